From an optimization exercise on the open Yosys and OpenROAD flow, aimed at a short achievable clock period and few clock cycles; shortcuts taken in it are not production practice. Function was checked by simulation only, so behaviour that the tests miss may differ from the original. Order is by start time. A run may have started before the one above it ended, and the first run may already hold edits. Not every run is shown, and edits may drop behaviour that the tests do not exercise.

`constraint.sdc`:
```
create_clock -name core_clock -period 22.0 [get_ports {clk_i}]
set_input_delay 4.4000 -clock core_clock [delete_from_list [all_inputs] [get_ports {clk_i}]]
set_output_delay 4.4000 -clock core_clock [all_outputs]
set_load 0.01 [all_outputs]
```
`config.mk`:
```
export PLATFORM = sky130hd
export DESIGN_NAME = riscv_multicycle
export DESIGN_NICKNAME = riscv_multicycle
export VERILOG_FILES = /design/flow/design.v
export SDC_FILE = /design/flow/constraint.sdc
export NUM_CORES = 4
export LEC_CHECK = 0
export CAP_MARGIN = 20
export CORE_MARGIN = 2
export CORE_UTILIZATION = 40
export SLEW_MARGIN = 20
```
`design.v`:
```
`timescale 1ns / 1ps
module MUX(
    input logic [31:0] A,
    input logic [31:0] B,
    input logic  S,
    output logic [31:0] C
    );
    always_comb begin
        C = (!S) ? A : B;
    end
endmodule
`timescale 1ns / 1ps
module state3_MUX(
    input logic [31:0] A,
    input logic [31:0] B,
    input logic [31:0] C,
    input logic [1:0] S,
    output logic [31:0] R
    );
    always_comb begin
        case(S)
            2'b00: R = A;
            2'b01: R = B;
            2'b10: R = C;
            default: R = A;
        endcase
    end
endmodule
`timescale 1ns / 1ps
module PC_Adder(
    input logic [31:0] a,
    input logic [31:0] b,
    output logic [31:0] c
    );
    always_comb begin
        c = a + b;
    end
endmodule
`timescale 1ns / 1ps
module program_counter(
    input logic clk,
    input logic rst_n,
    input logic enable, 
    input logic [31:0] PC_next,
    output logic [31:0] PC 
    );
    always_ff @(posedge clk) begin
    if (!rst_n)
        PC <= 32'h00000000;                
    else if (PC == 32'h00000000)
        PC <= 32'h80000000;                
    else if (enable)
        PC <= PC_next;                     
end
endmodule
`timescale 1ns / 1ps
module f_d_pipeline(
    input logic clk,
    input logic rst_n,
    input logic clear,  
    input logic enable, 
    input logic [31:0] instr_f,
    input logic [31:0] pc_f,
    input logic [31:0] pcplus4_f,
    output logic [31:0] instr_d,
    output logic [31:0] pc_d,
    output logic [31:0] pcplus4_d
);
    always_ff @(posedge clk) begin
        if (!rst_n) begin
            instr_d   <= 32'h00000000; 
            pc_d      <= 32'b0;
            pcplus4_d <= 32'b0;
        end
        else if (clear) begin
            instr_d   <= 32'h00000000; 
            pc_d      <= 32'hFFFFFFFF;
            pcplus4_d <= 32'hFFFFFFFF;
        end
        else if (enable) begin
            instr_d   <= instr_f;
            pc_d      <= pc_f;
            pcplus4_d <= pcplus4_f;
        end
    end
endmodule
`timescale 1ns / 1ps
module register_file #(
)(
    input logic clk,
    input logic rst_n,  
    input logic [4:0] rs1,
    input logic [4:0] rs2,
    input logic [4:0] rd,
    input logic [31:0] write_data,
    input logic write_enable,
    output logic [31:0] read_data1,
    output logic [31:0] read_data2 
    );
    logic [31:0] registers [0:31];
    always_ff @(posedge clk) begin
        if(!rst_n) begin
            for(int i=0; i<32; i++) begin
                registers[i] <= 32'b0;
            end
        end
        else if(write_enable && rd != 5'b0) begin    
            registers[rd] <= write_data;   
        end         
    end
    assign read_data1 = (write_enable && rd != 5'b0 && rd == rs1) ? write_data : registers[rs1];
    assign read_data2 = (write_enable && rd != 5'b0 && rd == rs2) ? write_data : registers[rs2];
endmodule
`timescale 1ns / 1ps
module main_decoder(
    input logic [6:0] op,
    input logic [2:0] funct3,
    input logic [6:0] funct7,
    input logic [11:0] imm12,
    output logic Branch,
    output logic MemWrite,
    output logic ALUSrc,
    output logic RegWrite,
    output logic [1:0] ResultSrc,
    output logic [1:0] ALUOp,
    output logic [2:0] ImmSrc,
    output logic Jump
    );
    always_comb begin
        Branch = (op == 7'b1100011);  
        MemWrite = (op == 7'b0100011);
        case(op)
            7'b0000011: ALUSrc = 1'b1;
            7'b0100011: ALUSrc = 1'b1;
            7'b0110111: ALUSrc = 1'b1;
            7'b0010011: begin
                if(((imm12 == 12'b011000000001) || (imm12 == 12'b011000000000) || (imm12 == 12'b011000000010)) && (funct3 == 3'b001))
                    ALUSrc = 1'b0;  
                else   
                    ALUSrc = 1'b1;  
            end
            default ALUSrc = 1'b0;
        endcase
        RegWrite = (op == 7'b0000011 || op == 7'b0110011 || op == 7'b0010011 || op == 7'b1101111 || op == 7'b0110111);
        case(op)
            7'b0110011: ResultSrc = 2'b00;  
            7'b0010011: ResultSrc = 2'b00;  
            7'b0110111: ResultSrc = 2'b00;  
            7'b0000011: ResultSrc = 2'b01;  
            7'b1101111: ResultSrc = 2'b10;  
            default:    ResultSrc = 2'b00;
        endcase
        case(op)
            7'b0110011: ALUOp = 2'b10;   
            7'b0010011: ALUOp = 2'b10;   
            7'b1100011: ALUOp = 2'b01;   
            default:    ALUOp = 2'b00;   
        endcase
        case(op)
            7'b0100011: ImmSrc = 3'b001;   
            7'b1100011: ImmSrc = 3'b010;   
            7'b1101111: ImmSrc = 3'b011;   
            7'b0110111: ImmSrc = 3'b100;   
            default:    ImmSrc = 3'b000;   
        endcase
        Jump = (op == 7'b1101111);
    end
endmodule
`timescale 1ns / 1ps
module ALU_decoder(
    input logic [1:0] ALUOp,
    input logic [2:0] funct3,
    input logic [6:0] funct7,
    input logic [11:0] imm12,
    input logic [6:0] op,
    output logic [3:0] ALUControl
    );
    always_comb begin
    case(ALUOp)
        2'b00: ALUControl = 4'b0000;  
        2'b01: ALUControl = 4'b0001;  
        2'b10: begin
            case(funct3)
                3'b000: 
                    ALUControl = ({op[5], funct7[5]} == 2'b11) ? 4'b0001 : 4'b0000;
                3'b010: ALUControl = 4'b0101;   
                3'b001: begin
                    case(imm12)
                        12'b011000000000: ALUControl = 4'b0111;  
                        12'b011000000001: ALUControl = 4'b0110;  
                        12'b011000000010: ALUControl = 4'b1000;  
                        default: ALUControl = 4'b0000;  
                    endcase
                end
                3'b110: ALUControl = 4'b0011;   
                3'b111: ALUControl = 4'b0010;   
                default: ALUControl = 4'b0000;  
            endcase
        end
        default: ALUControl = 4'b0000;          
    endcase
end
endmodule
`timescale 1ns / 1ps
module ControlUnit_Top(
    input logic [6:0] op,
    input logic [6:0] funct7,
    input logic [2:0] funct3,
    input logic [11:0] imm12,
    output logic RegWrite, ALUSrc, MemWrite,
    output logic [2:0] ImmSrc,
    output logic [1:0] ResultSrc,
    output logic [3:0] ALUControl,
    output logic Branch,
    output logic Jump
    );
    logic [1:0] ALUOp;
    main_decoder main_decoder(
        .op(op),
        .funct3(funct3),
        .funct7(funct7),
        .imm12(imm12),
        .Branch(Branch),
        .MemWrite(MemWrite),
        .ALUSrc(ALUSrc),
        .RegWrite(RegWrite),
        .ResultSrc(ResultSrc),
        .ALUOp(ALUOp),
        .ImmSrc(ImmSrc),
        .Jump(Jump) 
    );
    ALU_decoder ALU_decoder(
        .ALUOp(ALUOp),
        .funct3(funct3),
        .funct7(funct7),
        .imm12(imm12),
        .op(op),
        .ALUControl(ALUControl)
    );
endmodule
`timescale 1ns / 1ps
module Sign_Extend(
    input logic [2:0] ImmSrc,     
    input logic [31:0] Instr,     
    output logic [31:0] ExtImm     
);
    always_comb begin
        case (ImmSrc)
            3'b000:    ExtImm = {{20{Instr[31]}}, Instr[31:20]};                                          
            3'b001:    ExtImm = {{20{Instr[31]}}, Instr[31:25], Instr[11:7]};                             
            3'b010:    ExtImm = {{19{Instr[31]}}, Instr[31], Instr[7], Instr[30:25], Instr[11:8], 1'b0};  
            3'b011:    ExtImm = {{12{Instr[31]}}, Instr[19:12], Instr[20], Instr[30:21], 1'b0};           
            3'b100:    ExtImm = Instr[31:12] << 12;                                                       
            default:   ExtImm = 32'b0;   
        endcase
    end
endmodule
`timescale 1ns / 1ps
module d_e_pipeline(
    input logic clk,
    input logic rst_n,
    input logic clear,  
    input logic enable, 
    input logic [31:0] rd1_d,
    input logic [31:0] rd2_d,
    input logic [31:0] pc_d,
    input logic [4:0] rs1_d,
    input logic [4:0] rs2_d,
    input logic [4:0] rd_d,
    input logic [31:0] ext_imm_d,
    input logic [31:0] pcplus4_d,
    input logic RegWrite_d,
    input logic [1:0] ResultSrc_d,
    input logic MemWrite_d,
    input logic Jump_d,
    input logic Branch_d,
    input logic [3:0] ALUControl_d,
    input logic ALUSrc_d,
    input logic [31:0] instr_d,
    output logic [31:0] rd1_e,
    output logic [31:0] rd2_e,
    output logic [31:0] pc_e,
    output logic [4:0] rs1_e,
    output logic [4:0] rs2_e,
    output logic [4:0] rd_e,
    output logic [31:0] ext_imm_e,
    output logic [31:0] pcplus4_e,
    output logic RegWrite_e,
    output logic [1:0] ResultSrc_e,
    output logic MemWrite_e,
    output logic Jump_e,
    output logic Branch_e,
    output logic [3:0] ALUControl_e,
    output logic ALUSrc_e,
    output logic [31:0] instr_e
);
    always_ff @(posedge clk) begin
        if (!rst_n) begin
            rd1_e      <= 32'b0;
            rd2_e      <= 32'b0;
            pc_e       <= 32'b0;
            rs1_e      <= 5'b0;
            rs2_e      <= 5'b0;
            rd_e       <= 5'b0;
            ext_imm_e  <= 32'b0;
            pcplus4_e  <= 32'b0;
            RegWrite_e     <= 1'b0;
            MemWrite_e     <= 1'b0;
            ResultSrc_e    <= 2'b00;
            ALUControl_e   <= 4'b0000;
            ALUSrc_e       <= 1'b0;
            Jump_e         <= 1'b0;
            Branch_e       <= 1'b0;
            instr_e        <= 32'h00000000;
        end
        else if (clear) begin
            rd1_e      <= 32'b0;
            rd2_e      <= 32'b0;
            pc_e       <= 32'hFFFFFFFF;
            rs1_e      <= 5'b0;
            rs2_e      <= 5'b0;
            rd_e       <= 5'b0;
            ext_imm_e  <= 32'b0;
            pcplus4_e  <= 32'hFFFFFFFF;
            RegWrite_e     <= 1'b0;
            MemWrite_e     <= 1'b0;
            ResultSrc_e    <= 2'b00;
            ALUControl_e   <= 4'b0000;
            ALUSrc_e       <= 1'b0;
            Jump_e         <= 1'b0;
            Branch_e       <= 1'b0;
            instr_e        <= 32'h00000000;
        end
        else if (enable) begin
            rd1_e      <= rd1_d;
            rd2_e      <= rd2_d;
            pc_e       <= pc_d;
            rs1_e      <= rs1_d;
            rs2_e      <= rs2_d;
            rd_e       <= rd_d;
            ext_imm_e  <= ext_imm_d;
            pcplus4_e  <= pcplus4_d;
            RegWrite_e     <= RegWrite_d;
            MemWrite_e     <= MemWrite_d;
            ResultSrc_e    <= ResultSrc_d;
            ALUControl_e   <= ALUControl_d;
            ALUSrc_e       <= ALUSrc_d;
            Jump_e         <= Jump_d;
            Branch_e       <= Branch_d;
            instr_e        <= instr_d;
        end
    end
endmodule
`timescale 1ns / 1ps
module ALU(
    input logic [31:0] A,
    input logic [31:0] B,
    input logic [3:0] ALU_control,
    output logic [31:0] result,
    output logic Zero
    );
    localparam [3:0]
        ALU_ADD  = 4'b0000,
        ALU_SUB  = 4'b0001,
        ALU_AND  = 4'b0010,
        ALU_OR   = 4'b0011,
        ALU_XOR  = 4'b0100,
        ALU_SLT  = 4'b0101,
        ALU_CTZ  = 4'b0110,
        ALU_CLZ  = 4'b0111,
        ALU_CPOP = 4'b1000;
    always_comb begin
        case(ALU_control)
            ALU_ADD: result = A + B;
            ALU_SUB: result = A - B;
            ALU_AND: result = A & B;
            ALU_OR:  result = A | B;
            ALU_XOR: result = A ^ B; 
            ALU_SLT: result = ($signed(A) < $signed(B)) ? 32'd1 : 32'd0;  
            ALU_CTZ: begin
                result = 32'd32;
                for (int i = 0; i < 32; i++) begin
                    if (A[i] == 1'b1 && result == 32)
                        result = i;
                end
            end
            ALU_CLZ: begin
                result = 32'd32;
                for (int i = 31; i >= 0; i--) begin
                    if (A[i] == 1'b1 && result == 32)
                        result = 31 - i;
                end
            end
            ALU_CPOP: begin
                result = 32'b0;
                for (int i = 0; i < 32; i++) begin
                    if (A[i])
                        result += 1;
                end
            end
            default: result = 32'd0;
        endcase
    case (ALU_control)
        ALU_SUB:   Zero = (result == 0);                        
        ALU_SLT:   Zero = ($signed(A) < $signed(B));            
        default:   Zero = 0;
    endcase
    end
endmodule
`timescale 1ns / 1ps
module e_m_pipeline(
    input logic clk,
    input logic rst_n,
    input logic clear,  
    input logic enable, 
    input logic [31:0] ALUResult_e,
    input logic [31:0] WriteData_e,
    input logic [4:0] rd_e,
    input logic [31:0] pcplus4_e,
    input logic [31:0] pc_e,
    input logic RegWrite_e,
    input logic [1:0] ResultSrc_e,
    input logic MemWrite_e,
    input logic [31:0] instr_e,
    output logic [31:0] ALUResult_m,
    output logic [31:0] WriteData_m,
    output logic [4:0] rd_m,
    output logic [31:0] pcplus4_m,
    output logic [31:0] pc_m,
    output logic RegWrite_m,
    output logic [1:0] ResultSrc_m,
    output logic MemWrite_m,
    output logic [31:0] instr_m
);
    always_ff @(posedge clk) begin
        if (!rst_n) begin
            ALUResult_m   <= 32'b0; 
            WriteData_m   <= 32'b0;
            rd_m          <= 5'b0;
            pcplus4_m     <= 32'b0;
            pc_m          <= 32'b0;
            RegWrite_m     <= 1'b0;
            MemWrite_m     <= 1'b0;
            ResultSrc_m    <= 2'b00;
            instr_m        <= 32'h00000000;
        end
        else if (clear) begin
            ALUResult_m   <= 32'b0; 
            WriteData_m   <= 32'b0;
            rd_m          <= 5'b0;
            pcplus4_m     <= 32'hFFFFFFFF;
            pc_m          <= 32'hFFFFFFFF;
            RegWrite_m     <= 1'b0;
            MemWrite_m     <= 1'b0;
            ResultSrc_m    <= 2'b00;
            instr_m        <= 32'h00000000;
        end
        else if (enable) begin
            ALUResult_m   <= ALUResult_e;
            WriteData_m   <= WriteData_e;
            rd_m          <= rd_e;
            pcplus4_m     <= pcplus4_e;
            pc_m          <= pc_e;
            RegWrite_m     <= RegWrite_e;
            ResultSrc_m    <= ResultSrc_e;
            MemWrite_m     <= MemWrite_e;
            instr_m        <= instr_e;
        end
    end
endmodule
`timescale 1ns / 1ps
module m_w_pipeline(
    input logic clk,
    input logic rst_n,
    input logic clear,  
    input logic enable, 
    input logic [31:0] ALUResult_m,
    input logic [31:0] ReadData_m,
    input logic [4:0] rd_m,
    input logic [31:0] pcplus4_m,
    input logic [31:0] pc_m,
    input logic RegWrite_m,
    input logic [1:0] ResultSrc_m,
    input logic [31:0] instr_m,
    input logic [31:0] WriteData_m,
    input logic MemWrite_m,
    output logic [31:0] ALUResult_w,
    output logic [31:0] ReadData_w,
    output logic [4:0] rd_w,
    output logic [31:0] pcplus4_w,
    output logic [31:0] pc_w,
    output logic RegWrite_w,
    output logic [1:0] ResultSrc_w,
    output logic [31:0] instr_w,
    output logic [31:0] WriteData_w,
    output logic MemWrite_w
);
    always_ff @(posedge clk) begin
        if (!rst_n) begin
            ALUResult_w   <= 32'b0; 
            ReadData_w    <= 32'b0;
            rd_w          <= 5'b0;
            pcplus4_w     <= 32'b0;
            pc_w          <= 32'b0;
            RegWrite_w     <= 1'b0;
            ResultSrc_w    <= 2'b00;
            instr_w        <= 32'h00000000;
            WriteData_w    <= 32'h00000000;
            MemWrite_w     <= 1'b0;
        end
        else if (clear) begin
            ALUResult_w   <= 32'b0; 
            ReadData_w    <= 32'b0;
            rd_w          <= 5'b0;
            pcplus4_w     <= 32'hFFFFFFFF;
            pc_w          <= 32'hFFFFFFFF;
            RegWrite_w     <= 1'b0;
            ResultSrc_w    <= 2'b00;
            instr_w        <= 32'h00000000;
            WriteData_w    <= 32'h00000000;
            MemWrite_w     <= 1'b0;
        end
        else if (enable) begin
            ALUResult_w   <= ALUResult_m;
            ReadData_w    <= ReadData_m;
            rd_w          <= rd_m;
            pcplus4_w     <= pcplus4_m;
            pc_w          <= pc_m;
            RegWrite_w     <= RegWrite_m;
            ResultSrc_w    <= ResultSrc_m;
            instr_w        <= instr_m;
            WriteData_w    <= WriteData_m;
            MemWrite_w     <= MemWrite_m;
        end
    end
endmodule
`timescale 1ns / 1ps
module hazard_unit(
    input logic [4:0] RS1_e,
    input logic [4:0] RS2_e,
    input logic [4:0] RD_m,
    input logic [4:0] RD_w,
    input logic RegWrite_m,
    input logic RegWrite_w,
    input logic [4:0] RS1_d,
    input logic [4:0] RS2_d,
    input logic [4:0] RD_e,
    input logic [1:0] ResultSrc_e,
    input logic PCSrc_e,
    output logic [1:0] ForwardA_e,
    output logic [1:0] ForwardB_e,
    output logic Stall_f,
    output logic Stall_d,
    output logic Flush_e, 
    output logic Flush_d
);
    logic lw_stall;
    always_comb begin
        if((RS1_e == RD_m) && (RegWrite_m) && (RD_m != 0)) begin
            ForwardA_e = 2'b10;
        end
        else if((RS1_e == RD_w) && (RegWrite_w) && (RD_w != 0)) begin
            ForwardA_e = 2'b01;
        end
        else begin
            ForwardA_e = 2'b00;
        end
        if((RS2_e == RD_m) && (RegWrite_m) && (RD_m != 0)) begin
            ForwardB_e = 2'b10;
        end
        else if((RS2_e == RD_w) && (RegWrite_w) && (RD_w != 0)) begin
            ForwardB_e = 2'b01;
        end
        else begin
            ForwardB_e = 2'b00;
        end
        if(((RS1_d == RD_e) || (RS2_d == RD_e)) && (ResultSrc_e == 2'b01)) begin
            lw_stall = 1'b1;
        end
        else begin
            lw_stall = 1'b0;
        end
        Stall_f = lw_stall;
        Stall_d = lw_stall;
        Flush_e = (lw_stall | PCSrc_e);
        Flush_d = PCSrc_e;       
    end
endmodule
`timescale 1ns / 1ps
module riscv_multicycle (
    input  logic        clk_i,           
    input  logic        rstn_i,          
    output logic [31:0] imem_addr_o,     
    input  logic [31:0] imem_rdata_i,    
    output logic [31:0] dmem_addr_o,     
    output logic [31:0] dmem_wdata_o,    
    output logic        dmem_we_o,       
    input  logic [31:0] dmem_rdata_i,    
    output logic        update_o,        
    output logic [31:0] pc_o,            
    output logic [31:0] instr_o,         
    output logic [ 4:0] reg_addr_o,      
    output logic [31:0] reg_data_o,      
    output logic [31:0] mem_addr_o,      
    output logic [31:0] mem_data_o,      
    output logic        mem_wrt_o        
);
    logic [31:0] instr_f, pc_f, nextPC_f, PCplus4_f;
    logic [31:0] instr_d, pc_d, PCplus_d, RD1_d, RD2_d, Imm_Ext_d;
    logic [4:0] RS1_d, RS2_d, RD_d;
    logic [3:0] ALUControl_d;
    logic [2:0] ImmSrc_d;
    logic [1:0] ResultSrc_d;
    logic RegWrite_d, ALU_Src_d, MemWrite_d, Branch_d, Jump_d;
    logic [31:0] instr_e, RD1_e, RD2_e, pc_e, Imm_Ext_e, PCplus4_e, WriteData_e, SrcA_e, SrcB_e, ALUResult_e, PCTarget_e;
    logic [4:0] RS1_e, RS2_e, RD_e;
    logic [3:0] ALUControl_e;
    logic [1:0] ResultSrc_e;
    logic RegWrite_e, ALU_Src_e, MemWrite_e, Branch_e, Jump_e, Zero_e, PCSrc_e;
    logic [31:0] instr_m, ALUResult_m, WriteData_m, PCplus4_m, ReadData_m, pc_m;
    logic [4:0] RD_m;
    logic [1:0] ResultSrc_m;
    logic RegWrite_m, MemWrite_m;
    logic [31:0] instr_w, ALUResult_w, ReadData_w, PCplus4_w, Result_w, pc_w, WriteData_w;
    logic [4:0] RD_w;
    logic [1:0] ResultSrc_w;
    logic RegWrite_w, MemWrite_w;
    logic [1:0] ForwardA_e, ForwardB_e;
    logic Stall_f, Stall_d, Flush_e, Flush_d;
    MUX nextPC_MUX(
        .A(PCplus4_f),
        .B(PCTarget_e),
        .S(PCSrc_e), 
        .C(nextPC_f)
    );
    program_counter program_counter(
        .clk(clk_i),
        .rst_n(rstn_i),
        .enable(!Stall_f),
        .PC_next(nextPC_f),
        .PC(pc_f) 
    );
    PC_Adder PC_Adder(
        .a(pc_f),
        .b(32'd4),
        .c(PCplus4_f)
    );
    assign imem_addr_o = pc_f;
    assign instr_f = (!rstn_i || pc_f < 32'h80000000) ? 32'b0 : imem_rdata_i;
    f_d_pipeline f_d_pipeline(
        .clk(clk_i),
        .rst_n(rstn_i),
        .clear(Flush_d),  
        .enable(!Stall_d), 
        .instr_f(instr_f),
        .pc_f(pc_f),
        .pcplus4_f(PCplus4_f),
        .instr_d(instr_d),
        .pc_d(pc_d),
        .pcplus4_d(PCplus_d)
    );
    assign RS1_d = instr_d[19:15];
    assign RS2_d = instr_d[24:20];
    assign RD_d  = instr_d[11:7]; 
    register_file register_file(
        .clk(clk_i),
        .rst_n(rstn_i),
        .rs1(RS1_d),
        .rs2(RS2_d),
        .rd(RD_w),
        .write_data(Result_w), 
        .write_enable(RegWrite_w), 
        .read_data1(RD1_d),
        .read_data2(RD2_d)     
    );
    ControlUnit_Top ControlUnit_d(
        .op(instr_d[6:0]),
        .funct7(instr_d[31:25]),
        .funct3(instr_d[14:12]),
        .imm12(instr_d[31:20]),
        .RegWrite(RegWrite_d),
        .ALUSrc(ALU_Src_d),
        .MemWrite(MemWrite_d),
        .ResultSrc(ResultSrc_d),
        .ImmSrc(ImmSrc_d),
        .ALUControl(ALUControl_d),
        .Branch(Branch_d),
        .Jump(Jump_d)
    );
    Sign_Extend Sign_Extend(
        .ImmSrc(ImmSrc_d),
        .Instr(instr_d),
        .ExtImm(Imm_Ext_d)
    );
    d_e_pipeline d_e_pipeline(
        .clk(clk_i),
        .rst_n(rstn_i),
        .clear(Flush_e),
        .enable(1'b1),
        .rd1_d(RD1_d),
        .rd2_d(RD2_d),
        .pc_d(pc_d),
        .rs1_d(RS1_d),
        .rs2_d(RS2_d),
        .rd_d(RD_d),
        .ext_imm_d(Imm_Ext_d),
        .pcplus4_d(PCplus_d),
        .RegWrite_d(RegWrite_d),
        .ResultSrc_d(ResultSrc_d),
        .MemWrite_d(MemWrite_d),
        .Jump_d(Jump_d),
        .Branch_d(Branch_d),
        .ALUControl_d(ALUControl_d),
        .ALUSrc_d(ALU_Src_d),
        .instr_d(instr_d),
        .rd1_e(RD1_e),
        .rd2_e(RD2_e),
        .pc_e(pc_e),
        .rs1_e(RS1_e),
        .rs2_e(RS2_e),
        .rd_e(RD_e),
        .ext_imm_e(Imm_Ext_e),
        .pcplus4_e(PCplus4_e),
        .RegWrite_e(RegWrite_e),
        .ResultSrc_e(ResultSrc_e),
        .MemWrite_e(MemWrite_e),
        .Jump_e(Jump_e),
        .Branch_e(Branch_e),
        .ALUControl_e(ALUControl_e),
        .ALUSrc_e(ALU_Src_e),
        .instr_e(instr_e)
    ); 
    state3_MUX srcB_hazard_mux(
        .A(RD2_e),
        .B(Result_w),
        .C(ALUResult_m),
        .S(ForwardB_e),
        .R(WriteData_e)
    );
    MUX mux_register_to_ALU(
        .A(WriteData_e), 
        .B(Imm_Ext_e),
        .S(ALU_Src_e),
        .C(SrcB_e)
    );
    state3_MUX srcA_hazard_mux(
        .A(RD1_e),
        .B(Result_w),
        .C(ALUResult_m),
        .S(ForwardA_e),
        .R(SrcA_e)
    );
    ALU ALU(
        .A(SrcA_e), 
        .B(SrcB_e),
        .ALU_control(ALUControl_e),
        .result(ALUResult_e),
        .Zero(Zero_e)
    );
    assign PCSrc_e = ((Zero_e & Branch_e) | (Jump_e));
    PC_Adder Target_PC_Adder_e(
        .a(pc_e),
        .b(Imm_Ext_e),
        .c(PCTarget_e)
    );
    e_m_pipeline e_m_pipeline(
        .clk(clk_i),
        .rst_n(rstn_i),
        .clear(1'b0),  
        .enable(1'b1), 
        .ALUResult_e(ALUResult_e),
        .WriteData_e(WriteData_e),  
        .rd_e(RD_e),
        .pcplus4_e(PCplus4_e),
        .pc_e(pc_e),
        .RegWrite_e(RegWrite_e),
        .ResultSrc_e(ResultSrc_e),
        .MemWrite_e(MemWrite_e),
        .instr_e(instr_e),
        .ALUResult_m(ALUResult_m),
        .WriteData_m(WriteData_m),  
        .rd_m(RD_m),
        .pcplus4_m(PCplus4_m),
        .pc_m(pc_m),
        .RegWrite_m(RegWrite_m),
        .ResultSrc_m(ResultSrc_m),
        .MemWrite_m(MemWrite_m),
        .instr_m(instr_m)
    );
    assign dmem_addr_o  = ALUResult_m;
    assign dmem_wdata_o = WriteData_m;
    assign dmem_we_o    = MemWrite_m;
    assign ReadData_m   = dmem_rdata_i;
    m_w_pipeline m_w_pipeline(
        .clk(clk_i),
        .rst_n(rstn_i),
        .clear(1'b0),  
        .enable(1'b1), 
        .ALUResult_m(ALUResult_m),
        .ReadData_m(ReadData_m),
        .rd_m(RD_m),
        .pcplus4_m(PCplus4_m),
        .pc_m(pc_m),
        .RegWrite_m(RegWrite_m),
        .ResultSrc_m(ResultSrc_m),
        .instr_m(instr_m),
        .WriteData_m(WriteData_m),
        .MemWrite_m(MemWrite_m),
        .ALUResult_w(ALUResult_w),
        .ReadData_w(ReadData_w),
        .rd_w(RD_w),
        .pcplus4_w(PCplus4_w),
        .pc_w(pc_w),
        .RegWrite_w(RegWrite_w),
        .ResultSrc_w(ResultSrc_w),
        .instr_w(instr_w),
        .WriteData_w(WriteData_w),
        .MemWrite_w(MemWrite_w)
    );
    state3_MUX mux_dmemory_to_registerfile(
        .A(ALUResult_w),
        .B(ReadData_w),
        .C(PCplus4_w),
        .S(ResultSrc_w),
        .R(Result_w)
    );
    hazard_unit hazard_unit(
        .RS1_e(RS1_e),
        .RS2_e(RS2_e),
        .RD_m(RD_m),
        .RD_w(RD_w),
        .RegWrite_m(RegWrite_m),
        .RegWrite_w(RegWrite_w),
        .RS1_d(RS1_d),
        .RS2_d(RS2_d),
        .RD_e(RD_e),
        .ResultSrc_e(ResultSrc_e),
        .PCSrc_e(PCSrc_e),
        .ForwardA_e(ForwardA_e),
        .ForwardB_e(ForwardB_e),
        .Stall_f(Stall_f),
        .Stall_d(Stall_d),
        .Flush_e(Flush_e), 
        .Flush_d(Flush_d)
    ); 
    assign pc_o        = pc_w;                                       
    assign instr_o     = instr_w;                                    
    assign reg_addr_o  = RD_w & {5{RegWrite_w}};                     
    assign reg_data_o  = Result_w & {32{RegWrite_w}};                
    assign mem_addr_o  = (ALUResult_w >> 2) & {32{MemWrite_w}};     
    assign mem_data_o  = WriteData_w & {32{MemWrite_w}};           
    assign mem_wrt_o   = MemWrite_w;                                
    assign update_o    = (instr_w != 32'b0) && rstn_i;
endmodule
```
`run.sh`:
```
#!/bin/bash
# synth_recipe.tcl (not shown) runs the flow's synth.tcl, then flattens the netlist and writes it again
# the make line also repeats each setting of config.mk as NAME=value (left out here)
make -C /OpenROAD-flow-scripts/flow DESIGN_CONFIG=/design/flow/config.mk WORK_HOME=/design/flow/orfs CLKGATE_MAP_FILE= SYNTH_SCRIPT=/design/flow/synth_recipe.tcl finish
```
==> key figures, run 1 <==
Outcome
  • Status: finished clean

CTS
  • Root cell of the clock tree: clkbuf_16
  • H-tree depth: 4
  • Clock Path Buffers: 3
  • Reg clk slew, reported paths: 60 ps
  • Total CTS buffers: 177
  • Hold_buf cts: 0
  • CTS tree: yes
  • Sink Count: 1706
  • Clock latency on the worst-skew pair: 860 ps

Placed design
  • GPL Wtd Cong: 0.974
  • DP Cell Count: 10965
  • Dpl hpwl: 239000 um
  • IO buf count: 327

Drt
  • DRT met1 WL: 134000 um
  • DRT Pass-1 Iters: 6
  • Remaining DRCs: 0
  • Detailed-route via count: 70708
  • Met3 wire len: 41800 um
  • Routed Antenna Nets: 0
  • DR iter-0 viols: 10329
  • WL/cell: 31.8 um
  • Met2 routed wirelength: 163000 um
  • Vias per inst: 6.25
  • Routed wire length: 360000 um
  • Highest metal used: met5

Cells and area
  • Share of cells above drive strength 1: 0.181
  • Filler cells: 20365
  • Finished Layout Cells: 11319
  • # nets final: 8407
  • Final core occ: 0.464
  • Synth-to-Final Area Change: 15.3%

STA
  • Fin Clk Skew: 73.8 ps
  • Slew Viols, Final: 0
  • Fin crit share: 0.952
  • Setup TNS Final: 0 ps
  • Final Hold Vio Count: 0
  • F_max: 0.0477 GHz
  • Slew at the pin with the worst max-slew slack: 1270 ps
  • Count of final setup violators: 0
  • Min cycle time layout: 20950 ps
  • Slew Limit Headroom: 0.150

Worst setup path
  • Startpoint class of the critical path: register
  • WS Path Type: register to register
  • Largest fanout on the critical path: 7
  • Most used cell, CP: ha_1
  • CP Data Required Time: 22740 ps
  • Critical Path Slowest Stage Cell: or4_4
  • CP peak stage delay: 560 ps
  • Data arrival, critical path: 21690 ps
  • Crit end category: register

Logic synthesis
  • Post-Syn Area: 90400 um2
  • Top post-synthesis cells by count: nor2_1 (1544), edfxtp_1 (1024), dfxtp_1 (682), mux4_2 (640), and2_1 (508)
  • Post-synth cell types: 126
  • FF+latch count, synth: 1706
  • Synth warn: 14
  • Post-synth top flop: edfxtp_1
  • EDFF count, synth: 1024
  • Largest cells by area after synthesis: edfxtp_1 (34%), mux4_2 (16%), dfxtp_1 (15%)
  • Yosys top cell by area: edfxtp_1
  • Synthesized area per cell: 11.4 um2
  • Synth async-reset ratio: 0
  • Most common cell in the netlist: nor2_1
  • Yosys top cell area share: 0.340
  • Mapped Cells: 7942
  • Post-synthesis sequential area ratio: 0.491

Flow run
  • MaxCap Viol Count: 0

Die
  • Die area: 230000 um2
  • Vert. Die Dim: 479 um
  • Die W: 479 um
  • Core Rows: 174
  • Starting Density: 0.402
  • Boundary Pins: 330
  • Core area: 225000 um2

Global routing
  • Total GRT Usage: 0.305
  • Vias in the first global route: 67982
  • Grt ovf: 0
  • Largest net degree at the start of global routing: 145
  • First-pass GRT wire length: 502000 um
  • Initial antenna violation count: 15

Min path
  • Hold Path Class: register to register
sequential cells by signal, summed over array words and instances, names as in the netlist, 32 cells and up, named ones only:
name / cells
f_d_pipeline.instr_d: 32
m_w_pipeline.ALUResult_w: 32
d_e_pipeline.pcplus4_e: 32
e_m_pipeline.WriteData_m: 32
register_file.registers: 1024
e_m_pipeline.pc_m: 32
m_w_pipeline.pc_w: 32
d_e_pipeline.ext_imm_e: 32
m_w_pipeline.instr_w: 32
f_d_pipeline.pcplus4_d: 32
e_m_pipeline.ALUResult_m: 32
d_e_pipeline.rd1_e: 32
d_e_pipeline.rd2_e: 32
m_w_pipeline.WriteData_w: 32
m_w_pipeline.ReadData_w: 32
through the flow:
stage	worst slack, ps	area [um2]	hold WS [ps]
after floorplan	21.0	90500	412
after detailed placement	454	97900	418
final	1050	104000	430
after global placement	833	97900	417
after CTS	308	104000	430
after global routing	-100	104000	438
final timing paths:
check | to | cells after the start | slack [ps] | startpoint
max | program_counter.PC[22]$_SDFFE_PP0N_ | 117 | 1050 | e_m_pipeline.rd_m[1]$_SDFF_PN0_
min | m_w_pipeline.instr_w[26]$_SDFF_PN0_ | 1 | 430 | e_m_pipeline.instr_m[26]$_SDFF_PN0_
max reg2reg | program_counter.PC[22]$_SDFFE_PP0N_ | 117 | 1050 | e_m_pipeline.rd_m[1]$_SDFF_PN0_
min reg2reg | m_w_pipeline.instr_w[26]$_SDFF_PN0_ | 1 | 430 | e_m_pipeline.instr_m[26]$_SDFF_PN0_
logic make-up (layout without fill, tap and decap cells):
group                    after synthesis  count (layout)  share of synthesized area
buffers and inverters                862            1206                     0.0374
adder cells (fa/ha/maj)              169             169                     0.0236
AND/OR/NAND/NOR                     2974            2974                      0.151
flip-flops                          1706            1706                      0.491
AO/OA/AOI/OAI                       1222            1224                     0.0936
other                                  1              40                  0.0000415
XOR/XNOR                             264             264                     0.0316
multiplexers                         744             744                      0.171
layout make-up:
class	instances	area, um2	area share
clock inverters	87	973	0.00934
flip-flops and latches	1706	44400	0.426
inverters	236	896	0.00859
well taps	2992	3740	0.0359
multi-input cells	5409	43300	0.416
clock buffers	241	4930	0.0473
repair buffers	642	5920	0.0568
diodes	6	15.0	0.000144
routing by layer:
| layer | global-route usage | vias up |
|---|---|---|
| li1 | - | 29486 |
| met1 | 0.398 | 35486 |
| met4 | 0.161 | 10 |
| met5 | 0 | - |
| met2 | 0.472 | 4782 |
| met3 | 0.0708 | 944 |
critical path, delay by kind of cell, from the launching register on:
kind	cells	cell delay [ps]
flip-flops	1	340
AO/OA/AOI/OAI	34	4780
buffers and inverters	10	1020
adder cells (fa/ha/maj)	30	8790
XOR/XNOR	1	150
multiplexers	6	1420
AND/OR/NAND/NOR	36	4290
placed cells by master, fill, tap and decap left out, types with 37 or more instances in the layout:
cell type,n
nor2_1,1540
edfxtp_1,1024
dfxtp_1,671
mux4_2,640
and2_1,508
nand2_1,338
clkdlybuf4s50_1,326
buf_4,291
a21oi_1,261
inv_1,216
o21ai_0,195
clkbuf_16,184
ha_1,164
xnor2_1,155
a211oi_1,148
nand3_1,127
nor3_1,99
mux2i_1,73
o22ai_1,69
xor2_1,66
a31oi_1,62
nand2b_1,46
and3_1,43
clkbuf_1,41
nor2b_1,40
nand2_2,37
nor4_1,37
timing repair:
action | 4_1_cts | 5_1_grt
gates resized for setup | 0 | 39
endpoints found under the hold margin | 0 | 0
endpoints found under the setup margin | 0 | 326
setup buffers | 0 | 14
Testbench counts, summed over its fixed seeds: cycles 11,204.
Power of run 1 is not shown: the default activity estimate is doubtful for this run.
==> run 2, diff against run 1 <==
==> design.v (replaced) <==
`timescale 1ns / 1ps
module riscv_multicycle (
    input  logic        clk_i,
    input  logic        rstn_i,
    output logic [31:0] imem_addr_o,
    input  logic [31:0] imem_rdata_i,
    output logic [31:0] dmem_addr_o,
    output logic [31:0] dmem_wdata_o,
    output logic        dmem_we_o,
    input  logic [31:0] dmem_rdata_i,
    output logic        update_o,
    output logic [31:0] pc_o,
    output logic [31:0] instr_o,
    output logic [ 4:0] reg_addr_o,
    output logic [31:0] reg_data_o,
    output logic [31:0] mem_addr_o,
    output logic [31:0] mem_data_o,
    output logic        mem_wrt_o
);
    function automatic logic [5:0] clz32(input logic [31:0] x);
        logic [15:0] v2, c2;
        logic [7:0]  v4;  logic [15:0] c4;
        logic [3:0]  v8;  logic [11:0] c8;
        logic [1:0]  v16; logic [7:0]  c16;
        logic [4:0]  c32;
        for (int i = 0; i < 16; i++) begin
            v2[i] = x[2*i+1] | x[2*i];
            c2[i] = ~x[2*i+1];
        end
        for (int i = 0; i < 8; i++) begin
            v4[i] = v2[2*i+1] | v2[2*i];
            c4[2*i +: 2] = v2[2*i+1] ? {1'b0, c2[2*i+1]} : {1'b1, c2[2*i]};
        end
        for (int i = 0; i < 4; i++) begin
            v8[i] = v4[2*i+1] | v4[2*i];
            c8[3*i +: 3] = v4[2*i+1] ? {1'b0, c4[2*(2*i+1) +: 2]} : {1'b1, c4[2*(2*i) +: 2]};
        end
        for (int i = 0; i < 2; i++) begin
            v16[i] = v8[2*i+1] | v8[2*i];
            c16[4*i +: 4] = v8[2*i+1] ? {1'b0, c8[3*(2*i+1) +: 3]} : {1'b1, c8[3*(2*i) +: 3]};
        end
        c32 = v16[1] ? {1'b0, c16[7:4]} : {1'b1, c16[3:0]};
        clz32 = (v16[1] | v16[0]) ? {1'b0, c32} : 6'd32;
    endfunction
    function automatic logic [31:0] rev32(input logic [31:0] x);
        for (int i = 0; i < 32; i++) rev32[i] = x[31-i];
    endfunction
    function automatic logic [5:0] cpop32(input logic [31:0] x);
        logic [31:0] s2; logic [23:0] s4; logic [15:0] s8; logic [9:0] s16;
        for (int i = 0; i < 16; i++) s2[2*i +: 2] = {1'b0, x[2*i]} + {1'b0, x[2*i+1]};
        for (int i = 0; i < 8; i++)  s4[3*i +: 3] = {1'b0, s2[2*(2*i) +: 2]} + {1'b0, s2[2*(2*i+1) +: 2]};
        for (int i = 0; i < 4; i++)  s8[4*i +: 4] = {1'b0, s4[3*(2*i) +: 3]} + {1'b0, s4[3*(2*i+1) +: 3]};
        for (int i = 0; i < 2; i++)  s16[5*i +: 5] = {1'b0, s8[4*(2*i) +: 4]} + {1'b0, s8[4*(2*i+1) +: 4]};
        cpop32 = {1'b0, s16[4:0]} + {1'b0, s16[9:5]};
    endfunction
    logic rst_q;                          
    always_ff @(posedge clk_i) rst_q <= rstn_i;
    logic [31:0] pc_f;
    logic [31:1][31:0] rfq;               
    logic [1023:0]     rfv;               
    logic        x_run;                   
    logic [31:0] x_pc, x_ins;
    logic [31:0] x_a, x_b, x_sd;          
    logic        x_cin;
    logic [4:0]  x_rd;
    logic        x_wr;                    
    logic        x_tr;                    
    logic        x_st;                    
    logic        x_add, x_and, x_or, x_slt, x_clz, x_ctz, x_cpop, x_ld;
    logic        r_v;
    logic [31:0] r_pc, r_ins, r_data, r_maddr, r_mdata;
    logic [4:0]  r_rd;
    logic        r_mw;
    logic [31:0] x_sum, x_res;
    logic        x_lt;
    logic [5:0]  x_clzv, x_ctzv, x_cpopv;
    assign x_sum   = x_a + x_b + {31'b0, x_cin};
    assign x_lt    = (x_a[31] == x_b[31]) ? x_a[31] : x_sum[31];
    assign x_clzv  = clz32(x_a);
    assign x_ctzv  = clz32(rev32(x_a));
    assign x_cpopv = cpop32(x_a);
    assign x_res = ({32{x_add}}  & x_sum)
                 | ({32{x_and}}  & (x_a & x_b))
                 | ({32{x_or}}   & (x_a | x_b))
                 | ({32{x_slt}}  & {31'b0, x_lt})
                 | ({32{x_clz}}  & {26'b0, x_clzv})
                 | ({32{x_ctz}}  & {26'b0, x_ctzv})
                 | ({32{x_cpop}} & {26'b0, x_cpopv})
                 | ({32{x_ld}}   & dmem_rdata_i);
    assign dmem_addr_o  = x_sum;
    assign dmem_wdata_o = x_sd;
    assign dmem_we_o    = x_st;
    logic [31:0] ins;
    logic [6:0]  op;
    logic [2:0]  f3;
    logic [4:0]  rs1, rs2, rd;
    logic        is_op, is_opi, is_ld, is_st, is_br, is_jal, is_lui, is_alu, is_zbb;
    logic [31:0] imm_i, imm_s, imm_b, imm_j, imm_u;
    logic [31:0] rf1, rf2, v1, v2, bsrc;
    logic        fw1, fw2, eq, neg;
    logic [31:0] pc4, pc_br, pc_j, pc_next;
    assign ins = imem_rdata_i;
    assign op  = ins[6:0];
    assign f3  = ins[14:12];
    assign rs1 = ins[19:15];
    assign rs2 = ins[24:20];
    assign rd  = ins[11:7];
    assign is_op  = (op == 7'b0110011);
    assign is_opi = (op == 7'b0010011);
    assign is_ld  = (op == 7'b0000011);
    assign is_st  = (op == 7'b0100011);
    assign is_br  = (op == 7'b1100011);
    assign is_jal = (op == 7'b1101111);
    assign is_lui = (op == 7'b0110111);
    assign is_alu = is_op | is_opi;
    assign is_zbb = (f3 == 3'b001) && (ins[31:22] == 10'b0110000000) && (ins[21:20] != 2'b11);
    assign imm_i = {{20{ins[31]}}, ins[31:20]};
    assign imm_s = {{20{ins[31]}}, ins[31:25], ins[11:7]};
    assign imm_b = {{19{ins[31]}}, ins[31], ins[7], ins[30:25], ins[11:8], 1'b0};
    assign imm_j = {{11{ins[31]}}, ins[31], ins[19:12], ins[20], ins[30:21], 1'b0};
    assign imm_u = {ins[31:12], 12'b0};
    assign rfv = {rfq, 32'b0};
    assign rf1 = rfv[32*rs1 +: 32];
    assign rf2 = rfv[32*rs2 +: 32];
    assign fw1 = x_wr && (x_rd == rs1);
    assign fw2 = x_wr && (x_rd == rs2);
    assign v1  = fw1 ? x_res : rf1;
    assign v2  = fw2 ? x_res : rf2;
    assign eq  = (v1 == v2);
    assign pc4     = pc_f + 32'd4;
    assign pc_br   = pc_f + imm_b;
    assign pc_j    = pc_f + imm_j;
    assign pc_next = is_jal ? pc_j : (is_br && eq) ? pc_br : pc4;
    assign imem_addr_o = pc_f;
    always_comb begin
        if (is_op)       bsrc = v2;
        else if (is_st)  bsrc = imm_s;
        else if (is_lui) bsrc = imm_u;
        else if (is_jal) bsrc = 32'b0;
        else             bsrc = imm_i;
    end
    assign neg = is_alu && ((f3 == 3'b010) || (f3 == 3'b000 && is_op && ins[30]));
    always_ff @(posedge clk_i) begin
        if (!rst_q) pc_f <= 32'h80000000;
        else        pc_f <= pc_next;
    end
    always_ff @(posedge clk_i) begin
        for (int i = 1; i < 32; i++) begin
            if (!rst_q)                      rfq[i] <= 32'b0;
            else if (x_wr && x_rd == 5'(i))  rfq[i] <= x_res;
        end
    end
    always_ff @(posedge clk_i) begin
        x_run <= rstn_i & rst_q;
        x_wr  <= rstn_i & rst_q & (is_alu | is_ld | is_jal | is_lui) & (rd != 5'd0);
        x_st  <= rstn_i & rst_q & is_st;
        x_tr  <= is_alu | is_ld | is_jal | is_lui;
        x_pc  <= pc_f;
        x_ins <= ins;
        x_rd  <= rd;
        x_a   <= is_jal ? pc4 : v1;
        x_b   <= neg ? ~bsrc : bsrc;
        x_cin <= neg;
        x_sd  <= v2;
        x_ld  <= is_ld;
        x_and <= is_alu && f3 == 3'b111;
        x_or  <= is_alu && f3 == 3'b110;
        x_slt <= is_alu && f3 == 3'b010;
        x_clz <= is_alu && is_zbb && ins[21:20] == 2'b00;
        x_ctz <= is_alu && is_zbb && ins[21:20] == 2'b01;
        x_cpop<= is_alu && is_zbb && ins[21:20] == 2'b10;
        x_add <= !(is_ld || (is_alu && (f3 == 3'b111 || f3 == 3'b110 || f3 == 3'b010 || is_zbb)));
    end
    always_ff @(posedge clk_i) begin
        r_v     <= x_run & rstn_i;
        r_pc    <= x_pc;
        r_ins   <= x_ins;
        r_rd    <= x_tr ? x_rd : 5'b0;
        r_data  <= x_tr ? x_res : 32'b0;
        r_mw    <= x_st;
        r_maddr <= x_st ? {2'b0, x_sum[31:2]} : 32'b0;
        r_mdata <= x_st ? x_sd : 32'b0;
    end
    assign update_o   = r_v & rstn_i;
    assign pc_o       = r_pc;
    assign instr_o    = r_ins;
    assign reg_addr_o = r_rd;
    assign reg_data_o = r_data;
    assign mem_addr_o = r_maddr;
    assign mem_data_o = r_mdata;
    assign mem_wrt_o  = r_mw;
endmodule
==> run 2 against run 1 <==
Register-to-register slack improved by 11000 ps. First-iteration DRC count decreased by 31%. Die area decreased by 21%. Design area decreased by 22%. Flip-flop and latch count decreased by 346. Core utilization decreased by 0.29 points. Sequential share of layout area decreased by 9.2 points. Critical path type is now input pin to register. Synthesized cell count decreased by 14%. Maximum frequency increased by 73%.
==> key figures, run 2 <==
STA
  • Slew Limit Headroom: 0.126 (-0.0236)
  • Final Hold Vio Count: 0 (unchanged)
  • Slew Viols, Final: 0 (unchanged)
  • Slew at the pin with the worst max-slew slack: 1270 ps (+6.60 ps)
  • F_max: 0.0828 GHz (+73%)
  • Setup TNS Final: 0 ps (unchanged)
  • Min cycle time layout: 12080 ps (-8860 ps)
  • Count of final setup violators: 0 (unchanged)
  • Fin Clk Skew: 30.1 ps (-43.7 ps)
  • Fin crit share: 0.549 (-0.403)
  • RSZ-0062 raised after global routing: false

CTS
  • Clock latency on the worst-skew pair: 820 ps (-40 ps)
  • Resized Gates After CTS: 0 (unchanged)
  • H-tree depth: 4 (unchanged)
  • Total CTS buffers: 145 (-18%)
  • CTS tree: yes
  • Hold_buf cts: 0 (unchanged)
  • Root cell of the clock tree: clkbuf_16
  • Sink Count: 1360 (-20%)
  • Post-CTS Setup Bufs: 0 (unchanged)
  • Clock Path Buffers: 3 (unchanged)
  • Reg clk slew, reported paths: 60 ps (about the same)

Min path
  • Hold path start: x_pc[16]$_DFF_P_
  • Hold Path Class: register to register
  • Hold Path Depth: 0 (-1)

Die
  • Die W: 426 um (-11%)
  • Vert. Die Dim: 426 um (-11%)
  • Boundary Pins: 330 (unchanged)
  • Die area: 181000 um2 (-21%)
  • Core Rows: 154 (-11%)
  • Starting Density: 0.403 (+0.000632)
  • Core area: 176000 um2 (-21%)

Logic synthesis
  • Most common cell in the netlist: dfxtp_1
  • EDFF count, synth: 0 (-100%)
  • Synth async-reset ratio: 0 (unchanged)
  • Yosys top cell by area: dfxtp_1
  • Top post-synthesis cells by count: dfxtp_1 (1360), nand2_1 (1167), o211a_1 (1001), clkbuf_1 (537), mux4_2 (506)
  • FF+latch count, synth: 1360 (-20%)
  • Post-synth cell types: 98 (-22%)
  • Synth warn: 1 (-13)
  • Yosys top cell area share: 0.383 (+0.0426)
  • Mapped Cells: 6841 (-14%)
  • Synthesized area per cell: 10.4 um2 (-8.7%)
  • Post-synth top flop: dfxtp_1
  • Largest cells by area after synthesis: dfxtp_1 (38%), mux4_2 (16%), o211a_1 (14%)
  • Post-Syn Area: 71100 um2 (-21%)
  • Post-synthesis sequential area ratio: 0.383 (-0.108)

Global routing
  • Largest net degree at the start of global routing: 227 (+57%)
  • Grt ovf: 0 (unchanged)
  • First-pass GRT wire length: 389000 um (-23%)
  • Initial antenna violation count: 7 (-8)
  • Total GRT Usage: 0.289 (-0.0158)
  • Vias in the first global route: 55520 (-18%)

Cells and area
  • Final core occ: 0.461 (-0.00294)
  • Most common cell after layout, fill and taps aside: dfxtp_1
  • Filler cells: 16328 (-20%)
  • # nets final: 6999 (-17%)
  • Largest reg by FF count: rfq
  • Synth-to-Final Area Change: 14.4%
  • Final Cell Area: 81400 um2 (-22%)
  • FF/Latch Area: 27200 um2 (-39%)
  • Max reg flops: 992 (-3.1%)
  • Multi-input gate area: 40900 um2 (-5.7%)
  • Share of cells above drive strength 1: 0.160 (-0.0215)
  • Commonest non-fill, non-tap cells in the layout: dfxtp_1 (1356), nand2_1 (1167), o211a_1 (1001), mux4_2 (506), clkdlybuf4s50_1 (315)

Worst setup path
  • Startpoint class of the critical path: input pin
  • Most used cell, CP: buf_4
  • Worst r2r path cells: 25 (-79%)
  • CP startpoint: imem_rdata_i[15]
  • Data arrival, critical path: 12780 ps (-8910 ps)
  • Reg2reg setup slack: 11910 ps (+10860 ps)
  • CP Data Required Time: 22700 ps (-40 ps)
  • CP Cell Sequence: buf_8 > buf_4 > buf_4 > buf_4 > mux2_2 > a221oi_1 > a221oi_1 > o211ai_1 > xnor2_1 > nand2_1 > a2111oi_0 > nand4_1 > a2111o_1 > nor4_2 > nand4_2 > nor3b_4 > buf_4 > mux2_1 > o211a_1
  • CP endpoint: pc_f[17]$_SDFF_PN0_
  • CP peak stage delay: 760 ps (+200 ps)
  • Crit end category: register
  • Largest fanout on the critical path: 40 (+33)
  • FF-to-FF End: pc_f[17]$_SDFF_PN0_
  • WS Path Type: input pin to register
  • Critical R2R Launch: x_a[23]$_DFF_P_
  • Critical Path Slowest Stage Cell: buf_4

Placed design
  • GPL Wtd Cong: 0.954 (-2.1%)
  • Placement Cell Area: 76000 um2 (-22%)
  • Dpl hpwl: 173000 um (-27%)
  • IO buf count: 325 (-0.61%)

Drt
  • DRT Pass-1 Iters: 9 (+3)
  • Routed wire length: 269000 um (-25%)
  • WL/cell: 29.0 um (-8.8%)
  • Vias per inst: 6.34 (+1.5%)
  • Detailed-route via count: 58672 (-17%)
  • DR iter-0 viols: 7131 (-31%)
  • Routed Antenna Nets: 0 (unchanged)
  • Remaining DRCs: 0 (unchanged)

Flow run
  • MaxCap Viol Count: 0 (unchanged)

Outcome
  • Status: finished clean
==> run 2: final cells by class <==
cell class	instances	share of cell area
well taps	2340	0.0360
diodes	4	0.000123
inverters	133	0.00616
repair buffers	483	0.0567
flip-flops and latches	1360	0.335
clock inverters	63	0.0121
clock buffers	205	0.0521
multi-input cells	4666	0.502
==> run 2: critical path: cells and delay by family <==
kind | cells | cell delay (ps)
AO/OA/AOI/OAI | 6 | 2340
buffers and inverters | 5 | 2760
multiplexers | 2 | 780
AND/OR/NAND/NOR | 5 | 2070
XOR/XNOR | 1 | 270
==> run 2: metrics by stage <==
step	worst slack [ps]	hold slack [ps]	std cells
floorplan	13050	310	6844
finish	9920	322	9254
global route	9670	324	9251
CTS	10140	324	9247
detailed placement	9280	312	8979
global placement	9460	310	8977
==> run 2: how the worst min path moves through the flow <==
stage                                   end  slack [ps]
final                      r_pc[16]$_DFF_P_         320
after global routing      r_ins[13]$_DFF_P_         320
after CTS                  r_pc[12]$_DFF_P_         320
after detailed placement  r_ins[29]$_DFF_P_         310
after global placement     r_ins[2]$_DFF_P_         310
after floorplan            r_ins[0]$_DFF_P_         310
==> run 2: routing by layer <==
metal / up-vias / share of wire / global-route usage
met2: 3074 / 0.45 / 0.452
met1: 29606 / 0.40 / 0.376
met4: 2 / 0.061 / 0.160
li1: 25382 / - / -
met5: - / 0.000041 / 0
met3: 608 / 0.094 / 0.0540
==> run 2: cells by family after synthesis <==
| family | count (synthesis) | share of synthesized area |
|---|---|---|
| AOI/OAI and AO/OA | 1785 | 0.215 |
| xor gates and xnor gates | 163 | 0.0201 |
| adders and majority gates | 144 | 0.0283 |
| buffers and inverters | 818 | 0.0493 |
| DFF | 1360 | 0.383 |
| muxes | 694 | 0.188 |
| other | 1 | 0.0000527 |
| and+or+nand+nor | 1876 | 0.116 |
Testbench counts for the RTL of run 2, summed over its fixed seeds: cycles 8,973.
Power of run 2 is not shown: the default activity estimate is doubtful for this run.
==> run 3, diff against run 2 <==
--- a/design.v
+++ b/design.v
@@ -56,5 +56,6 @@
     logic rst_q;                          
     always_ff @(posedge clk_i) rst_q <= rstn_i;
-    logic [31:0] pc_f;
+    logic [31:0] x_pc4, x_off;            
+    logic        x_jmp, x_br;
     logic [31:1][31:0] rfq;               
     logic [1023:0]     rfv;               
@@ -98,6 +99,6 @@
     logic [31:0] imm_i, imm_s, imm_b, imm_j, imm_u;
     logic [31:0] rf1, rf2, v1, v2, bsrc;
-    logic        fw1, fw2, eq, neg;
-    logic [31:0] pc4, pc_br, pc_j, pc_next;
+    logic        fw1, fw2, rd1, rd2, take, neg;
+    logic [31:0] pc, pc4;
     assign ins = imem_rdata_i;
     assign op  = ins[6:0];
@@ -125,12 +126,12 @@
     assign fw1 = x_wr && (x_rd == rs1);
     assign fw2 = x_wr && (x_rd == rs2);
-    assign v1  = fw1 ? x_res : rf1;
-    assign v2  = fw2 ? x_res : rf2;
-    assign eq  = (v1 == v2);
-    assign pc4     = pc_f + 32'd4;
-    assign pc_br   = pc_f + imm_b;
-    assign pc_j    = pc_f + imm_j;
-    assign pc_next = is_jal ? pc_j : (is_br && eq) ? pc_br : pc4;
-    assign imem_addr_o = pc_f;
+    assign rd1 = rst_q & ~fw1;
+    assign rd2 = rst_q & ~fw2;
+    assign v1  = ({32{fw1}} & x_res) | ({32{rd1}} & rf1);
+    assign v2  = ({32{fw2}} & x_res) | ({32{rd2}} & rf2);
+    assign take    = x_jmp | (x_br & (x_a == x_sd));
+    assign pc      = !rst_q ? 32'h80000000 : take ? x_pc + x_off : x_pc4;
+    assign pc4     = pc + 32'd4;
+    assign imem_addr_o = pc;
     always_comb begin
         if (is_op)       bsrc = v2;
@@ -142,8 +143,4 @@
     assign neg = is_alu && ((f3 == 3'b010) || (f3 == 3'b000 && is_op && ins[30]));
     always_ff @(posedge clk_i) begin
-        if (!rst_q) pc_f <= 32'h80000000;
-        else        pc_f <= pc_next;
-    end
-    always_ff @(posedge clk_i) begin
         for (int i = 1; i < 32; i++) begin
             if (!rst_q)                      rfq[i] <= 32'b0;
@@ -152,9 +149,13 @@
     end
     always_ff @(posedge clk_i) begin
-        x_run <= rstn_i & rst_q;
-        x_wr  <= rstn_i & rst_q & (is_alu | is_ld | is_jal | is_lui) & (rd != 5'd0);
-        x_st  <= rstn_i & rst_q & is_st;
+        x_run <= rstn_i;
+        x_wr  <= rstn_i & (is_alu | is_ld | is_jal | is_lui) & (rd != 5'd0);
+        x_st  <= rstn_i & is_st;
         x_tr  <= is_alu | is_ld | is_jal | is_lui;
-        x_pc  <= pc_f;
+        x_pc  <= pc;
+        x_pc4 <= pc4;
+        x_off <= is_jal ? imm_j : imm_b;
+        x_jmp <= is_jal;
+        x_br  <= is_br;
         x_ins <= ins;
         x_rd  <= rd;
==> flow/run.sh (new file) <==
#!/bin/bash
# Layout flow: the standard ORFS flow (standard.sh, standard synthesis unchanged) with two
# changes to how the layout is made:
#  - the port buffers that buffer_ports inserts on every input and output are buf_4 cells
#    (the default pick is a slow delay buffer), so each port still gets its own buffer;
set -euo pipefail
export BUFFER_PORTS_ARGS="-buffer_cell sky130_fd_sc_hd__buf_4"
export SETUP_SLACK_MARGIN=13
bash standard.sh > standard_flow.log 2>&1
==> standard.sh (new file) <==
#!/bin/bash
# synth_recipe.tcl (not shown) runs the flow's synth.tcl, then flattens the netlist and writes it again
# the make line also repeats each setting of config.mk as NAME=value (left out here)
make -C /OpenROAD-flow-scripts/flow DESIGN_CONFIG=/design/flow/config.mk WORK_HOME=/design/flow/orfs CLKGATE_MAP_FILE= SYNTH_SCRIPT=/design/flow/synth_recipe.tcl "${@:-finish}"
removed: run.sh
==> run 3 against run 2 <==
Clock skew is 4.3 ps higher. Still clean. Final cell count is 6.7% lower. Sequential share of layout area is 2.7 points higher. Maximum frequency grew 31%. Non-clock buffer count fell by 5. Via count decreased by 8.4%. First-iteration DRC count shrank 17%. Clock-buffer cell count up 8. Core utilization about the same. Critical endpoint is now update_o. Die area down 6.3%.
==> key figures, run 3 <==
Global routing
  • Total GRT Usage: 0.287 (-0.00185)
  • First-pass GRT wire length: 360000 um (-7.5%)
  • Initial antenna violation count: 10 (+3)
  • Grt ovf: 0 (unchanged)
  • Largest net degree at the start of global routing: 103 (-55%)
  • Vias in the first global route: 51164 (-7.8%)

Drt
  • Routed wire length: 249000 um (-7.3%)
  • WL/cell: 28.8 um (-0.71%)
  • DR iter-0 viols: 5950 (-17%)
  • Remaining DRCs: 0 (unchanged)
  • Detailed-route via count: 53728 (-8.4%)
  • DRT Pass-1 Iters: 6 (-3)
  • Routed Antenna Nets: 0 (unchanged)
  • Vias per inst: 6.22 (-1.9%)

Worst setup path
  • WP buf/inv: 2 (-3)
  • Critical R2R Launch: x_a[15]$_DFF_P_
  • Crit end category: output pin
  • Critical Path Slowest Stage Cell: and2_4
  • Data arrival, critical path: 4790 ps (-7990 ps)
  • Startpoint class of the critical path: input pin
  • Reg2reg setup slack: 15110 ps (+3200 ps)
  • CP peak stage delay: 140 ps (-620 ps)
  • WS Path Type: input pin to output pin
  • Largest delay contributor family on the critical path: buffers and inverters
  • Worst r2r path cells: 18 (-28%)
  • FF-to-FF End: x_b[2]$_DFF_P_
  • CP Cell Sequence: buf_12 > and2_4 > buf_6
  • CP Data Required Time: 17600 ps (-5100 ps)
  • Largest fanout on the critical path: 2 (-95%)

Logic synthesis
  • Post-synth cell types: 97 (-1.0%)
  • Largest cells by area after synthesis: dfxtp_1 (41%), mux4_2 (19%), a211oi_1 (10%)
  • Post-Syn Area: 66600 um2 (-6.4%)
  • Top post-synthesis cells by count: dfxtp_1 (1375), nor2_1 (1065), a211oi_1 (924), mux4_2 (572), clkbuf_1 (547)
  • Most common cell in the netlist: dfxtp_1
  • Yosys top cell area share: 0.413 (+0.0307)
  • Mapped Cells: 6346 (-7.2%)
  • EDFF count, synth: 0 (unchanged)
  • FF+latch count, synth: 1375 (+1.1%)
  • Synthesized area per cell: 10.5 um2 (+0.90%)
  • Synth async-reset ratio: 0 (unchanged)
  • Yosys top cell by area: dfxtp_1
  • Synth warn: 1 (unchanged)
  • Post-synth top flop: dfxtp_1
  • Post-synthesis sequential area ratio: 0.413 (+0.0307)

Outcome
  • Status: finished clean

STA
  • Final worst slack: 12810 ps (+2890 ps)
  • Fin Clk Skew: 34.4 ps (+4.28 ps)
  • F_max: 0.109 GHz (+31%)
  • Setup TNS Final: 0 ps (unchanged)
  • Slew at the pin with the worst max-slew slack: 1160 ps (-119 ps)
  • Min cycle time layout: 9190 ps (-2890 ps)
  • Count of final setup violators: 0 (unchanged)
  • Final Hold Vio Count: 0 (unchanged)
  • Fin crit share: 0.418 (-0.131)
  • Fin Hold WS: 321 ps (-0.953 ps)
  • Slew Viols, Final: 0 (unchanged)
  • Slew Limit Headroom: 0.224 (+0.0979)
  • RSZ-0062 raised after global routing: true

Placed design
  • Post-placement worst setup slack: 12690 ps (+3410 ps)
  • IO buf count: 327 (+0.62%)
  • DP Cell Count: 8361 (-6.9%)
  • GPL Wtd Cong: 1.02 (+7.2%)
  • Dpl hpwl: 162000 um (-6.5%)

CTS
  • Root cell of the clock tree: clkbuf_16
  • Reg clk slew, reported paths: 70 ps (about the same)
  • Clock latency on the worst-skew pair: 820 ps (about the same)
  • Hold_buf cts: 0 (unchanged)
  • Total CTS buffers: 148 (+2.1%)
  • H-tree depth: 4 (unchanged)
  • CTS tree: yes
  • Sink Count: 1375 (+1.1%)
  • Clock Path Buffers: 3 (unchanged)

Cells and area
  • Largest reg by FF count: rfq
  • Synth-to-Final Area Change: 14.4% (about the same)
  • Finished Layout Cells: 8637 (-6.7%)
  • # nets final: 6522 (-6.8%)
  • Share of cells above drive strength 1: 0.230 (+0.0699)
  • Commonest non-fill, non-tap cells in the layout: dfxtp_1 (1372), nor2_1 (1033), a211oi_1 (924), mux4_2 (572), buf_4 (466)
  • Max reg flops: 992 (unchanged)
  • Most common cell after layout, fill and taps aside: dfxtp_1

Die
  • Die W: 412 um (-3.2%)
  • Boundary Pins: 330 (unchanged)
  • Core Rows: 149 (-3.2%)
  • Die area: 170000 um2 (-6.3%)
  • Starting Density: 0.403 (about the same)
  • Core area: 165000 um2 (-6.4%)
  • Vert. Die Dim: 412 um (-3.2%)

Min path
  • Hold Path End: r_ins[24]$_DFF_P_
  • Hold path start: x_ins[24]$_DFF_P_
  • Hold Path Depth: 0 (unchanged)
  • Hold Path Class: register to register

Flow run
  • MaxCap Viol Count: 0 (unchanged)
run 3: cell type report:
| cell class | count | area (um2) |
|---|---|---|
| repair buffers | 478 | 3700 |
| clock buffers | 213 | 4310 |
| inverters | 119 | 454 |
| multi-input cells | 4204 | 36700 |
| flip-flops and latches | 1375 | 27500 |
| fillers | 15227 | 89000 |
| well taps | 2189 | 2740 |
| clock inverters | 56 | 713 |
| diodes | 3 | 7.51 |
run 3: worst max path at each step:
stage	from	endpoint	slack, ps	depth (start not counted)
after floorplan	rstn_i	update_o	13050	1
after global placement	rstn_i	update_o	12690	3
after detailed placement	rstn_i	update_o	12690	3
after CTS	rstn_i	update_o	12800	3
after global routing	rstn_i	update_o	12810	3
final	rstn_i	update_o	12810	3
run 3: kinds of logic (layout without fill, tap and decap cells):
group,after synthesis,count (layout),share of synthesized area
mux,718,718,0.217
simple gates,1529,1529,0.0991
buf+inv,768,866,0.0445
other cells,1,5,0.0000563
flops,1375,1375,0.413
xor+xnor,141,141,0.0188
compound gates,1684,1684,0.180
fa+ha+maj,130,130,0.0275
run 3: layer usage:
| metal | global-route usage | vias up | wire, um |
|---|---|---|---|
| li1 | - | 23701 | - |
| met1 | 0.372 | 26541 | 98700 |
| met2 | 0.442 | 2852 | 111000 |
| met3 | 0.0620 | 634 | 23200 |
| met4 | 0.168 | 0 | 16600 |
| met5 | 0 | - | 0 |
run 3: stage by stage:
step	cell area, um2	utilization
after floorplan	66600	-
after global placement	71000	0.430
after detailed placement	71000	0.430
after CTS	76100	0.461
after global routing	76200	0.461
final	76200	0.461
run 3: what timing repair did:
action                     CTS  global route
setup endpoints to repair    6             7
gates resized for setup      9             3
setup buffers                1             1
pin swaps                    1             2
Testbench counts for the RTL of run 3, summed over its fixed seeds: cycles 8,965.
Power of run 3 is not shown: the default activity estimate is doubtful for this run.
==> run 4, diff against run 3 <==
==> run.sh (new file) <==
#!/bin/bash
# synth_recipe.tcl (not shown) runs the flow's synth.tcl, then flattens the netlist and writes it again
# the make line also repeats each setting of config.mk as NAME=value (left out here)
make -C /OpenROAD-flow-scripts/flow DESIGN_CONFIG=/design/flow/config.mk WORK_HOME=/design/flow/orfs CLKGATE_MAP_FILE= SYNTH_SCRIPT=/design/flow/synth_recipe.tcl finish
removed: flow/run.sh
removed: standard.sh
==> run 4 against run 3 <==
Still clean on timing, DRC and antenna. Routed wire length is 2.0% lower. Register-to-register slack improved by 210 ps. Synthesized cell count is the same. Setup slack worse by 1200 ps. Maximum frequency decreased by 12%.
==> key figures, run 4 <==
Outcome
  • Status: finished clean

CTS
  • CTS tree: yes
  • H-tree depth: 4 (unchanged)
  • Root cell of the clock tree: clkbuf_16
  • Resized Gates After CTS: 0 (-9)
  • Clock Path Buffers: 3 (unchanged)
  • Post-CTS Setup Bufs: 0 (-1)
  • Sink Count: 1375 (unchanged)
  • Total CTS buffers: 151 (+2.0%)
  • Clock latency on the worst-skew pair: 820 ps (about the same)
  • Reg clk slew, reported paths: 60 ps (about the same)
  • Hold_buf cts: 0 (unchanged)

STA
  • Slew at the pin with the worst max-slew slack: 1190 ps (+37.6 ps)
  • Fin crit share: 0.473 (+0.0548)
  • Slew Viols, Final: 0 (unchanged)
  • Slew Limit Headroom: 0.204 (-0.0195)
  • Min cycle time layout: 10400 ps (+1210 ps)
  • Setup TNS Final: 0 ps (unchanged)
  • F_max: 0.0962 GHz (-12%)
  • Count of final setup violators: 0 (unchanged)
  • Fin Clk Skew: 38.7 ps (+4.25 ps)
  • RSZ-0062 raised after global routing: false
  • Final Hold Vio Count: 0 (unchanged)

Worst setup path
  • CP Data Required Time: 17600 ps (about the same)
  • Critical Path Slowest Stage Cell: clkdlybuf4s50_1
  • Stages on worst setup path: 4 (+1)
  • Startpoint class of the critical path: input pin
  • WS Path Type: input pin to output pin
  • Crit end category: output pin
  • Worst r2r path cells: 18 (unchanged)
  • Largest delay contributor family on the critical path: buffers and inverters
  • Data arrival, critical path: 6000 ps (+1210 ps)
  • CP Cell Sequence: clkdlybuf4s50_1 > buf_4 > and2_1 > clkdlybuf4s50_1
  • Reg2reg setup slack: 15320 ps (+210 ps)
  • WP buf/inv: 3 (+1)
  • Largest fanout on the critical path: 5 (+3)
  • Most used cell, CP: clkdlybuf4s50_1
  • CP peak stage delay: 590 ps (+450 ps)

Drt
  • Remaining DRCs: 0 (unchanged)
  • Vias per inst: 6.20 (-0.36%)
  • DR iter-0 viols: 5894 (-0.94%)
  • DRT Pass-1 Iters: 6 (unchanged)
  • Routed Antenna Nets: 0 (unchanged)
  • Detailed-route via count: 53474 (-0.47%)
  • WL/cell: 28.3 um (-1.9%)
  • Routed wire length: 244000 um (-2.0%)

Logic synthesis
  • Most common cell in the netlist: dfxtp_1
  • Synth async-reset ratio: 0 (unchanged)
  • Post-synth top flop: dfxtp_1
  • Synthesized area per cell: 10.5 um2 (unchanged)
  • Yosys top cell area share: 0.413 (unchanged)
  • Largest cells by area after synthesis: dfxtp_1 (41%), mux4_2 (19%), a211oi_1 (10%)
  • Post-Syn Area: 66600 um2 (unchanged)
  • Synth warn: 1 (unchanged)
  • Yosys top cell by area: dfxtp_1
  • Top post-synthesis cells by count: dfxtp_1 (1375), nor2_1 (1065), a211oi_1 (924), mux4_2 (572), clkbuf_1 (547)
  • EDFF count, synth: 0 (unchanged)
  • Mapped Cells: 6346 (unchanged)
  • Post-synthesis sequential area ratio: 0.413 (unchanged)
  • FF+latch count, synth: 1375 (unchanged)
  • Post-synth cell types: 97 (unchanged)

Global routing
  • Grt ovf: 0 (unchanged)
  • First-pass GRT wire length: 356000 um (-1.0%)
  • Most used routing layer: met2
  • Vias in the first global route: 51403 (+0.47%)
  • M3 GR Usage: 0.0543 (-0.00767)
  • Total GRT Usage: 0.282 (-0.00487)
  • Initial antenna violation count: 15 (+5)
  • Largest net degree at the start of global routing: 222 (+120%)
  • M2 GR Usage: 0.440 (-0.00107)
  • Met1 usage: 0.362 (-0.00944)

Flow run
  • MaxCap Viol Count: 0 (unchanged)

Cells and area
  • Max reg flops: 992 (unchanged)
  • Share of cells above drive strength 1: 0.178 (-0.0512)
  • # nets final: 6508 (-0.21%)
  • Final Cell Area: 76900 um2 (+0.93%)
  • Synth-to-Final Area Change: 15.5%
  • Largest reg by FF count: rfq
  • Filler cells: 15258 (+0.20%)
  • Commonest non-fill, non-tap cells in the layout: dfxtp_1 (1372), nor2_1 (1034), a211oi_1 (924), mux4_2 (572), clkdlybuf4s50_1 (317)
  • Most common cell after layout, fill and taps aside: dfxtp_1

Die
  • Vert. Die Dim: 412 um (unchanged)
  • Die W: 412 um (unchanged)
  • Core area: 165000 um2 (unchanged)
  • Starting Density: 0.403 (unchanged)
  • Core Rows: 149 (unchanged)
  • Die area: 170000 um2 (unchanged)
  • Boundary Pins: 330 (unchanged)

Placed design
  • GPL Wtd Cong: 1.02 (-0.45%)
  • Dpl hpwl: 153000 um (-5.4%)
  • IO buf count: 327 (unchanged)
  • Placement Cell Area: 71700 um2 (+1.0%)

Min path
  • Hold Path Class: register to register
  • Hold Path Depth: 0 (unchanged)
-- run 4: metal layers --
layer | wire length (um) | share of wire
met5 | 18 | 0.000074
met4 | 16300 | 0.067
met3 | 20100 | 0.082
met2 | 111000 | 0.45
met1 | 96800 | 0.40
-- run 4: cells by family after synthesis --
| logic type | synth area share |
|---|---|
| adder cells (fa/ha/maj) | 0.0275 |
| AO/OA/AOI/OAI | 0.180 |
| other | 0.0000563 |
| AND/OR/NAND/NOR | 0.0991 |
| flip-flops | 0.413 |
| multiplexers | 0.217 |
| XOR/XNOR | 0.0188 |
| buffers and inverters | 0.0445 |
-- run 4: final cells by class --
class | count | area [um2] | share of cell area
multi-input cells | 4204 | 36700 | 0.477
flip-flops and latches | 1375 | 27500 | 0.358
clock buffers | 221 | 4480 | 0.0582
repair buffers | 461 | 4410 | 0.0574
well taps | 2189 | 2740 | 0.0356
clock inverters | 54 | 572 | 0.00744
inverters | 119 | 454 | 0.00591
diodes | 4 | 10.0 | 0.000130
-- run 4: worst register-to-register path, stage by stage, from the launching register on --
cell and delay [ps]:
dfxtp_1 580, inv_1 210, fa_1 640, fa_1 470, fa_1 490, fa_1 580
fa_1 470, fa_1 500, inv_1 60, ha_1 220, fa_1 470, xor2_1 190
a22oi_1 170, o2111ai_1 290, a41oi_4 250, buf_4 430, o22ai_1 290, nor2_1 150
a21oi_1 70
-- run 4: path summary, 6_finish.rpt --
kind,from,endpoint
min reg2reg,x_ins[21]$_DFF_P_,r_ins[21]$_DFF_P_
min,x_ins[21]$_DFF_P_,r_ins[21]$_DFF_P_
max,rstn_i,update_o
max reg2reg,x_a[13]$_DFF_P_,x_a[2]$_DFF_P_
-- run 4: metrics by stage --
stage | std cells | setup WS [ps] | hold WS, ps | util
final | 8627 | 11600 | 325 | 0.465
after global routing | 8624 | 11600 | 328 | 0.465
after CTS | 8620 | 11610 | 326 | 0.465
after detailed placement | 8345 | 11620 | 312 | 0.434
after global placement | 8344 | 11590 | 311 | 0.434
after floorplan | 6347 | 13050 | 310 | -
Power of run 4 is not shown: the default activity estimate is doubtful for this run.
==> run 5, diff against run 4 <==
--- a/design.v
+++ b/design.v
@@ -60,5 +60,4 @@
     logic [31:1][31:0] rfq;               
     logic [1023:0]     rfv;               
-    logic        x_run;                   
     logic [31:0] x_pc, x_ins;
     logic [31:0] x_a, x_b, x_sd;          
@@ -91,5 +90,5 @@
     assign dmem_addr_o  = x_sum;
     assign dmem_wdata_o = x_sd;
-    assign dmem_we_o    = x_st;
+    assign dmem_we_o    = x_st & rst_q;
     logic [31:0] ins;
     logic [6:0]  op;
@@ -124,6 +123,6 @@
     assign rf1 = rfv[32*rs1 +: 32];
     assign rf2 = rfv[32*rs2 +: 32];
-    assign fw1 = x_wr && (x_rd == rs1);
-    assign fw2 = x_wr && (x_rd == rs2);
+    assign fw1 = rst_q && x_wr && (x_rd == rs1);
+    assign fw2 = rst_q && x_wr && (x_rd == rs2);
     assign rd1 = rst_q & ~fw1;
     assign rd2 = rst_q & ~fw2;
@@ -149,7 +148,6 @@
     end
     always_ff @(posedge clk_i) begin
-        x_run <= rstn_i;
-        x_wr  <= rstn_i & (is_alu | is_ld | is_jal | is_lui) & (rd != 5'd0);
-        x_st  <= rstn_i & is_st;
+        x_wr  <= (is_alu | is_ld | is_jal | is_lui) & (rd != 5'd0);
+        x_st  <= is_st;
         x_tr  <= is_alu | is_ld | is_jal | is_lui;
         x_pc  <= pc;
@@ -174,5 +172,5 @@
     end
     always_ff @(posedge clk_i) begin
-        r_v     <= x_run & rstn_i;
+        r_v     <= rst_q & rstn_i;
         r_pc    <= x_pc;
         r_ins   <= x_ins;
==> flow/run.sh (new file) <==
#!/bin/bash
# Layout flow: the standard ORFS flow (standard.sh, standard synthesis unchanged) with two
# changes to how the layout is made:
#  - the port buffers that buffer_ports inserts on every input and output are buf_4 cells
#    (the default pick is a slow delay buffer), so each port still gets its own buffer;
set -euo pipefail
export BUFFER_PORTS_ARGS="-buffer_cell sky130_fd_sc_hd__buf_4"
export SETUP_SLACK_MARGIN=13
bash standard.sh > standard_flow.log 2>&1
==> standard.sh (new file) <==
#!/bin/bash
# synth_recipe.tcl (not shown) runs the flow's synth.tcl, then flattens the netlist and writes it again
# the make line also repeats each setting of config.mk as NAME=value (left out here)
make -C /OpenROAD-flow-scripts/flow DESIGN_CONFIG=/design/flow/config.mk WORK_HOME=/design/flow/orfs CLKGATE_MAP_FILE= SYNTH_SCRIPT=/design/flow/synth_recipe.tcl "${@:-finish}"
removed: run.sh
==> run 5 against run 4 <==
First-iteration DRC count increased by 3.7%. Die area decreased by 0.34%. Synthesized area decreased by 0.34%. Clock-buffer cell count decreased by 5. Still clean. Routed wire length decreased by 1.3%. Synthesized cell count increased by 0.17%. Critical path depth decreased by 1. Sequential share of layout area increased by 0.40 points. Clock skew decreased by 6.4 ps. Highest routed layer unchanged. Global-route usage decreased by 0.51 points.
==> key figures, run 5 <==
CTS
  • Root cell of the clock tree: clkbuf_16
  • H-tree depth: 4 (unchanged)
  • Total CTS buffers: 153 (+1.3%)
  • CTS tree: yes
  • Clock latency on the worst-skew pair: 830 ps (about the same)
  • Sink Count: 1375 (unchanged)
  • Reg clk slew, reported paths: 60 ps (about the same)
  • Clock Path Buffers: 3 (unchanged)

Logic synthesis
  • Yosys top cell by area: dfxtp_1
  • Post-synth top flop: dfxtp_1
  • Post-synthesis sequential area ratio: 0.415 (+0.00141)
  • Yosys top cell area share: 0.415 (+0.00141)
  • Post-synth cell types: 94 (-3.1%)
  • Largest cells by area after synthesis: dfxtp_1 (41%), mux4_2 (19%), a211oi_1 (10%)
  • EDFF count, synth: 0 (unchanged)
  • Synth warn: 1 (unchanged)
  • Synth async-reset ratio: 0 (unchanged)
  • Mapped Cells: 6357 (+0.17%)
  • FF+latch count, synth: 1375 (unchanged)
  • Most common cell in the netlist: dfxtp_1
  • Synthesized area per cell: 10.4 um2 (-0.51%)
  • Post-Syn Area: 66300 um2 (-0.34%)
  • Top post-synthesis cells by count: dfxtp_1 (1375), nor2_1 (1024), a211oi_1 (912), mux4_2 (571), clkbuf_1 (564)

Die
  • Die W: 411 um (-0.17%)
  • Die area: 169000 um2 (-0.34%)
  • Starting Density: 0.403 (-0.000462)
  • Core Rows: 149 (unchanged)
  • Vert. Die Dim: 411 um (-0.17%)
  • Boundary Pins: 330 (unchanged)
  • Core area: 165000 um2 (-0.23%)

STA
  • Slew Limit Headroom: 0.162 (-0.0430)
  • Min cycle time layout: 9130 ps (-1270 ps)
  • Fin Clk Skew: 32.3 ps (-6.39 ps)
  • Setup TNS Final: 0 ps (unchanged)
  • Fin crit share: 0.415 (-0.0576)
  • F_max: 0.110 GHz (+14%)
  • Count of final setup violators: 0 (unchanged)
  • Slew at the pin with the worst max-slew slack: 1260 ps (+64.5 ps)
  • Final Hold Vio Count: 0 (unchanged)
  • Slew Viols, Final: 0 (unchanged)
  • RSZ-0062 raised after global routing: true

Drt
  • Remaining DRCs: 0 (unchanged)
  • DRT met1 WL: 97200 um (+0.40%)
  • DR iter-0 viols: 6115 (+3.7%)
  • Detailed-route via count: 53173 (-0.56%)
  • Met3 wire len: 21400 um (+6.5%)
  • DRT Pass-1 Iters: 6 (unchanged)
  • Vias per inst: 6.16 (-0.56%)
  • WL/cell: 27.9 um (-1.3%)
  • Met2 routed wirelength: 110000 um (-1.2%)
  • Routed wire length: 241000 um (-1.3%)
  • Routed Antenna Nets: 0 (unchanged)
  • Highest metal used: met5

Global routing
  • Vias in the first global route: 50583 (-1.6%)
  • Initial antenna violation count: 4 (-11)
  • Largest net degree at the start of global routing: 236 (+6.3%)
  • First-pass GRT wire length: 349000 um (-1.8%)
  • Grt ovf: 0 (unchanged)
  • Total GRT Usage: 0.277 (-0.00508)

Cells and area
  • Synth-to-Final Area Change: 14.6%
  • Largest reg by FF count: rfq
  • Filler cells: 15266 (+0.052%)
  • Most common cell after layout, fill and taps aside: dfxtp_1
  • Max reg flops: 992 (unchanged)
  • # nets final: 6510 (+0.031%)
  • Share of cells above drive strength 1: 0.224 (+0.0457)
  • Commonest non-fill, non-tap cells in the layout: dfxtp_1 (1371), nor2_1 (993), a211oi_1 (911), mux4_2 (571), buf_4 (441)

Outcome
  • Status: finished clean

Worst setup path
  • Largest fanout on the critical path: 3 (-2)
  • Data arrival, critical path: 4730 ps (-1270 ps)
  • CP Data Required Time: 17600 ps (about the same)
  • WS Path Type: input pin to output pin
  • Startpoint class of the critical path: input pin
  • Crit end category: output pin

Placed design
  • IO buf count: 327 (unchanged)
  • GPL Wtd Cong: 1.01 (-0.81%)
  • Dpl hpwl: 152000 um (-0.64%)

Min path
  • Hold Path Class: register to register

Flow run
  • MaxCap Viol Count: 0 (unchanged)
-- run 5: routing by layer --
layer	GRT usage	vias to the layer above
met4	0.128	4
met1	0.365	26305
met5	0	-
li1	-	23648
met2	0.438	2649
met3	0.0545	567
-- run 5: worst paths after layout --
kind / from / to / slack [ps] / depth (start not counted)
setup / recovery: rstn_i / update_o / 12870 / 3
hold / removal: x_ins[24]$_DFF_P_ / r_ins[24]$_DFF_P_ / 320 / 0
setup reg to reg: x_a[9]$_DFF_P_ / x_a[4]$_DFF_P_ / 15100 / 17
hold reg to reg: x_ins[24]$_DFF_P_ / r_ins[24]$_DFF_P_ / 320 / 0
-- run 5: area by class of cell --
class / instances / area, um2 / area share
multi-input cells: 4206 / 36500 / 0.480
flip-flops and latches: 1375 / 27500 / 0.362
clock buffers: 216 / 4430 / 0.0583
repair buffers: 459 / 3590 / 0.0473
well taps: 2189 / 2740 / 0.0360
clock inverters: 59 / 736 / 0.00968
inverters: 119 / 454 / 0.00598
diodes: 4 / 10.0 / 0.000132
-- run 5: critical path, stage by stage --
cell	delay, ps
buf_6	90
and2_4	130
buf_6	110
-- run 5: what timing repair did --
| item | CTS | global route |
|---|---|---|
| setup buffers | 0 | 1 |
| hold buffers | 0 | 0 |
| setup endpoints to repair | 4 | 7 |
| resized for setup | 4 | 4 |
| pin swaps | 0 | 1 |
-- run 5: logic make-up (layout without fill, tap and decap cells) --
group                      Yosys count  count (layout)  share of synthesized area
AOI/OAI and AO/OA                 1663            1663                      0.175
and+or+nand+nor                   1544            1544                     0.0998
DFF                               1375            1375                      0.415
buffers and inverters              777             853                     0.0455
muxes                              714             714                      0.217
xor gates and xnor gates           153             153                     0.0203
adders and majority gates          130             130                     0.0276
other                                1               6                  0.0000565
-- run 5: metrics by stage --
stage | utilization | instances | instance area (um2) | hold slack, ps | setup WS [ps]
after floorplan | - | 6358 | 66300 | 310 | 13050
after global routing | 0.461 | 8623 | 76000 | 331 | 12860
final | 0.461 | 8627 | 76000 | 321 | 12870
after CTS | 0.461 | 8620 | 75900 | 326 | 12870
after detailed placement | 0.429 | 8345 | 70700 | 312 | 12820
after global placement | 0.429 | 8343 | 70700 | 311 | 12820
Testbench counts for the RTL of run 5, summed over its fixed seeds: cycles 8,965.
Power of run 5 is not shown: the default activity estimate is doubtful for this run.
==> run 6, diff against run 5 <==
==> run.sh (new file) <==
#!/bin/bash
# synth_recipe.tcl (not shown) runs the flow's synth.tcl, then flattens the netlist and writes it again
# the make line also repeats each setting of config.mk as NAME=value (left out here)
make -C /OpenROAD-flow-scripts/flow DESIGN_CONFIG=/design/flow/config.mk WORK_HOME=/design/flow/orfs CLKGATE_MAP_FILE= SYNTH_SCRIPT=/design/flow/synth_recipe.tcl finish
removed: flow/run.sh
removed: standard.sh
==> run 6 against run 5 <==
Still clean. Non-clock buffer count decreased by 12. First-iteration DRC count decreased by 2.1%. Maximum frequency decreased by 8.3%. Via count decreased by 0.45%. Critical endpoint unchanged. Highest routed layer unchanged.
==> key figures, run 6 <==
Outcome
  • Status: finished clean

CTS
  • Clock latency on the worst-skew pair: 830 ps (about the same)
  • Clock Path Buffers: 3 (unchanged)
  • Reg clk slew, reported paths: 60 ps (about the same)
  • Hold_buf cts: 0 (unchanged)
  • Resized Gates After CTS: 0 (-4)
  • Total CTS buffers: 154 (+0.65%)
  • Post-CTS Setup Bufs: 0 (unchanged)
  • Root cell of the clock tree: clkbuf_16
  • Sink Count: 1375 (unchanged)
  • H-tree depth: 4 (unchanged)
  • CTS tree: yes

Flow run
  • MaxCap Viol Count: 0 (unchanged)

Logic synthesis
  • Yosys top cell by area: dfxtp_1
  • Post-synth top flop: dfxtp_1
  • Synth warn: 1 (unchanged)
  • Synthesized area per cell: 10.4 um2 (unchanged)
  • Post-Syn Area: 66300 um2 (unchanged)
  • Top post-synthesis cells by count: dfxtp_1 (1375), nor2_1 (1024), a211oi_1 (912), mux4_2 (571), clkbuf_1 (564)
  • EDFF count, synth: 0 (unchanged)
  • Post-synth cell types: 94 (unchanged)
  • Mapped Cells: 6357 (unchanged)
  • Yosys top cell area share: 0.415 (unchanged)
  • Most common cell in the netlist: dfxtp_1
  • Largest cells by area after synthesis: dfxtp_1 (41%), mux4_2 (19%), a211oi_1 (10%)
  • Synth async-reset ratio: 0 (unchanged)
  • Post-synthesis sequential area ratio: 0.415 (unchanged)
  • FF+latch count, synth: 1375 (unchanged)

Placed design
  • IO buf count: 327 (unchanged)
  • Dpl hpwl: 148000 um (-2.5%)
  • GPL Wtd Cong: 0.958 (-5.1%)

Drt
  • Detailed-route via count: 52933 (-0.45%)
  • DRT Pass-1 Iters: 6 (unchanged)
  • Routed wire length: 237000 um (-1.7%)
  • Remaining DRCs: 0 (unchanged)
  • Routed Antenna Nets: 0 (unchanged)
  • WL/cell: 27.5 um (-1.6%)
  • Vias per inst: 6.14 (-0.34%)
  • DR iter-0 viols: 5985 (-2.1%)

Cells and area
  • Synth-to-Final Area Change: 15.7%
  • Final core occ: 0.466 (+0.00443)
  • Most common cell after layout, fill and taps aside: dfxtp_1
  • Share of cells above drive strength 1: 0.174 (-0.0503)
  • # nets final: 6499 (-0.17%)
  • Multi-input gate area: 36500 um2 (about the same)
  • Max reg flops: 992 (unchanged)
  • Commonest non-fill, non-tap cells in the layout: dfxtp_1 (1371), nor2_1 (993), a211oi_1 (911), mux4_2 (571), clkdlybuf4s50_1 (317)
  • FF/Latch Area: 27500 um2 (unchanged)
  • Largest reg by FF count: rfq
  • Filler cells: 15063 (-1.3%)

STA
  • Slew at the pin with the worst max-slew slack: 1280 ps (+23.4 ps)
  • F_max: 0.100 GHz (-8.3%)
  • Count of final setup violators: 0 (unchanged)
  • Final Hold Vio Count: 0 (unchanged)
  • Setup TNS Final: 0 ps (unchanged)
  • Slew Limit Headroom: 0.121 (-0.0400)
  • Fin crit share: 0.452 (+0.0374)
  • RSZ-0062 raised after global routing: false
  • Min cycle time layout: 9950 ps (+823 ps)
  • Fin Clk Skew: 42.5 ps (+10.3 ps)
  • Slew Viols, Final: 0 (unchanged)

Die
  • Die area: 169000 um2 (unchanged)
  • Starting Density: 0.403 (unchanged)
  • Vert. Die Dim: 411 um (unchanged)
  • Core area: 165000 um2 (unchanged)
  • Die W: 411 um (unchanged)
  • Boundary Pins: 330 (unchanged)
  • Core Rows: 149 (unchanged)

Global routing
  • Grt ovf: 0 (unchanged)
  • Vias in the first global route: 51044 (+0.91%)
  • Largest net degree at the start of global routing: 223 (-5.5%)
  • Total GRT Usage: 0.274 (-0.00321)
  • Initial antenna violation count: 4 (unchanged)
  • First-pass GRT wire length: 347000 um (-0.72%)

Worst setup path
  • Largest fanout on the critical path: 3 (unchanged)
  • CP Data Required Time: 17600 ps (about the same)
  • Data arrival, critical path: 5550 ps (+820 ps)
  • Reg2reg setup slack: 15400 ps (+300 ps)
  • WS Path Type: input pin to output pin
  • Crit end category: output pin
  • Startpoint class of the critical path: input pin

Min path
  • Hold Path Class: register to register
-- run 6: cell types whose count changed in the layout (fill, tap and decap cells not counted), moves of 3 or more --
cell             delta
clkdlybuf4s50_1   +317
clkinvlp_4          +3
buf_4             -326
buf_12              +3
diode_2             -3
mux2i_1             -3
clkinv_8            +4
mux2i_2             +3
buf_6               -5
bufinv_16           -3
clkbuf_8            +7
clkinv_2            -3
-- run 6: kinds of logic after synthesis --
logic type / count (synthesis) / synth area share
AOI/OAI and AO/OA: 1663 / 0.175
and+or+nand+nor: 1544 / 0.0998
DFF: 1375 / 0.415
buffers and inverters: 777 / 0.0455
muxes: 714 / 0.217
xor gates and xnor gates: 153 / 0.0203
adders and majority gates: 130 / 0.0276
other: 1 / 0.0000565
-- run 6: layout make-up --
cell class,count,share of cell area
Clock inverter,57,0.00872
Tap cell,2189,0.0357
Sequential cell,1375,0.359
Multi-Input combinational cell,4206,0.476
Inverter,119,0.00592
Antenna cell,1,0.0000326
Clock buffer,223,0.0590
Timing Repair Buffer,447,0.0561
-- run 6: routing by layer --
| metal | global-route usage | wire, um | vias to the layer above |
|---|---|---|---|
| li1 | - | - | 23645 |
| met1 | 0.361 | 97500 | 26267 |
| met2 | 0.430 | 108000 | 2502 |
| met3 | 0.0533 | 19500 | 515 |
| met4 | 0.133 | 11900 | 4 |
| met5 | 0 | 33 | - |
-- run 6: metrics by stage --
step | hold slack [ps] | cell area (um2) | setup WS [ps] | cells
floorplan | 310 | 66300 | 13050 | 6358
global placement | 311 | 71400 | 12020 | 8333
detailed placement | 312 | 71500 | 12060 | 8335
CTS | 320 | 76700 | 12050 | 8615
global route | 327 | 76700 | 12040 | 8616
finish | 324 | 76700 | 12050 | 8617
-- run 6: critical path, cell delays in order --
cell and delay, ps:
clkdlybuf4s50_1 490, and2_1 130, clkdlybuf4s50_1 530
-- run 6: path summary, 6_finish.rpt --
check | endpoint | from | cells after the start
hold / removal | r_ins[2]$_DFF_P_ | x_ins[2]$_DFF_P_ | 0
hold reg to reg | r_ins[2]$_DFF_P_ | x_ins[2]$_DFF_P_ | 0
setup reg to reg | x_b[2]$_DFF_P_ | x_a[27]$_DFF_P_ | 18
setup / recovery | update_o | rstn_i | 3
Power of run 6 is not shown: the default activity estimate is doubtful for this run.

[static timing again, ports no longer ideal]
The flow's constraints put no driver on any port. The routed layouts listed below were extracted and timed again, unchanged, in two steps.
Step 1 sets driving cells, clkbuf_16 on the clock port and buf_2 on the other inputs (assumed; they add their load-dependent delay and slew).
Step 2 also shifts input and output timing later by t, the mid clock arrival at the registers, as if the neighbouring blocks saw the same clock.
Slacks: no drivers / after step 1 / after step 2; pairs: no drivers / after step 1.
run | shift t [ns] | slack for setup (ns) | worst setup path after step 2 | worst register clock-pin slew, ns
run 1 | 0.912 | 1.052 / 1.052 / 1.052 | register to register | 0.07 / 0.07
run 2 | 0.901 | 9.917 / 9.956 / 9.055 | input to register | 0.07 / 0.07
run 3 | 0.887 | 12.806 / 12.731 / 12.725 | input to register | 0.07 / 0.07
run 4 | 0.880 | 11.600 / 11.569 / 11.569 | input to output | 0.07 / 0.07
run 5 | 0.891 | 12.868 / 12.831 / 12.831 | input to output | 0.07 / 0.07
run 6 | 0.889 | 12.045 / 12.021 / 12.021 | input to output | 0.07 / 0.07
After both steps setup and hold are still met in every run listed. For run 2, which loses most, drivers alone change the setup slack by +0.039 ns; drivers and shift together by -0.862 ns.
